This is an optimization exercise on Yosys and OpenROAD, whose aim is small area, a short achievable clock period and few clock cycles, not a production implementation.
Function was checked by simulation only, so behaviour that the tests miss may differ from the original.
Order is by start time. A run may have started before the one above it ended, and the first run may already hold edits.
The series may have gaps, and a smaller design here may also do less where the tests do not look.
Power figures rest on the tool's default switching activity, not on a simulated workload.

==> design.v <==
module mux2to1_32(
    input [31:0] a,
    input [31:0] b,
    input sel,
    output [31:0] o
    );
assign o = sel ? a : b;
endmodule
module mux4to1_32(
    input [31:0] a,
	 input [31:0] b,
	 input [31:0] c,
	 input [31:0] d,
    input [1:0] sel,
    output [31:0] o
    );
assign o = sel[1] ? (sel[0]? d: c) : (sel[0]? b: a) ;
endmodule
module mux4to1_5(
    input [5:0] a,
	 input [5:0] b,
	 input [5:0] c,
	 input [5:0] d,
    input [1:0] sel,
    output [5:0] o
    );
assign o = sel[1] ? (sel[0]? d: c) : (sel[0]? b: a) ;
endmodule
module Regs(
	clk, 
	rst,
	reg_R_addr_A,
	reg_R_addr_B,
	reg_W_addr,
	wdata,
	reg_we,
	rdata_A,
	rdata_B
);
	input clk, rst, reg_we;
	input [4:0] reg_R_addr_A, reg_R_addr_B, reg_W_addr;
	input [31:0] wdata;
	output [31:0] rdata_A, rdata_B;
	wire [31:0] register [0:31]; 
	genvar i;
	assign register[0] = 32'h00000000;
	assign rdata_A = (reg_R_addr_A == 0) ? 0 : register[reg_R_addr_A]; 
	assign rdata_B = (reg_R_addr_B == 0) ? 0 : register[reg_R_addr_B]; 
	generate
		for (i=1; i<32; i=i+1) begin : r
			reg [31:0] q;
			assign register[i] = q;
			always @(posedge clk or posedge rst) begin
				if (rst==1) 
					q <= 0;
				else if ((reg_W_addr == i) && (reg_we == 1))
					q <= wdata;
			end
		end
	endgenerate
endmodule
module alu(A, B, ALU_operation, res, zero, overflow );
	input signed [31:0] A, B;
	input [2:0] ALU_operation;
	output [31:0] res;
	output zero, overflow ;
	wire [31:0] res_and, res_or, res_add, res_sub, res_nor, res_slt, res_xor, res_srl;
	reg [31:0] res;
	parameter one = 32'h00000001, zero_0 = 32'h00000000;
	assign res_and = A&B;
	assign res_or = A|B;
	assign res_add = A+B;
	assign res_sub = A-B;
	assign res_nor=~(A | B);
	assign res_slt =(A < B) ? one : zero_0;
	assign res_xor = A^B;
	assign res_srl = B>>1;
	always @*
		case (ALU_operation)
			3'b000: res=res_and;
			3'b001: res=res_or;
			3'b010: res=res_add;
			3'b110: res=res_sub;
			3'b100: res=res_nor;
			3'b111: res=res_slt;
			3'b011: res=res_xor;
			3'b101: res=res_srl;
			default: res=res_add;
		endcase
	assign zero = (res==0)? 1: 0;
endmodule
module data_path(
    clk,
    reset, 
    MIO_ready,
    IorD, 
    IRWrite, 
    RegDst,
    RegWrite,
    MemtoReg,
    ALUSrcA, 
    ALUSrcB, 
    PCSource, 
    PCWrite, 
    PCWriteCond, 
    Beq,
    ALU_operation, 
    PC_Current, 
    data2CPU, 
    Inst_R, 
    data_out, 
    M_addr, 
    zero, 
    overflow 
); 
    input clk, reset; 
    input MIO_ready, IorD, IRWrite, RegWrite, ALUSrcA, PCWrite, PCWriteCond, Beq;
    input [1:0] RegDst, MemtoReg, ALUSrcB, PCSource; 
    input [2:0] ALU_operation;
    input [31:0] data2CPU; 
    output [31:0] Inst_R, M_addr, data_out, PC_Current;
    output zero, overflow; 
    reg [31:0] Inst_R, ALU_Out, MDR, PC_Current; 
    wire reset, rst, zero, overflow, IRWrite, MIO_ready, RegWrite, Beq, modificative;
    wire IorD, ALUSrcA, PCWrite, PCWriteCond; 
    wire [1:0] RegDst, MemtoReg, ALUSrcB, PCSource; 
    wire [31:0] Alu_A, Alu_B, res; 
    wire [31:0] w_reg_data,  rdata_A,  rdata_B,  data_out,  data2CPU, M_addr; 
    wire [2:0] ALU_operation; 
    wire [15:0] imm; 
    wire [4:0] reg_Rs_addr_A, reg_Rt_addr_B, reg_rd_addr, reg_Wt_addr; 
    assign rst = reset; 
    always @(posedge clk or posedge rst)begin
        if (rst) begin
            Inst_R<=0; 
            MDR<=0;
            ALU_Out<=0;
        end else begin
            if (IRWrite && MIO_ready) 
                Inst_R<=data2CPU; 
            else 
                Inst_R<=Inst_R; 
            if (MIO_ready) MDR<=data2CPU;
            ALU_Out<=res; 
        end 
    end 
    alu x_ALU(
        .A(Alu_A),
        .B(Alu_B),
        .ALU_operation(ALU_operation),
        .res(res),
        .zero(zero),
        .overflow(overflow)
    ); 
    Regs reg_files( 
        .clk(clk),
        .rst(rst),
        .reg_R_addr_A(reg_Rs_addr_A),
        .reg_R_addr_B(reg_Rt_addr_B),
        .reg_W_addr(reg_Wt_addr),
        .wdata(w_reg_data),
        .reg_we(RegWrite),
        .rdata_A(rdata_A),
        .rdata_B(rdata_B)
    ); 
    assign reg_Rs_addr_A=Inst_R[25:21];  
    assign reg_Rt_addr_B=Inst_R[20:16];  
    assign reg_rd_addr=Inst_R[15:11];  
    assign imm=Inst_R[15:0];  
    mux4to1_32 mux_w_reg_data(
        .a(ALU_Out),  
        .b(MDR),  
        .c({imm,16'h0000}),  
        .d(PC_Current),  
        .sel(MemtoReg),
        .o(w_reg_data)
    );
    mux4to1_5 mux_w_reg_addr(
        .a(reg_Rt_addr_B),  
        .b(reg_rd_addr),  
        .c(5'b11111),  
        .d(5'b00000),  
        .sel(RegDst),
        .o(reg_Wt_addr)
    );  
    mux2to1_32 mux_Alu_A(
        .a(rdata_A),
        .b(PC_Current),
        .sel(ALUSrcA),
        .o(Alu_A)
    );
    mux4to1_32 mux_Alu_B(
        .a(rdata_B),
        .b(32'h00000004),  
        .c({{16{imm[15]}},imm}),  
        .d({{14{imm[15]}},imm,2'b00}),  
        .sel(ALUSrcB),
        .o(Alu_B)
    );
    assign modificative=PCWrite||(PCWriteCond&&(~(zero||Beq)|(zero&&Beq)));
    always @(posedge clk or posedge reset)begin 
        if (reset==1)  
            PC_Current<=32'h00000000; 
        else if (modificative==1)begin 
            case(PCSource)
                2'b00: if (MIO_ready || !IRWrite) PC_Current <= res;  
                2'b01: PC_Current <= ALU_Out;  
                2'b10: PC_Current <= {PC_Current[31:28],Inst_R[25:0],2'b00};  
                2'b11: PC_Current <= ALU_Out;  
            endcase 
        end
    end 
    assign data_out=rdata_B; 
    mux2to1_32 mux_M_addr (
        .a(ALU_Out),
        .b(PC_Current),
        .sel(IorD),
        .o(M_addr)
    ); 
endmodule  
module ctrl(
    clk,
    reset,
    Inst_in,
    zero,
    overflow,
    MIO_ready,
    MemRead, 
    MemWrite, 
    ALU_operation,
    state_out, 
    CPU_MIO, 
    IorD, 
    IRWrite, 
    RegDst,
    RegWrite,
    MemtoReg,
    ALUSrcA, 
    ALUSrcB, 
    PCSource, 
    PCWrite, 
    PCWriteCond, 
    Beq
); 
    input clk,reset; 
    input zero,overflow,MIO_ready;
    input [31:0] Inst_in; 
    output [2:0] ALU_operation; 
    output CPU_MIO,MemRead,MemWrite,IorD,IRWrite,RegWrite,ALUSrcA,PCWrite,PCWriteCond,Beq;
    output [4:0] state_out; 
    output [1:0] RegDst,MemtoReg,ALUSrcB,PCSource; 
    wire [4:0] 	state_out; 
    wire reset,MIO_ready; 
    reg	CPU_MIO,MemRead,MemWrite,IorD,IRWrite,RegWrite,ALUSrcA,PCWrite,PCWriteCond,Beq; 
    reg [1:0] RegDst,MemtoReg,ALUSrcB,PCSource; 
    reg [2:0] ALU_operation; 
    reg [4:0] state; 
    parameter 
        IF = 5'b00000,
        ID = 5'b00001,
        EX_R = 5'b00010,
        EX_Mem =5'b00011,
        EX_I = 5'b00100,
        Lui_WB = 5'b00101,
        EX_beq = 5'b00110,
        EX_bne = 5'b00111,
        EX_jr = 5'b01000,
        EX_JAL = 5'b01001,
        EX_jalr = 5'b10000,
        Exe_J = 5'b01010,
        MEM_RD = 5'b01011,
        MEM_WD = 5'b01100,
        WB_R = 5'b01101,
        WB_I = 5'b01110,
        WB_LW = 5'b01111,
        Error = 5'b11111; 
    parameter 
        AND = 3'b000,
        OR = 3'b001,
        ADD = 3'b010,
        SUB = 3'b110,
        NOR = 3'b100,
        SLT = 3'b111,
        XOR =  3'b011,
        SRL = 3'b101; 
    assign state_out=state; 
    always @(posedge clk or posedge reset)
        if (reset==1) begin
            {PCWrite,PCWriteCond,IorD,MemRead,MemWrite,IRWrite,MemtoReg,PCSource,ALUSrcB,ALUSrcA,RegWrite,RegDst, CPU_MIO}<=17'h12821;  
            Beq<=0;
            ALU_operation<=ADD;
            state <= IF; 
        end else 
            case (state)
                IF: begin
                    if(MIO_ready)begin
                        {PCWrite,PCWriteCond,IorD,MemRead,MemWrite,IRWrite,MemtoReg,PCSource,ALUSrcB,ALUSrcA,RegWrite,RegDst, CPU_MIO}<=17'h00060;
                        ALU_operation<=ADD;
                        state <= ID; 
                    end 
                    else begin
                        state <=IF; {PCWrite,PCWriteCond,IorD,MemRead,MemWrite,IRWrite,MemtoReg,PCSource,ALUSrcB,ALUSrcA,RegWrite,RegDst, CPU_MIO}<=17'h12821;
                    end 
                end 
                ID: begin 
                    case (Inst_in[31:26])
                        6'b000000: begin 
                            {PCWrite,PCWriteCond,IorD,MemRead,MemWrite,IRWrite,MemtoReg,PCSource,ALUSrcB,ALUSrcA,RegWrite,RegDst, CPU_MIO}<=17'h00010;
                            state <= EX_R; 
                            case (Inst_in[5:0])
                                6'b100000: ALU_operation<=ADD;
                                6'b100010: ALU_operation<=SUB;
                                6'b100100: ALU_operation<=AND;
                                6'b100101: ALU_operation<=OR;
                                6'b100111: ALU_operation<=NOR;
                                6'b101010: ALU_operation<=SLT;
                                6'b000010: ALU_operation<=SRL;  
                                6'b100110: ALU_operation<=XOR; 
                                6'b001000: begin 
                                    {PCWrite,PCWriteCond,IorD,MemRead,MemWrite,IRWrite,MemtoReg,PCSource,ALUSrcB,ALUSrcA,RegWrite,RegDst, CPU_MIO}<=17'h10010;
                                    ALU_operation<=ADD; 
                                    state <= EX_jr; 
                                end 
                                6'b001001:begin
                                    {PCWrite,PCWriteCond,IorD,MemRead,MemWrite,IRWrite,MemtoReg,PCSource,ALUSrcB,ALUSrcA,RegWrite,RegDst, CPU_MIO}<=17'h00208;   
                                    ALU_operation<=ADD;
                                    state <=EX_jalr;
                                end
                                default: ALU_operation <= ADD; 
                            endcase
                        end 
                        6'b100011: begin  
                            {PCWrite,PCWriteCond,IorD,MemRead,MemWrite,IRWrite,MemtoReg,PCSource,ALUSrcB,ALUSrcA,RegWrite,RegDst, CPU_MIO}<=17'h00050;
                            ALU_operation<=ADD;
                            state <= EX_Mem; 
                        end 
                        6'b101011:begin  
                            {PCWrite,PCWriteCond,IorD,MemRead,MemWrite,IRWrite,MemtoReg,PCSource,ALUSrcB,ALUSrcA,RegWrite,RegDst, CPU_MIO}<=17'h00050;
                            ALU_operation<=ADD;
                            state <= EX_Mem; 
                        end 
                        6'b000010:begin  
                            {PCWrite,PCWriteCond,IorD,MemRead,MemWrite,IRWrite,MemtoReg,PCSource,ALUSrcB,ALUSrcA,RegWrite,RegDst, CPU_MIO}<=17'h10160;
                            state <= Exe_J; 
                        end 
                        6'b000011:begin  
                            {PCWrite,PCWriteCond,IorD,MemRead,MemWrite,IRWrite,MemtoReg,PCSource,ALUSrcB,ALUSrcA,RegWrite,RegDst, CPU_MIO}<=17'h1076c;
                            state <= EX_JAL; 
                        end 
                        6'b000100:begin  
                            {PCWrite,PCWriteCond,IorD,MemRead,MemWrite,IRWrite,MemtoReg,PCSource,ALUSrcB,ALUSrcA,RegWrite,RegDst, CPU_MIO}<=17'h08090;
                            Beq<=1;
                            ALU_operation<= SUB;
                            state <= EX_beq;
                        end 
                        6'b000101:begin  
                            {PCWrite,PCWriteCond,IorD,MemRead,MemWrite,IRWrite,MemtoReg,PCSource,ALUSrcB,ALUSrcA,RegWrite,RegDst, CPU_MIO}<=17'h08090;
                            Beq<=0;
                            ALU_operation<= SUB; 
                            state <= EX_bne; 
                        end 
                        6'b001000:begin  
                            {PCWrite,PCWriteCond,IorD,MemRead,MemWrite,IRWrite,MemtoReg,PCSource,ALUSrcB,ALUSrcA,RegWrite,RegDst, CPU_MIO}<=17'h00050;
                            ALU_operation <= ADD;
                            state <= EX_I; 
                        end 
                        6'b001100:begin  
                            {PCWrite,PCWriteCond,IorD,MemRead,MemWrite,IRWrite,MemtoReg,PCSource,ALUSrcB,ALUSrcA,RegWrite,RegDst, CPU_MIO}<=17'h00050;
                            ALU_operation <= AND;
                            state <= EX_I;
                        end
                        6'b001101:begin  
                            {PCWrite,PCWriteCond,IorD,MemRead,MemWrite,IRWrite,MemtoReg,PCSource,ALUSrcB,ALUSrcA,RegWrite,RegDst, CPU_MIO}<=17'h00050;
                            ALU_operation <= OR;
                            state <= EX_I;
                        end
                        6'b001110:begin  
                            {PCWrite,PCWriteCond,IorD,MemRead,MemWrite,IRWrite,MemtoReg,PCSource,ALUSrcB,ALUSrcA,RegWrite,RegDst, CPU_MIO}<=17'h00050;
                            ALU_operation <= XOR;
                            state <= EX_I;
                        end
                        6'b001010:begin  
                            {PCWrite,PCWriteCond,IorD,MemRead,MemWrite,IRWrite,MemtoReg,PCSource,ALUSrcB,ALUSrcA,RegWrite,RegDst, CPU_MIO}<=17'h00050;
                            ALU_operation <= SLT;
                            state <= EX_I; 
                        end 
                        6'b001111:begin  
                            {PCWrite,PCWriteCond,IorD,MemRead,MemWrite,IRWrite,MemtoReg,PCSource,ALUSrcB,ALUSrcA,RegWrite,RegDst, CPU_MIO}<=17'h00468;
                            state <= Lui_WB; 
                        end 
                        default: begin
                            {PCWrite,PCWriteCond,IorD,MemRead,MemWrite,IRWrite,MemtoReg,PCSource,ALUSrcB,ALUSrcA,RegWrite,RegDst, CPU_MIO}<=17'h12821;
                            state <= Error; 
                        end
                    endcase
                end  
                EX_jalr:begin
                    {PCWrite,PCWriteCond,IorD,MemRead,MemWrite,IRWrite,MemtoReg,PCSource,ALUSrcB,ALUSrcA,RegWrite,RegDst, CPU_MIO}<=17'h10018;
                    ALU_operation<=ADD; state <= EX_jr;
                end
                EX_Mem: begin
                    if (Inst_in[31:26]==6'b100011) begin
                        {PCWrite,PCWriteCond,IorD,MemRead,MemWrite,IRWrite,MemtoReg,PCSource,ALUSrcB,ALUSrcA,RegWrite,RegDst, CPU_MIO}<=17'h06051; 
                        state <= MEM_RD;
                    end else if (Inst_in[31:26]==6'b101011) begin 
                        {PCWrite,PCWriteCond,IorD,MemRead,MemWrite,IRWrite,MemtoReg,PCSource,ALUSrcB,ALUSrcA,RegWrite,RegDst, CPU_MIO}<=17'h05051; 
                        state <= MEM_WD; 
                    end 
                end 
                MEM_RD: begin
                    if (MIO_ready) begin
                        {PCWrite,PCWriteCond,IorD,MemRead,MemWrite,IRWrite,MemtoReg,PCSource,ALUSrcB,ALUSrcA,RegWrite,RegDst, CPU_MIO}<=17'h00208; state <= WB_LW; 
                    end else begin
                        state <=MEM_RD; 
                        {PCWrite,PCWriteCond,IorD,MemRead,MemWrite,IRWrite,MemtoReg,PCSource,ALUSrcB,ALUSrcA,RegWrite,RegDst, CPU_MIO}<=17'h06050; 
                    end 
                end 
                MEM_WD:begin
                    if(MIO_ready)begin
                        {PCWrite,PCWriteCond,IorD,MemRead,MemWrite,IRWrite,MemtoReg,PCSource,ALUSrcB,ALUSrcA,RegWrite,RegDst, CPU_MIO}<=17'h12821;
                        ALU_operation<=ADD;
                        state <= IF; 
                    end else begin 
                        state <=MEM_WD; 
                        {PCWrite,PCWriteCond,IorD,MemRead,MemWrite,IRWrite,MemtoReg,PCSource,ALUSrcB,ALUSrcA,RegWrite,RegDst, CPU_MIO}<=17'h05050; 
                    end 
                end 
                WB_LW:begin
                    {PCWrite,PCWriteCond,IorD,MemRead,MemWrite,IRWrite,MemtoReg,PCSource,ALUSrcB,ALUSrcA,RegWrite,RegDst, CPU_MIO}<=17'h12821;
                    ALU_operation<=ADD; state <=IF; end
                EX_R:begin
                    {PCWrite,PCWriteCond,IorD,MemRead,MemWrite,IRWrite,MemtoReg,PCSource,ALUSrcB,ALUSrcA,RegWrite,RegDst, CPU_MIO}<=17'h0001a; state <= WB_R; end
                EX_I:begin
                    {PCWrite,PCWriteCond,IorD,MemRead,MemWrite,IRWrite,MemtoReg,PCSource,ALUSrcB,ALUSrcA,RegWrite,RegDst, CPU_MIO}<=17'h00058; state <= WB_I; end
                WB_R:begin
                    {PCWrite,PCWriteCond,IorD,MemRead,MemWrite,IRWrite,MemtoReg,PCSource,ALUSrcB,ALUSrcA,RegWrite,RegDst, CPU_MIO}<=17'h12821;
                    ALU_operation<=ADD; state <= IF; end
                WB_I:begin
                    {PCWrite,PCWriteCond,IorD,MemRead,MemWrite,IRWrite,MemtoReg,PCSource,ALUSrcB,ALUSrcA,RegWrite,RegDst, CPU_MIO}<=17'h12821;
                    ALU_operation<=ADD; state <= IF; end
                Exe_J:begin
                    {PCWrite,PCWriteCond,IorD,MemRead,MemWrite,IRWrite,MemtoReg,PCSource,ALUSrcB,ALUSrcA,RegWrite,RegDst, CPU_MIO}<=17'h12821;
                    ALU_operation<=ADD; state <= IF; end
                EX_bne:begin
                    {PCWrite,PCWriteCond,IorD,MemRead,MemWrite,IRWrite,MemtoReg,PCSource,ALUSrcB,ALUSrcA,RegWrite,RegDst, CPU_MIO}<=17'h12821;
                    ALU_operation<=ADD; state <= IF; end
                EX_beq:begin
                    {PCWrite,PCWriteCond,IorD,MemRead,MemWrite,IRWrite,MemtoReg,PCSource,ALUSrcB,ALUSrcA,RegWrite,RegDst, CPU_MIO}<=17'h12821;
                    ALU_operation<=ADD; state <= IF; end
                EX_jr:begin
                    {PCWrite,PCWriteCond,IorD,MemRead,MemWrite,IRWrite,MemtoReg,PCSource,ALUSrcB,ALUSrcA,RegWrite,RegDst, CPU_MIO}<=17'h12821;
                    ALU_operation<=ADD; state <= IF; end
                EX_JAL:begin
                    {PCWrite,PCWriteCond,IorD,MemRead,MemWrite,IRWrite,MemtoReg,PCSource,ALUSrcB,ALUSrcA,RegWrite,RegDst, CPU_MIO}<=17'h12821;
                    ALU_operation<=ADD; state <= IF; end
                Lui_WB:begin
                    {PCWrite,PCWriteCond,IorD,MemRead,MemWrite,IRWrite,MemtoReg,PCSource,ALUSrcB,ALUSrcA,RegWrite,RegDst, CPU_MIO}<=17'h12821;
                    ALU_operation<=ADD; state <= IF; end
                Error: state <= Error; 
                default: begin 
                    {PCWrite,PCWriteCond,IorD,MemRead,MemWrite,IRWrite,MemtoReg,PCSource,ALUSrcB,ALUSrcA,RegWrite,RegDst, CPU_MIO}<=17'h12821;
                    Beq<=0;ALU_operation<=ADD;
                    state <= Error; 
                end 
            endcase 
endmodule 
module Muliti_cycle_Cpu(
    clk, 
    reset, 
    MIO_ready, 
    mem_w, 
    Addr_out, 
    data_out, 
    data_in 
); 
    input clk,reset,MIO_ready;
    output 	 mem_w; 
    output [31:0] Addr_out; 
    output [31:0] data_out; 
    input [31:0]  data_in; 
    wire [31:0] 	 Inst,Addr_out,PC_Current,data_in,data_out; 
    wire [4:0] 	 state; 
    wire [2:0] 	 ALU_operation; 
    wire [1:0] 	 RegDst,MemtoReg,ALUSrcB,PCSource; 
    wire 	 CPU_MIO,MemRead,MemWrite,IorD,IRWrite,RegWrite,ALUSrcA,PCWrite,PCWriteCond,Beq;
    wire 	 reset,MIO_ready, mem_w,zero,overflow; 
    ctrl x_ctrl(
        .clk(clk),
        .reset(reset),
        .Inst_in(Inst),
        .zero(zero),
        .overflow(overflow),
        .MIO_ready(MIO_ready),
        .MemRead(MemRead),
        .MemWrite(MemWrite),
        .ALU_operation(ALU_operation),
        .state_out(state),
        .CPU_MIO(CPU_MIO),
        .IorD(IorD),
        .IRWrite(IRWrite),
        .RegDst(RegDst),
        .RegWrite(RegWrite),
        .MemtoReg(MemtoReg),
        .ALUSrcA(ALUSrcA),
        .ALUSrcB(ALUSrcB),
        .PCSource(PCSource),
        .PCWrite(PCWrite),
        .PCWriteCond(PCWriteCond),
        .Beq(Beq)
    ); 
    data_path x_datapath(
        .clk(clk),
        .reset(reset),
        .MIO_ready(MIO_ready),
        .IorD(IorD),
        .IRWrite(IRWrite),
        .RegDst(RegDst),
        .RegWrite(RegWrite),
        .MemtoReg(MemtoReg),
        .ALUSrcA(ALUSrcA),
        .ALUSrcB(ALUSrcB),
        .PCSource(PCSource),
        .PCWrite(PCWrite),
        .PCWriteCond(PCWriteCond),
        .Beq(Beq), 
        .ALU_operation(ALU_operation),
        .PC_Current(PC_Current),
        .data2CPU(data_in),
        .Inst_R(Inst),
        .data_out(data_out),
        .M_addr(Addr_out),
        .zero(zero),
        .overflow(overflow)
    ); 
    assign mem_w=MemWrite&&(~MemRead);
endmodule 
==> run.sh <==
#!/bin/bash
# synth_recipe.tcl (not shown) runs the flow's synth.tcl, then flattens the netlist and writes it again
# the make line also repeats each setting of config.mk as NAME=value (left out here)
make -C /OpenROAD-flow-scripts/flow DESIGN_CONFIG=/design/flow/config.mk WORK_HOME=/design/flow/orfs CLKGATE_MAP_FILE= SYNTH_SCRIPT=/design/flow/synth_recipe.tcl finish
==> config.mk <==
export PLATFORM = sky130hd
export DESIGN_NAME = Muliti_cycle_Cpu
export DESIGN_NICKNAME = Muliti_cycle_Cpu
export VERILOG_FILES = /design/flow/design.v
export SDC_FILE = /design/flow/constraint.sdc
export NUM_CORES = 4
export LEC_CHECK = 0
export CAP_MARGIN = 30
export CORE_MARGIN = 2
export CORE_UTILIZATION = 40
export SLEW_MARGIN = 30
==> constraint.sdc <==
create_clock -name core_clock -period 12.0 [get_ports {clk}]
set_input_delay 2.4000 -clock core_clock [delete_from_list [all_inputs] [get_ports {clk}]]
set_output_delay 2.4000 -clock core_clock [all_outputs]
set_load 0.01 [all_outputs]
==> results by group, run 1 <==
CTS
  • Clk sink count: about 1100
  • Max H-tree Level: 4
  • Clock latency (worst-skew pair): 830 ps
  • Post-CTS Setup Bufs: 0
  • CTS Buf Count: between 100 and 150
  • Root buffer cell: clkbuf_16
  • CTS resizes: 0
  • Worst-path clk slew: roughly 60 ps
  • Clock tree buffer depth: 3
  • CTS tree: built
  • Hold Buf Count CTS: 0

Critical path
  • Setup slack, reg-to-reg: around 1800 ps
  • CP Buf/Inv Count: 3
  • Top delay family on crit path: simple AND/OR/NAND/NOR gates
  • Cell breakdown of the critical path: buf_4 > nand3b_1 > nor2_2 > buf_4 > a22oi_1 > nand4_1 > or4_1 > nand2_1 > o21ai_0 > ha_1 > nor3_1 > a221oi_1 > o211a_1 > o21ai_0 > a31oi_1 > a21oi_1 > nor4b_1 > nand4_1 > o21a_1 > a221oi_4 > buf_4 > mux2_4
  • Slowest stage delay, CP: 850 ps
  • Worst reg2reg path depth: 22
  • Critical path launch point type: register
  • Cell at the slowest stage of the critical path: nor2_2
  • Worst reg2reg path startpoint: x_datapath.Inst_R[18]
  • Setup CP Type: register to register
  • Crit path depth: 22
  • Worst endpoint data arrival time: 10850 ps
  • Most frequent CP cell: buf_4
  • Critical Path Fanout Max: 32
  • Required @ worst endpoint: ~13000 ps
  • Crit. End Element: register
  • RR Endpoint: x_datapath.PC_Current[1]

Global route
  • Vias in the first global route: 60600
  • Largest net degree at the start of global routing: 160
  • Grt total ovfl: 0
  • Total global routing track utilization: 41.9%
  • First-pass GRT wire length: 482000 µm
  • Initial antenna violation count: 23

Timing
  • Worst slew margin: 22.2%
  • RSZ-0062 raised after global routing: no
  • Tcrit/Tclk final: between 80% and 90%
  • Hold Vio Cnt, Final: 0
  • Period minus WS final: between 10000 and 15000 ps
  • F_max: ~100 MHz
  • Setup Skew: just over 50 ps
  • Final Max Tran Viols: 0
  • Finish-stage setup viols: 0
  • Final hold slack: between 500 and 600 ps
  • Tightest Pin Transition: ~1200 ps

Synth
  • Post-synth EDFFs: 0
  • Mean Syn Cell Area: about 8.7 µm²
  • Largest cells by area after synthesis: dfrtp_1, o21ai_0, nand2_1, a22oi_1, clkbuf_1
  • Synthesized area: between 60000 and 70000 µm²
  • Top_reg_cell synth: dfrtp_1
  • Area leader, netlist: dfrtp_1
  • Share of the synthesized area in the top cell type: 44.8%
  • Synth Register Bits: between 1000 and 1500
  • Count of cell types in the netlist: 89
  • Syn. warnings: 7
  • Commonest cells in the synthesized netlist: nand2_1, dfrtp_1, o21ai_0, clkbuf_1, a22oi_1
  • Seq/Total Area, Yosys: 45.1%
  • Top-count cell post-synth: nand2_1
  • Post-Syn Instances: about 7300
  • Synth async-reset ratio: 100%

Layout
  • Final Instance Area: between 70000 and 80000 µm²
  • Finished Layout Cells: roughly 9300
  • Finished Core Util: 45.5%
  • Final net count: 7258
  • Share of layout cells above drive strength 1: a little under an eighth
  • Syn-to-layout area delta: 13.2%

Min path
  • Hold path depth: 2
  • Hold crit path type: register to register
  • Worst Hold End: x_ctrl.IRWrite
  • Hold path startpoint: x_ctrl.IRWrite

Detailed routing
  • DR WL/cell: 37.6 µm
  • Iter 0 DRT Violations: approximately 13000
  • Drt drc: 0
  • Post-DR vias/cell: around 7.1
  • Pre-antenna DRT Iters: 12
  • Detail Route Antenna Nets: 0
  • Via count: 65900
  • Total wire length: ~350000 µm

Placement
  • Area post-placement: between 60000 and 70000 µm²
  • Hpwl dp: approximately 220000 µm
  • IO Port Bufs: a little under 100
  • Final GP Congestion: between 1 and 1.5
  • Placed instance count: 9043

Floorplanning
  • Die Area: roughly 160000 µm²
  • Initial Utilization: between 40% and 50%
  • Die Y: about 400 µm
  • FP Rows: ~150
  • Core area: 158000 µm²
  • Die Span X: about 400 µm
  • IO Pins: 100

Run
  • Max-Cap Viols: 0

Pwr
  • PD cells: between 200 and 300 nW/µm²
  • Pleak: slightly above 30 nW
  • VDD IR max: approximately 160 µV

Status
  • Status: no timing/DRC/antenna violations
## how the worst max path moves through the flow
stage	to	slack, ps	from
finish	x_datapath.PC_Current[1]	1820	x_datapath.Inst_R[18]
global placement	x_datapath.PC_Current[26]	2310	x_datapath.Inst_R[16]
floorplan	x_ctrl.ALUSrcA	-6200	reset
detailed placement	x_datapath.PC_Current[26]	2490	x_datapath.Inst_R[16]
global route	x_datapath.PC_Current[27]	2010	x_datapath.Inst_R[17]
CTS	x_datapath.PC_Current[27]	2410	x_datapath.Inst_R[16]
## tightest hold or removal path, delay by kind of cell, from the launching register on
| family | cells | cell delay (ps) |
|---|---|---|
| flip-flops | 1 | 370 |
| AO/OA/AOI/OAI | 1 | 60 |
| buffers and inverters | 1 | 60 |
## state kept, by name, indices dropped and copies added, names as in the netlist, 2 cells and up
register and count:
x_ctrl.PCSource 2, x_ctrl.ALUSrcB 2, x_datapath.PC_Current 32, x_datapath.reg_files.r.q 992
x_datapath.ALU_Out 32, x_datapath.Inst_R 32, x_datapath.MDR 32, x_ctrl.MemtoReg 2
x_ctrl.state 5, x_ctrl.RegDst 2, x_ctrl.ALU_operation 3
## through the flow
stage	TNS (ps)	power [mW]	setup slack [ps]
after floorplan	-7078950	10.8	-6200
after global placement	0	14.4	2310
after detailed placement	0	14.5	2490
after CTS	0	18.8	2410
after global routing	0	19.9	2010
final	0	19.3	1820
## cell usage in the layout (no fill, tap or decap), types with 27 or more instances in the layout
master	instances
nand3_1	233
nor2_4	41
a31oi_1	48
clkbuf_8	30
nor2_1	244
or4_1	36
o21ai_0	1075
mux2i_1	87
nor4_1	40
ha_1	111
nor3_1	47
o22ai_1	34
inv_1	111
dfrtp_1	1129
a2111oi_0	65
nand4_1	153
a21oi_1	295
clkdlybuf4s50_1	98
buf_4	197
a221oi_1	88
a22o_1	83
nor2b_1	52
a222oi_1	35
nand2_1	1248
xnor2_1	27
clkbuf_16	136
and3_1	208
mux2_2	145
a22oi_1	488
## cell type report
class | instances | area (µm²)
fillers | 15300 | 86200
multi-input cells | 5396 | 32900
flip-flops and latches | 1145 | 28700
clock buffers | 191 | 3910
repair buffers | 319 | 2830
well taps | 2072 | 2590
clock inverters | 51 | 648
inverters | 113 | 428
diodes | 17 | 42.5
## cell families after synthesis
group | share of synthesized area [%]
AND/OR/NAND/NOR | 18.1
AO/OA/AOI/OAI | 24.8
flip-flops | 45.1
buffers and inverters | 4.81
adder cells (fa/ha/maj) | 2.26
multiplexers | 4.57
XOR/XNOR | 0.454
## power breakdown
| part | switching [mW] | internal (mW) |
|---|---|---|
| Clock | 1.83 | 2.45 |
| Sequential | 1.86 | 5.33 |
| Combinational | 5.43 | 2.40 |
## metal layers
| metal | GRT usage, % | vias to the layer above | routed length [µm] |
|---|---|---|---|
| li1 | - | 26300 | - |
| met5 | 1.81 | - | 552 |
| met3 | 18.5 | 1877 | 52600 |
| met2 | 58.6 | 5900 | 139000 |
| met4 | 28.5 | 18 | 31600 |
| met1 | 51.6 | 31800 | 126000 |
Testbench counts, summed over its fixed seeds: cycles 262,166.
==> run 2: changes to the inputs <==
==> design.v (replaced) <==
module Regs(
    input         clk,
    input         clr,
    input  [4:0]  ra,
    input  [4:0]  rb,
    input  [4:0]  wa,
    input  [31:0] wdata,
    input         we,
    output [31:0] rdata_A,
    output [31:0] rdata_B
);
    wire [31:0] register [0:31];
    assign register[0] = 32'h00000000;
    assign rdata_A = register[ra];
    assign rdata_B = register[rb];
    wire [31:0] wd = clr ? 32'h00000000 : wdata;
    genvar i;
    generate
        for (i = 1; i < 32; i = i + 1) begin : r
            reg [31:0] q;
            assign register[i] = q;
            always @(posedge clk)
                if (clr || (we && wa == i))
                    q <= wd;
        end
    endgenerate
endmodule
module Muliti_cycle_Cpu(
    input         clk,
    input         reset,
    input         MIO_ready,
    output        mem_w,
    output [31:0] Addr_out,
    output [31:0] data_out,
    input  [31:0] data_in
);
    reg [31:2] pc;           
    reg [31:2] addr;         
    reg        rst_q;        
    reg        d_valid;
    reg [31:0] ir;           
    reg        e_valid;
    reg [31:0] e_a, e_b, e_x;    
    reg [4:0]  e_rd;
    reg        e_we, e_lw, e_sw, e_beq, e_bne;
    reg        e_add, e_sub, e_and, e_or, e_xor, e_nor, e_slt, e_srl;
    reg [31:0] res;          
    reg [4:0]  w_rd;
    reg        w_we, w_lw, w_sw;
    assign Addr_out = {addr, 2'b00};
    assign data_out = res;
    assign mem_w    = w_sw;
    wire w_mem = w_lw | w_sw;
    wire hold  = w_mem & ~MIO_ready;     
    wire [31:0] wdata = w_lw ? data_in : res;
    wire        wr_en = w_we & ~hold;
    wire [5:0] op = ir[31:26];
    wire [5:0] fn = ir[5:0];
    wire [4:0] rs = ir[25:21];
    wire [4:0] rt = ir[20:16];
    wire [4:0] rd = ir[15:11];
    wire is_r    = (op == 6'b000000);
    wire is_jr   = is_r & ~fn[5] & fn[3];
    wire is_srl  = is_r & ~fn[5] & ~fn[3];
    wire is_rslt = is_r & fn[5] & fn[3];
    wire is_rlog = is_r & fn[5] & ~fn[3] & fn[2];
    wire is_rar  = is_r & fn[5] & ~fn[3] & ~fn[2];
    wire is_j    = (op[5:1] == 5'b00001) & ~op[0];
    wire is_jal  = (op[5:1] == 5'b00001) & op[0];
    wire is_br   = (op[5:1] == 5'b00010);
    wire is_imm  = ~op[5] & op[3];       
    wire is_lui  = is_imm & (op[2:0] == 3'b111);
    wire is_ilog = is_imm & op[2] & ~is_lui;
    wire is_mem  = op[5];
    wire is_lw   = is_mem & ~op[3];
    wire is_sw   = is_mem & op[3];
    wire uses_rt = is_r | is_br | is_sw;
    wire [4:0] dst = is_r ? rd : is_jal ? 5'd31 : rt;
    wire writes = (is_r & ~is_jr) | is_imm | is_lw | is_jal;
    wire d_we = writes & (dst != 5'd0);
    wire [1:0] lsel = is_r ? fn[1:0] : op[1:0];
    wire [31:0] rf_a, rf_b;
    wire [31:0] alu_out;
    wire fwdE_a = e_valid & e_we & (e_rd == rs);
    wire fwdE_b = e_valid & e_we & (e_rd == rt);
    wire fwdW_a = w_we & (w_rd == rs);
    wire fwdW_b = w_we & (w_rd == rt);
    wire [31:0] rs_val = fwdE_a ? alu_out : fwdW_a ? wdata : rf_a;
    wire [31:0] rt_val = fwdE_b ? alu_out : fwdW_b ? wdata : rf_b;
    wire haz_lu = e_valid & e_lw & ((e_rd == rs) | (uses_rt & (e_rd == rt))) & e_we;
    wire haz_jr = is_jr & ((e_valid & e_we & (e_rd == rs)) | (w_lw & w_we & (w_rd == rs)));
    wire d_go   = d_valid & ~haz_lu & ~haz_jr;
    wire [29:0] se30 = {{14{ir[15]}}, ir[15:0]};
    wire [31:2] br_tgt = pc + se30;
    wire [31:2] j_tgt  = {pc[31:28], ir[25:0]};
    wire [31:0] bx  = e_sub | e_slt ? ~e_b : e_b;
    wire [32:0] sum = {1'b0, e_a} + {1'b0, bx} + {32'b0, e_sub | e_slt};
    wire lt  = (e_a[31] ^ e_b[31]) ? e_a[31] : sum[31];
    wire eq  = (e_a == e_b);
    wire e_taken = e_valid & ((e_beq & eq) | (e_bne & ~eq));
    assign alu_out = ({32{e_add | e_sub}} & sum[31:0])
                   | ({32{e_and}} & (e_a & e_b))
                   | ({32{e_or }} & (e_a | e_b))
                   | ({32{e_xor}} & (e_a ^ e_b))
                   | ({32{e_nor}} & ~(e_a | e_b))
                   | ({32{e_slt}} & {31'b0, lt})
                   | ({32{e_srl}} & {1'b0, e_b[31:1]});
    wire d_redir  = d_go & (is_j | is_jal | is_jr);
    wire d_accept = ~d_valid | d_go;
    wire fetch_ok = ~w_mem & MIO_ready & d_accept;
    reg [31:2] pc_next;
    always @* begin
        if (e_taken)       pc_next = e_x[31:2];
        else if (d_redir)  pc_next = is_jr ? rs_val[31:2] : j_tgt;
        else if (fetch_ok) pc_next = pc + 30'd1;
        else               pc_next = pc;
    end
    always @(posedge clk) rst_q <= reset;
    Regs rf(
        .clk(clk), .clr(rst_q),
        .ra(rs), .rb(rt),
        .wa(w_rd), .wdata(wdata), .we(wr_en),
        .rdata_A(rf_a), .rdata_B(rf_b)
    );
    always @(posedge clk or posedge reset) begin
        if (reset) begin
            pc <= 30'd0;
            addr <= 30'd0;
            d_valid <= 1'b0;
            e_valid <= 1'b0;
            w_we <= 1'b0;
            w_lw <= 1'b0;
            w_sw <= 1'b0;
        end else if (!hold) begin
            pc   <= pc_next;
            addr <= (e_valid & (e_lw | e_sw)) ? sum[31:2] : pc_next;
            if (e_taken)
                d_valid <= 1'b0;
            else if (d_valid & ~d_go)
                d_valid <= 1'b1;
            else
                d_valid <= fetch_ok & ~d_redir;
            e_valid <= d_go & ~e_taken & ~is_j & ~is_jr;
            w_we <= e_valid & e_we;
            w_lw <= e_valid & e_lw;
            w_sw <= e_valid & e_sw;
        end
    end
    always @(posedge clk) begin
        if (!hold) begin
            if (d_accept & fetch_ok)
                ir <= data_in;
            e_a <= is_jal ? {pc, 2'b00} : is_lui ? 32'd0 : rs_val;
            e_b <= is_lui ? {ir[15:0], 16'd0}
                 : (is_imm | is_mem) ? {{16{ir[15]}}, ir[15:0]}
                 : is_jal ? 32'd0 : rt_val;
            e_x <= is_br ? {br_tgt, 2'b00} : rt_val;
            e_rd <= dst;
            e_we <= d_we;
            e_lw <= is_lw;
            e_sw <= is_sw;
            e_beq <= is_br & ~op[0];
            e_bne <= is_br & op[0];
            e_add <= is_rar & ~fn[1] | is_imm & (op[2:0] == 3'b000) | is_jal | is_mem;
            e_sub <= is_rar & fn[1];
            e_slt <= is_rslt | is_imm & (op[2:0] == 3'b010);
            e_and <= (is_rlog | is_ilog) & (lsel == 2'b00);
            e_or  <= (is_rlog | is_ilog) & (lsel == 2'b01) | is_lui;
            e_xor <= (is_rlog | is_ilog) & (lsel == 2'b10);
            e_nor <= is_rlog & (lsel == 2'b11);
            e_srl <= is_srl;
            res  <= e_sw ? e_x : alu_out;
            w_rd <= e_rd;
        end
    end
endmodule
==> run 2 against run 1 <==
  * First-iteration DRC count is 0.66% higher
  * Critical path depth is 15 lower
  * Sequential power up 6.1%
  * Utilization rose by 0.67 points
  * Combinational power decreased by 1%
  * Hold slack lost 4.7 ps
  * Largest power group unchanged
==> results by group, run 2 <==
Timing
  • F_max: about 180 MHz
  • Period minus WS final: approximately 5600 ps
  • Finish-stage setup viols: 0
  • Hold Vio Cnt, Final: 0
  • Tightest Pin Transition: between 1000 and 1500 ps
  • Final Max Tran Viols: 0
  • Worst slew margin: a little under a fifth
  • Setup TNS: 0 ps
  • RSZ-0062 raised after global routing: no
  • Setup Skew: around 41 ps
  • Tcrit/Tclk final: 46.5%

Synth
  • Top_reg_cell synth: edfxtp_1
  • Post-synth EDFFs: roughly 1200
  • Post-Syn Instances: about 5100
  • Syn. warnings: 2
  • Count of cell types in the netlist: 100
  • Largest cells by area after synthesis: edfxtp_1, a22oi_1, dfrtp_1, ha_1, nand2_1
  • Seq/Total Area, Yosys: between 60% and 70%
  • Simple-gate portion of the synthesized area: 11.2%
  • Mux contribution to synthesized area: 1.65%
  • Post-synthesis xor/xnor area fraction: 1.75%
  • Synth Area in Adders: around 2.7%
  • Mean Syn Cell Area: approximately 12 µm²
  • Synth Register Bits: 1241
  • Commonest cells in the synthesized netlist: edfxtp_1, a22oi_1, nand2_1, clkbuf_1, nor2_1
  • Synthesized area: roughly 61000 µm²
  • Top-count cell post-synth: edfxtp_1
  • Largest family of logic cells by synthesized area: compound AO/OA/AOI/OAI gates
  • Compound-Gate Fraction of Synth Area: about a fifth
  • Area leader, netlist: edfxtp_1
  • Synth async-reset ratio: 5.24%
  • Share of the synthesized area in the top cell type: between 50% and 60%

CTS
  • Post-CTS Setup Bufs: 0
  • Root buffer cell: clkbuf_16
  • Clk sink count: around 1200
  • Clock latency (worst-skew pair): 810 ps
  • Clock tree buffer depth: 3
  • CTS resizes: 0
  • CTS Buf Count: 132
  • CTS tree: built
  • Max H-tree Level: 4
  • Hold Buf Count CTS: 0
  • Worst-path clk slew: about 60 ps

Global route
  • Vias in the first global route: approximately 50000
  • Grt total ovfl: 0
  • Largest net degree at the start of global routing: 91
  • Initial antenna violation count: 31
  • Total global routing track utilization: 38.9%
  • First-pass GRT wire length: 422000 µm

Detailed routing
  • Detail Route Antenna Nets: 0
  • Iter 0 DRT Violations: between 10000 and 15000
  • Via count: ~55000
  • Total wire length: 315000 µm
  • Met3 wire len: 52800 µm
  • Pre-antenna DRT Iters: 10
  • Uppermost layer routed: met5
  • Wl on met1: 104000 µm
  • Met2 wire length: about 130000 µm
  • Post-DR vias/cell: ~7.5
  • Drt drc: 0
  • DR WL/cell: approximately 43 µm

Floorplanning
  • FP Rows: ~140
  • Die Y: 396 µm
  • Core area: about 150000 µm²
  • Initial Utilization: roughly 40%
  • IO Pins: 100
  • Die Area: 157000 µm²
  • Die Span X: slightly below 400 µm

Run
  • Max-Cap Viols: 0

Min path
  • Hold crit path type: register to register

Layout
  • Most frequent cells in the layout: edfxtp_1, a22oi_1, nand2_1
  • Commonest non-fill, non-tap cell in the layout: edfxtp_1
  • Final net count: about 5300
  • Max reg flops: between 900 and 1000
  • Filler cells: approximately 14000
  • Finished Core Util: 46.2%
  • Share of layout cells above drive strength 1: 11.4%
  • Syn-to-layout area delta: 14.5%
  • Final Instance Area: about 70000 µm²
  • Largest Register: rf.r.q

Critical path
  • Critical Path Fanout Max: 90
  • Critical path launch point type: input port
  • Worst endpoint data arrival time: roughly 6000 ps
  • Cell at the slowest stage of the critical path: o21bai_4
  • Most frequent CP cell: buf_4
  • Required @ worst endpoint: 12440 ps
  • Cell breakdown of the critical path: clkdlybuf4s50_1 > nor2_4 > buf_4 > inv_8 > nand3_1 > o21bai_4 > buf_4
  • Slowest stage delay, CP: 740 ps
  • Crit. End Element: register
  • Setup CP Type: input port to register

Pwr
  • VDD IR max: between 150 and 200 µV
  • Clock share of power: between 20% and 30%
  • Combinational share of power: between 30% and 40%
  • Switch share: 42.8%
  • Flop pwr share: 38.8%
  • Switching Power: around 8.4 mW
  • Power Internal: between 10 and 15 mW
  • PD cells: roughly 280 nW/µm²
  • Pleak: 25.6 nW

Placement
  • IO Port Bufs: 97
  • Hpwl dp: a little under 200000 µm
  • Area post-placement: between 60000 and 70000 µm²
  • Final GP Congestion: 0.993

Status
  • Status: no timing/DRC/antenna violations
## run 2: final cells by class
cell class,instances,area [µm²],share of cell area (%)
multi-input cells,3385,23400,33.3
well taps,2030,2540,3.61
diodes,17,42.5,0.0605
inverters,106,407,0.578
repair buffers,296,2540,3.62
flip-flops and latches,1241,36900,52.5
clock buffers,160,3580,5.09
clock inverters,77,832,1.18
## run 2: final timing paths
| path | from | endpoint | slack (ps) | cells past startpoint |
|---|---|---|---|---|
| max | MIO_ready | rf.r[3].q[8] | 6420 | 7 |
| min | addr[22] | addr[22] | 500 | 2 |
| max reg2reg | ir[21] | addr[30] | 6450 | 11 |
| min reg2reg | addr[22] | addr[22] | 500 | 2 |
| max in group asynchronous | reset | w_lw | 8950 | 3 |
| min in group asynchronous | reset | pc[20] | 1860 | 2 |
## run 2: power groups by stage
| stage | Combinational [mW] | Sequential, mW | Clock [mW] |
|---|---|---|---|
| finish | 7.75 | 7.63 | 4.28 |
| global route | 8.02 | 7.66 | 4.44 |
| CTS | 7.37 | 7.54 | 4.26 |
| detailed placement | 7.32 | 7.61 | 0 |
| global placement | 7.30 | 7.63 | 0 |
| floorplan | 4.20 | 7.09 | 0 |
## run 2: per-layer routing
layer  GRT usage [%]  vias to the layer above
li1                -                    20600
met1            47.2                    26500
met4            27.0                       30
met2            55.3                     6138
met5           0.216                        -
met3            17.0                     1713
## run 2: worst max-delay path: cells and delay by family
family / cells / cell delay, ps
AO/OA/AOI/OAI: 1 / 740
AND/OR/NAND/NOR: 2 / 710
buffers and inverters: 4 / 2070
## run 2: metrics by stage
step / std cells / power (mW) / hold slack, ps / worst slack [ps]
after floorplan: 5082 / 11.3 / 491 / 4260
after global placement: 7053 / 14.9 / 486 / 5730
after detailed placement: 7055 / 14.9 / 488 / 5680
after CTS: 7292 / 19.2 / 501 / 6490
after global routing: 7297 / 20.1 / 528 / 6330
final: 7312 / 19.7 / 496 / 6420
## run 2: cell families after synthesis
group                      count (synthesis)
xor gates and xnor gates                 123
other                                      1
DFF                                     1241
muxes                                     97
AOI/OAI and AO/OA                       1647
buffers and inverters                    456
and+or+nand+nor                         1387
adders and majority gates                129
Testbench counts for the RTL of run 2, summed over its fixed seeds: cycles 103,445.
==> run 3: changes to the inputs <==
--- a/design.v
+++ b/design.v
@@ -20,6 +20,6 @@
             reg [31:0] q;
+            wire sel = clr | (we & (wa == i));
             assign register[i] = q;
             always @(posedge clk)
-                if (clr || (we && wa == i))
-                    q <= wd;
+                q <= q ^ ({32{sel}} & (q ^ wd));
         end
@@ -43,3 +43,4 @@
     reg [31:0] e_a, e_b, e_x;    
-    reg [4:0]  e_rd;
+    reg [4:0]  e_rd, e_rs, e_rt;
+    reg        e_ra, e_rb, e_rx;      
     reg        e_we, e_lw, e_sw, e_beq, e_bne;
@@ -52,6 +53,4 @@
     assign mem_w    = w_sw;
-    wire w_mem = w_lw | w_sw;
-    wire hold  = w_mem & ~MIO_ready;     
-    wire [31:0] wdata = w_lw ? data_in : res;
-    wire        wr_en = w_we & ~hold;
+    wire stall = w_lw | w_sw;            
+    wire ready = MIO_ready;
     wire [5:0] op = ir[31:26];
@@ -67,4 +66,3 @@
     wire is_rar  = is_r & fn[5] & ~fn[3] & ~fn[2];
-    wire is_j    = (op[5:1] == 5'b00001) & ~op[0];
-    wire is_jal  = (op[5:1] == 5'b00001) & op[0];
+    wire is_jal  = (op[5:1] == 5'b00001) & op[0];    
     wire is_br   = (op[5:1] == 5'b00010);
@@ -76,3 +74,2 @@
     wire is_sw   = is_mem & op[3];
-    wire uses_rt = is_r | is_br | is_sw;
     wire [4:0] dst = is_r ? rd : is_jal ? 5'd31 : rt;
@@ -80,2 +77,5 @@
     wire d_we = writes & (dst != 5'd0);
+    wire a_reg = ~is_jal & ~is_lui & (rs != 5'd0);      
+    wire b_reg = (is_r | is_br) & (rt != 5'd0);         
+    wire x_reg = is_sw & (rt != 5'd0);                  
     wire [1:0] lsel = is_r ? fn[1:0] : op[1:0];
@@ -83,20 +83,29 @@
     wire [31:0] alu_out;
-    wire fwdE_a = e_valid & e_we & (e_rd == rs);
-    wire fwdE_b = e_valid & e_we & (e_rd == rt);
+    wire e_fw   = e_valid & e_we & ~e_lw;      
+    wire fwdE_a = e_fw & (e_rd == rs);
+    wire fwdE_b = e_fw & (e_rd == rt);
     wire fwdW_a = w_we & (w_rd == rs);
     wire fwdW_b = w_we & (w_rd == rt);
-    wire [31:0] rs_val = fwdE_a ? alu_out : fwdW_a ? wdata : rf_a;
-    wire [31:0] rt_val = fwdE_b ? alu_out : fwdW_b ? wdata : rf_b;
-    wire haz_lu = e_valid & e_lw & ((e_rd == rs) | (uses_rt & (e_rd == rt))) & e_we;
-    wire haz_jr = is_jr & ((e_valid & e_we & (e_rd == rs)) | (w_lw & w_we & (w_rd == rs)));
-    wire d_go   = d_valid & ~haz_lu & ~haz_jr;
+    wire [31:0] rs_old = fwdW_a ? res : rf_a;
+    wire [31:0] rt_old = fwdW_b ? res : rf_b;
+    wire haz_jr = is_jr & e_valid & e_we & e_lw & (e_rd == rs);
+    wire d_go   = d_valid & ~haz_jr & ~stall;
     wire [29:0] se30 = {{14{ir[15]}}, ir[15:0]};
-    wire [31:2] br_tgt = pc + se30;
-    wire [31:2] j_tgt  = {pc[31:28], ir[25:0]};
-    wire [31:0] bx  = e_sub | e_slt ? ~e_b : e_b;
-    wire [32:0] sum = {1'b0, e_a} + {1'b0, bx} + {32'b0, e_sub | e_slt};
-    wire lt  = (e_a[31] ^ e_b[31]) ? e_a[31] : sum[31];
+    wire [31:2] br_tgt = pc + se30;           
+    wire [31:0] a_oth = is_jal ? {pc[31:28], ir[25:0], 2'b00} : is_lui ? 32'd0 : rs_old;
+    wire [31:0] b_oth = b_reg ? rt_old
+                      : is_lui ? {ir[15:0], 16'd0}
+                      : (is_imm | is_mem) ? {{16{ir[15]}}, ir[15:0]}
+                      : 32'd0;
+    wire [31:0] x_oth = is_br ? {br_tgt, 2'b00} : rt_old;
+    wire [31:0] a_nxt = (fwdE_a & a_reg) ? alu_out : a_oth;
+    wire [31:0] b_nxt = (fwdE_b & b_reg) ? alu_out : b_oth;
+    wire [31:0] x_nxt = (fwdE_b & ~is_br) ? alu_out : x_oth;
+    wire [31:0] s_add = e_a + e_b;
+    wire [31:0] s_sub = e_a - e_b;
+    wire lt  = (e_a[31] ^ e_b[31]) ? e_a[31] : s_sub[31];
     wire eq  = (e_a == e_b);
-    wire e_taken = e_valid & ((e_beq & eq) | (e_bne & ~eq));
-    assign alu_out = ({32{e_add | e_sub}} & sum[31:0])
+    wire e_taken = e_valid & ~stall & ((e_beq & eq) | (e_bne & ~eq));
+    assign alu_out = ({32{e_add}} & s_add)
+                   | ({32{e_sub}} & s_sub)
                    | ({32{e_and}} & (e_a & e_b))
@@ -107,12 +116,16 @@
                    | ({32{e_srl}} & {1'b0, e_b[31:1]});
-    wire d_redir  = d_go & (is_j | is_jal | is_jr);
+    wire d_redir  = d_go & is_jr;
     wire d_accept = ~d_valid | d_go;
-    wire fetch_ok = ~w_mem & MIO_ready & d_accept;
-    reg [31:2] pc_next;
-    always @* begin
-        if (e_taken)       pc_next = e_x[31:2];
-        else if (d_redir)  pc_next = is_jr ? rs_val[31:2] : j_tgt;
-        else if (fetch_ok) pc_next = pc + 30'd1;
-        else               pc_next = pc;
-    end
+    wire fetch_ok = ready & d_accept & ~stall;
+    wire [31:2] pc_inc = pc + 30'd1;
+    wire [31:2] jr_tgt = (fwdE_a & ~e_lw) ? alu_out[31:2] : rs_old[31:2];
+    wire [31:2] pc_redir = e_taken ? e_x[31:2] : jr_tgt;
+    wire f_jmp = (data_in[31:27] == 5'b00001);
+    wire f_jal = f_jmp & data_in[26];
+    wire [31:2] f_tgt = {pc_inc[31:28], data_in[25:0]};
+    wire        redir = e_taken | d_redir;
+    wire        adv   = d_accept & ~stall;       
+    wire [31:2] pc_nrdy = redir ? pc_redir : pc;
+    wire [31:2] pc_rdy  = redir ? pc_redir : adv ? (f_jmp ? f_tgt : pc_inc) : pc;
+    wire [31:2] pc_next = ready ? pc_rdy : pc_nrdy;
     always @(posedge clk) rst_q <= reset;
@@ -121,3 +134,3 @@
         .ra(rs), .rb(rt),
-        .wa(w_rd), .wdata(wdata), .we(wr_en),
+        .wa(w_rd), .wdata(res), .we(w_we),
         .rdata_A(rf_a), .rdata_B(rf_b)
@@ -133,5 +146,10 @@
             w_sw <= 1'b0;
-        end else if (!hold) begin
+        end else if (stall) begin
+            if (ready) addr <= pc;
+            w_lw <= w_lw & ~ready;
+            w_sw <= w_sw & ~ready;
+            w_we <= w_lw & ready & (w_rd != 5'd0);
+        end else begin
             pc   <= pc_next;
-            addr <= (e_valid & (e_lw | e_sw)) ? sum[31:2] : pc_next;
+            addr <= (e_valid & (e_lw | e_sw)) ? s_add[31:2] : pc_next;
             if (e_taken)
@@ -141,5 +159,5 @@
             else
-                d_valid <= fetch_ok & ~d_redir;
-            e_valid <= d_go & ~e_taken & ~is_j & ~is_jr;
-            w_we <= e_valid & e_we;
+                d_valid <= fetch_ok & ~d_redir & ~(f_jmp & ~f_jal);
+            e_valid <= d_go & ~e_taken & ~is_jr;
+            w_we <= e_valid & e_we & ~e_lw;
             w_lw <= e_valid & e_lw;
@@ -149,11 +167,21 @@
     always @(posedge clk) begin
-        if (!hold) begin
-            if (d_accept & fetch_ok)
-                ir <= data_in;
-            e_a <= is_jal ? {pc, 2'b00} : is_lui ? 32'd0 : rs_val;
-            e_b <= is_lui ? {ir[15:0], 16'd0}
-                 : (is_imm | is_mem) ? {{16{ir[15]}}, ir[15:0]}
-                 : is_jal ? 32'd0 : rt_val;
-            e_x <= is_br ? {br_tgt, 2'b00} : rt_val;
+        if (stall) begin
+            if (w_lw) begin
+                res <= data_in;
+                if (e_ra && e_rs == w_rd) e_a <= data_in;
+                if (e_rb && e_rt == w_rd) e_b <= data_in;
+                if (e_rx && e_rt == w_rd) e_x <= data_in;
+            end
+        end else begin
+            if (d_accept)
+                ir <= f_jal ? {data_in[31:26], pc_inc[27:2]} : data_in;
+            e_a <= a_nxt;
+            e_b <= b_nxt;
+            e_x <= x_nxt;
             e_rd <= dst;
+            e_rs <= rs;
+            e_rt <= rt;
+            e_ra <= a_reg;
+            e_rb <= b_reg;
+            e_rx <= x_reg;
             e_we <= d_we;
==> flow/run.sh (new file) <==
#!/bin/bash
# Layout with the standard flow (standard.sh), changing only how it is made:
# timing repair aims for 8 ns of setup slack (the SDC and clock period are
# unchanged), the clock tree uses larger sink clusters without dummy loads, and
# the port buffers are buf_2 cells.
set -uo pipefail
CTS="-sink_clustering_enable -repair_clock_nets -dont_use_dummy_load -sink_clustering_size 24 -sink_clustering_max_diameter 80"
bash standard.sh SETUP_SLACK_MARGIN=8 "CTS_ARGS=$CTS" "BUFFER_PORTS_ARGS=-buffer_cell sky130_fd_sc_hd__buf_2" finish > standard_make.log 2>&1
exit $?
==> standard.sh (new file) <==
#!/bin/bash
# synth_recipe.tcl (not shown) runs the flow's synth.tcl, then flattens the netlist and writes it again
# the make line also repeats each setting of config.mk as NAME=value (left out here)
make -C /OpenROAD-flow-scripts/flow DESIGN_CONFIG=/design/flow/config.mk WORK_HOME=/design/flow/orfs CLKGATE_MAP_FILE= SYNTH_SCRIPT=/design/flow/synth_recipe.tcl "${@:-finish}"
--- a/config.mk
+++ b/config.mk
@@ -9,3 +9,3 @@
 export CORE_MARGIN = 2
-export CORE_UTILIZATION = 40
+export CORE_UTILIZATION = 55
 export SLEW_MARGIN = 30
removed: run.sh
==> run 3 against run 2 <==
  * Maximum frequency rose by 29%
  * Non-clock buffer count rose by 111
  * Still clean on timing, DRC and antenna
  * Final cell count fell by 1.3%
  * Synthesized cell count rose by 11%
  * Largest power group unchanged
  * Highest routed layer unchanged
  * Flip-flop and latch count rose by 13
  * Sequential power barely moved
  * Clock-buffer cell count fell by 93
  * Combinational power rose by 56%
  * Utilization rose by 15 points
  * First-iteration DRC count rose by 7.1%
  * Setup slack improved by 1200 ps
==> results by group, run 3 <==
Layout
  • Footprint of the multi-input gates: around 27000 µm²
  • Commonest non-fill, non-tap cell in the layout: edfxtp_1
  • Filler cells: 9362
  • Share of layout cells above drive strength 1: approximately 15%
  • Most frequent cells in the layout: edfxtp_1, a22oi_1, nand2_1
  • Final net count: just under 6000
  • Sequential cell area: around 37000 µm²
  • Syn-to-layout area delta: 10.7%

CTS
  • CTS Buf Count: 67
  • Hold Buf Count CTS: 0
  • Worst-path clk slew: ~100 ps
  • Clock tree buffer depth: 3
  • Clock latency (worst-skew pair): roughly 710 ps
  • Max H-tree Level: 3
  • Clk sink count: ~1300
  • Root buffer cell: clkbuf_16
  • CTS tree: built

Critical path
  • Critical Path Fanout Max: 23
  • Top delay family on crit path: compound AO/OA/AOI/OAI gates
  • Required @ worst endpoint: 12520 ps
  • Worst endpoint data arrival time: 4850 ps
  • Most frequent CP cell: a21oi_1
  • Setup CP Type: register to register
  • Cell at the slowest stage of the critical path: and2_2
  • Critical path launch point type: register
  • Cell breakdown of the critical path: buf_4 > nor3b_1 > and2_2 > buf_6 > a22oi_1 > nand4_1 > nor2_1 > a21oi_1 > a21oi_1 > o21ai_0 > o21a_1
  • CP Buf/Inv Count: 2
  • Slowest stage delay, CP: 560 ps
  • Crit. End Element: register

Pwr
  • Pleak: about 26 nW
  • VDD IR max: 176 µV
  • Combinational share of power: about 55%
  • PD cells: around 310 nW/µm²
  • Power Internal: between 10 and 15 mW
  • Flop pwr share: between 30 and 40%
  • Switch share: 49.3%
  • Switching Power: 10.9 mW
  • Clock share of power: 10.9%

Global route
  • Grt total ovfl: 0
  • Largest net degree at the start of global routing: 67
  • Initial antenna violation count: 13
  • Total global routing track utilization: 52.6%
  • Vias in the first global route: about 54000
  • First-pass GRT wire length: approximately 440000 µm

Detailed routing
  • Total wire length: 326000 µm
  • Via count: a little under 60000
  • Post-DR vias/cell: ~8.2
  • DR WL/cell: roughly 45 µm
  • Pre-antenna DRT Iters: 13
  • Detail Route Antenna Nets: 0
  • Drt drc: 0
  • Iter 0 DRT Violations: ~14000

Timing
  • Final hold slack: approximately 560 ps
  • Finish-stage setup viols: 0
  • F_max: 231 MHz
  • Tcrit/Tclk final: between 30% and 40%
  • Final Max Tran Viols: 0
  • Worst slew margin: 21.7%
  • Final worst slack: ~7700 ps
  • Setup Skew: slightly below 90 ps
  • Hold Vio Cnt, Final: 0
  • Tightest Pin Transition: roughly 1200 ps
  • Period minus WS final: around 4300 ps
  • Setup TNS: 0 ps
  • RSZ-0062 raised after global routing: yes

Placement
  • Final GP Congestion: around 1.0
  • Pre-CTS setup slack: approximately 7000 ps
  • IO Port Bufs: just under 100
  • Hpwl dp: just under 200000 µm

Status
  • Status: no timing/DRC/antenna violations

Synth
  • Commonest cells in the synthesized netlist: edfxtp_1, a22oi_1, nand2_1, clkbuf_1, nor2_1
  • Share of the synthesized area in the top cell type: between 50 and 60%
  • Top-count cell post-synth: edfxtp_1
  • Post-synth EDFFs: between 1000 and 1500
  • Count of cell types in the netlist: 90
  • Area leader, netlist: edfxtp_1
  • Syn. warnings: 2
  • Synthesized area: 64500 µm²
  • Top_reg_cell synth: edfxtp_1
  • Post-Syn Instances: ~5600
  • Seq/Total Area, Yosys: 57.9%
  • Largest cells by area after synthesis: edfxtp_1, a22oi_1, nand2_1, ha_1, dfrtp_1
  • Mean Syn Cell Area: approximately 11 µm²
  • Synth Register Bits: between 1000 and 1500
  • Synth async-reset ratio: ~5.2%

Floorplanning
  • FP Rows: approximately 130
  • IO Pins: 100
  • Die Y: between 300 and 400 µm
  • Die Area: ~120000 µm²
  • Die Span X: between 300 and 400 µm
  • Core area: around 120000 µm²
  • Initial Utilization: a little under three fifths

Min path
  • Hold crit path type: register to register

Run
  • Max-Cap Viols: 0
run 3: final timing paths:
check	from	end	slack, ps	depth (start not counted)
max	ir[16]	e_b[1]	7670	11
min	e_x[27]	pc[27]	560	2
max reg2reg	ir[16]	e_b[1]	7670	11
min reg2reg	e_x[27]	pc[27]	560	2
max in group asynchronous	reset	pc[28]	9210	3
min in group asynchronous	reset	w_we	1630	2
run 3: layout make-up:
| type | count | share of cell area (%) |
|---|---|---|
| Clock buffer | 67 | 2.35 |
| Sequential cell | 1254 | 52.3 |
| Tap cell | 1524 | 2.67 |
| Timing Repair Buffer | 407 | 4.38 |
| Antenna cell | 15 | 0.0526 |
| Inverter | 136 | 0.743 |
| Multi-Input combinational cell | 3817 | 37.6 |
run 3: tightest hold or removal path, stage by stage, from the launching register on:
cell and delay, ps:
edfxtp_1 370, a32oi_1 90, nand2_1 70
run 3: per-layer routing:
layer	routed length, µm	vias up	part of all wire [%]	track usage, %
li1	-	22400	-	-
met1	103000	28200	32	62.5
met2	131000	6691	40	73.8
met3	57100	2117	18	23.5
met4	34600	20	11	41.2
met5	687	-	0.21	3.08
run 3: power by group through the flow:
| stage | registers, mW | logic, mW | clock network (mW) |
|---|---|---|---|
| floorplan | 7.14 | 6.05 | 0 |
| global placement | 7.70 | 10.2 | 0 |
| detailed placement | 7.71 | 10.2 | 0 |
| CTS | 7.55 | 10.9 | 2.37 |
| global route | 7.67 | 12.3 | 2.51 |
| finish | 7.64 | 12.1 | 2.43 |
run 3: what timing repair did:
item | CTS | global route
pin swaps | 32 | 31
setup endpoints to repair | 160 | 130
setup buffers | 54 | 34
cloned | 2 | 1
hold endpoints to repair | 0 | 0
gates resized for setup | 170 | 121
run 3: logic make-up (layout without fill, tap and decap cells):
logic type,count (synthesis),count (layout),share of synthesized area [%]
XOR/XNOR,109,109,1.48
multiplexers,97,97,1.53
AND/OR/NAND/NOR,1541,1543,11.6
adder cells (fa/ha/maj),137,137,2.70
flip-flops,1254,1254,57.9
AO/OA/AOI/OAI,1929,1929,21.5
buffers and inverters,552,610,3.34
other,1,17,0.00581
run 3: through the flow:
step	util, %	total power, mW	std cells	cell area [µm²]
floorplan	-	13.2	5621	64600
global placement	58.2	17.9	7045	67600
detailed placement	58.2	17.9	7047	67600
CTS	60.7	20.9	7170	70500
global route	61.4	22.5	7207	71400
finish	61.5	22.2	7220	71400
Testbench counts for the RTL of run 3, summed over its fixed seeds: cycles 102,062.
==> run 4: changes to the inputs <==
--- a/design.v
+++ b/design.v
@@ -23,3 +23,3 @@
             always @(posedge clk)
-                q <= q ^ ({32{sel}} & (q ^ wd));
+                if (sel) q <= wd;
         end
@@ -41,15 +41,18 @@
     reg [31:0] ir;           
+    reg        d_pred;       
     reg        e_valid;
     reg [31:0] e_a, e_b, e_x;    
-    reg [4:0]  e_rd, e_rs, e_rt;
-    reg        e_ra, e_rb, e_rx;      
-    reg        e_we, e_lw, e_sw, e_beq, e_bne;
+    reg [4:0]  e_rd;
+    reg        e_la, e_lb, e_lx;      
+    reg        e_we, e_lw, e_sw, e_beq, e_bne, e_pred;
     reg        e_add, e_sub, e_and, e_or, e_xor, e_nor, e_slt, e_srl;
     reg [31:0] res;          
+    reg [31:0] dout;         
     reg [4:0]  w_rd;
     reg        w_we, w_lw, w_sw;
+    reg        w_mem;        
     assign Addr_out = {addr, 2'b00};
-    assign data_out = res;
+    assign data_out = dout;
     assign mem_w    = w_sw;
-    wire stall = w_lw | w_sw;            
+    wire stall = w_mem;                  
     wire ready = MIO_ready;
@@ -83,5 +86,4 @@
     wire [31:0] alu_out;
-    wire e_fw   = e_valid & e_we & ~e_lw;      
-    wire fwdE_a = e_fw & (e_rd == rs);
-    wire fwdE_b = e_fw & (e_rd == rt);
+    wire fwdE_a = e_valid & e_we & (e_rd == rs);
+    wire fwdE_b = e_valid & e_we & (e_rd == rt);
     wire fwdW_a = w_we & (w_rd == rs);
@@ -93,3 +95,3 @@
     wire [29:0] se30 = {{14{ir[15]}}, ir[15:0]};
-    wire [31:2] br_tgt = pc + se30;           
+    wire [31:2] br_tgt = pc + (se30 ^ {30{d_pred}}) + {29'd0, d_pred};
     wire [31:0] a_oth = is_jal ? {pc[31:28], ir[25:0], 2'b00} : is_lui ? 32'd0 : rs_old;
@@ -100,5 +102,5 @@
     wire [31:0] x_oth = is_br ? {br_tgt, 2'b00} : rt_old;
-    wire [31:0] a_nxt = (fwdE_a & a_reg) ? alu_out : a_oth;
-    wire [31:0] b_nxt = (fwdE_b & b_reg) ? alu_out : b_oth;
-    wire [31:0] x_nxt = (fwdE_b & ~is_br) ? alu_out : x_oth;
+    wire [31:0] a_nxt = (fwdE_a & ~e_lw & a_reg) ? alu_out : a_oth;
+    wire [31:0] b_nxt = (fwdE_b & ~e_lw & b_reg) ? alu_out : b_oth;
+    wire [31:0] x_nxt = (fwdE_b & ~e_lw & ~is_br) ? alu_out : x_oth;
     wire [31:0] s_add = e_a + e_b;
@@ -107,3 +109,3 @@
     wire eq  = (e_a == e_b);
-    wire e_taken = e_valid & ~stall & ((e_beq & eq) | (e_bne & ~eq));
+    wire e_taken = e_valid & ~stall & (((e_beq & eq) | (e_bne & ~eq)) ^ e_pred);
     assign alu_out = ({32{e_add}} & s_add)
@@ -124,3 +126,6 @@
     wire f_jal = f_jmp & data_in[26];
-    wire [31:2] f_tgt = {pc_inc[31:28], data_in[25:0]};
+    wire [6:0]  f_lo7 = {1'b0, pc_inc[7:2]} + {1'b0, data_in[5:0]};
+    wire f_bpred = (data_in[31:27] == 5'b00010) & (&data_in[15:5]) & f_lo7[6];
+    wire [31:2] f_tgt = f_jmp ? {pc_inc[31:28], data_in[25:0]} : {pc_inc[31:8], f_lo7[5:0]};
+    wire f_redir = f_jmp | f_bpred;
     wire        redir = e_taken | d_redir;
@@ -128,3 +133,8 @@
     wire [31:2] pc_nrdy = redir ? pc_redir : pc;
-    wire [31:2] pc_rdy  = redir ? pc_redir : adv ? (f_jmp ? f_tgt : pc_inc) : pc;
+    wire s_red = redir;
+    wire s_ft  = ~redir & adv & f_redir;
+    wire s_inc = ~redir & adv & ~f_redir;
+    wire s_hld = ~redir & ~adv;
+    wire [31:2] pc_rdy = ({30{s_red}} & pc_redir) | ({30{s_ft}} & f_tgt)
+                       | ({30{s_inc}} & pc_inc) | ({30{s_hld}} & pc);
     wire [31:2] pc_next = ready ? pc_rdy : pc_nrdy;
@@ -146,2 +156,3 @@
             w_sw <= 1'b0;
+            w_mem <= 1'b0;
         end else if (stall) begin
@@ -150,2 +161,3 @@
             w_sw <= w_sw & ~ready;
+            w_mem <= ~ready;
             w_we <= w_lw & ready & (w_rd != 5'd0);
@@ -164,2 +176,3 @@
             w_sw <= e_valid & e_sw;
+            w_mem <= e_valid & (e_lw | e_sw);
         end
@@ -170,9 +183,11 @@
                 res <= data_in;
-                if (e_ra && e_rs == w_rd) e_a <= data_in;
-                if (e_rb && e_rt == w_rd) e_b <= data_in;
-                if (e_rx && e_rt == w_rd) e_x <= data_in;
+                if (e_la) e_a <= data_in;
+                if (e_lb) e_b <= data_in;
+                if (e_lx) e_x <= data_in;
             end
         end else begin
-            if (d_accept)
+            if (d_accept) begin
                 ir <= f_jal ? {data_in[31:26], pc_inc[27:2]} : data_in;
+                d_pred <= f_bpred;
+            end
             e_a <= a_nxt;
@@ -181,7 +196,5 @@
             e_rd <= dst;
-            e_rs <= rs;
-            e_rt <= rt;
-            e_ra <= a_reg;
-            e_rb <= b_reg;
-            e_rx <= x_reg;
+            e_la <= e_lw & fwdE_a & a_reg;
+            e_lb <= e_lw & fwdE_b & b_reg;
+            e_lx <= e_lw & fwdE_b & x_reg;
             e_we <= d_we;
@@ -191,2 +204,3 @@
             e_bne <= is_br & op[0];
+            e_pred <= is_br & d_pred;
             e_add <= is_rar & ~fn[1] | is_imm & (op[2:0] == 3'b000) | is_jal | is_mem;
@@ -200,2 +214,3 @@
             res  <= e_sw ? e_x : alu_out;
+            if (e_sw) dout <= e_x;
             w_rd <= e_rd;
==> flow/run.sh (replaced) <==
#!/bin/bash
# Layout with the standard flow (standard.sh), changing only how it is made:
# timing repair aims for 8 ns of setup slack on the worst 10% of endpoints (the
# SDC and clock period are unchanged), the clock tree uses larger sink clusters
# without dummy loads, and the port buffers are buf_2 cells.
set -uo pipefail
CTS="-sink_clustering_enable -repair_clock_nets -dont_use_dummy_load -sink_clustering_size 24 -sink_clustering_max_diameter 80"
bash standard.sh SETUP_SLACK_MARGIN=8 TNS_END_PERCENT=10 "CTS_ARGS=$CTS" "BUFFER_PORTS_ARGS=-buffer_cell sky130_fd_sc_hd__buf_2" finish > standard_make.log 2>&1
exit $?
==> run 4 against run 3 <==
  * Register-to-register slack worse by 220 ps
  * Combinational power hardly changed
  * Sequential share of layout area fell by 0.36 points
  * Global-route usage grew 2.5 points
  * Clock skew grew 14 ps
  * Critical path depth increased by 1
  * Clock power up 7%
  * Design area up 2.7%
  * Die area rose by 1.5%
  * Setup slack worse by 220 ps
  * Final cell count rose by 1.1%
  * Largest cell class unchanged
  * Largest power group unchanged
  * Highest routed layer unchanged
==> results by group, run 4 <==
Pwr
  • VDD IR max: between 200 and 250 µV
  • Combinational share of power: 53.9%
  • Switching Power: around 11 mW
  • Flop pwr share: about a third
  • Power Internal: approximately 11 mW
  • Pleak: around 27 nW
  • Switch share: between 40% and 50%
  • Clock share of power: 11.5%
  • PD cells: roughly 300 nW/µm²
  • Total power: between 20 and 25 mW

Timing
  • Period minus WS final: roughly 4600 ps
  • RSZ-0062 raised after global routing: yes
  • Hold Vio Cnt, Final: 0
  • Finish-stage setup viols: 0
  • Tcrit/Tclk final: a little under two fifths
  • Worst slew margin: around a fifth
  • F_max: approximately 220 MHz
  • Setup TNS: 0 ps
  • Setup Skew: roughly 100 ps
  • Tightest Pin Transition: between 1000 and 1500 ps
  • Final Max Tran Viols: 0

Placement
  • Hpwl dp: approximately 200000 µm
  • IO Port Bufs: between 90 and 100
  • Final GP Congestion: 1.11
  • Area post-placement: a little under 70000 µm²

Layout
  • Max reg flops: around 990
  • Largest Register: rf.r.q
  • Filler cells: around 9400
  • Commonest non-fill, non-tap cell in the layout: edfxtp_1
  • Sequential cell area: around 38000 µm²
  • Syn-to-layout area delta: 12.0%
  • Most frequent cells in the layout: edfxtp_1, a22oi_1, nand2_1
  • Final net count: about 6000
  • Final Instance Area: approximately 73000 µm²
  • Share of layout cells above drive strength 1: between 10% and 20%
  • Footprint of the multi-input gates: between 20000 and 30000 µm²

Global route
  • Initial antenna violation count: 22
  • Grt total ovfl: 0
  • Total global routing track utilization: between 50% and 60%
  • First-pass GRT wire length: ~460000 µm
  • Largest net degree at the start of global routing: 64
  • Vias in the first global route: roughly 55000

Min path
  • Hold path depth: 0
  • Hold path startpoint: e_x[0]
  • Hold crit path type: register to register
  • Worst Hold End: dout[0]

Synth
  • Synthesized area: between 60000 and 70000 µm²
  • Synth async-reset ratio: 5.16%
  • Top-count cell post-synth: edfxtp_1
  • Seq/Total Area, Yosys: 58.1%
  • Mean Syn Cell Area: 11.6 µm²
  • Post-Syn Instances: 5635
  • Post-synth EDFFs: 1212
  • Synth Register Bits: between 1000 and 1500
  • Top_reg_cell synth: edfxtp_1
  • Count of cell types in the netlist: 100
  • Commonest cells in the synthesized netlist: edfxtp_1, a22oi_1, nand2_1, nor2_1, clkbuf_1
  • Largest cells by area after synthesis: edfxtp_1, a22oi_1, ha_1, nand2_1, dfrtp_1
  • Syn. warnings: 2
  • Area leader, netlist: edfxtp_1
  • Share of the synthesized area in the top cell type: between 50% and 60%

CTS
  • Worst-path clk slew: around 100 ps
  • Clock tree buffer depth: 3
  • Max H-tree Level: 3
  • Hold Buf Count CTS: 0
  • Clock latency (worst-skew pair): roughly 750 ps
  • Root buffer cell: clkbuf_16
  • Clk sink count: 1279
  • CTS tree: built
  • CTS Buf Count: 75

Floorplanning
  • FP Rows: approximately 130
  • Die Y: about 350 µm
  • Die Area: approximately 120000 µm²
  • Die Span X: roughly 350 µm
  • Core area: approximately 120000 µm²
  • IO Pins: 100
  • Initial Utilization: about 55%

Critical path
  • Worst reg2reg path startpoint: ir[20]
  • Crit. End Element: register
  • Required @ worst endpoint: 12380 ps
  • Critical Path Fanout Max: 17
  • RR Endpoint: e_b[9]
  • Worst endpoint data arrival time: between 4000 and 5000 ps
  • Worst reg2reg path depth: 12
  • Setup CP Type: register to register
  • Critical path launch point type: register
  • Setup slack, reg-to-reg: ~7400 ps

Status
  • Status: no timing/DRC/antenna violations

Detailed routing
  • Total wire length: approximately 340000 µm
  • Detail Route Antenna Nets: 0
  • Drt drc: 0
  • Post-DR vias/cell: 8.35
  • Pre-antenna DRT Iters: 14
  • Via count: between 60000 and 70000
  • Iter 0 DRT Violations: around 15000
  • DR WL/cell: 47.2 µm

Run
  • Max-Cap Viols: 0
[run 4: power groups by stage]
stage | Combinational, mW | Clock (mW) | Sequential [mW]
floorplan | 5.82 | 0 | 7.17
global placement | 10.1 | 0 | 7.77
detailed placement | 10.2 | 0 | 7.78
CTS | 10.8 | 2.55 | 7.67
global route | 12.2 | 2.67 | 7.80
finish | 12.1 | 2.59 | 7.79
[run 4: how the worst max path moves through the flow]
stage / to / cells after the start / slack [ps] / start
after global routing: addr[7] / 13 / 7730 / data_in[0]
after CTS: addr[31] / 17 / 7800 / e_a[7]
final: e_b[9] / 12 / 7440 / ir[20]
after floorplan: addr[7] / 13 / 7300 / data_in[0]
after global placement: addr[7] / 13 / 6690 / data_in[0]
after detailed placement: addr[7] / 13 / 6710 / data_in[0]
[run 4: area by class of cell]
class                   count  share of cell area [%]
diodes                     16                  0.0546
multi-input cells        3827                    37.5
well taps                1536                    2.62
inverters                 129                   0.669
repair buffers            436                    4.67
flip-flops and latches   1279                    51.9
clock buffers              75                    2.56
[run 4: worst max-delay path, stage by stage, from the launching register on]
cell	delay, ps
edfxtp_1	630
or2_2	560
nor2_4	140
buf_4	510
buf_4	530
a22oi_1	130
nand4_1	150
nor2_1	70
nand3_1	300
o211ai_1	320
o21ai_0	200
a221oi_1	130
nor2_2	510
[run 4: cells by family (layout without fill, tap and decap cells)]
group	after synthesis	count (layout)	synth area share (%)
multiplexers	111	111	1.74
flip-flops	1279	1279	58.1
other	1	18	0.00573
adder cells (fa/ha/maj)	144	144	2.81
AND/OR/NAND/NOR	1525	1527	11.2
AO/OA/AOI/OAI	1914	1914	21.2
buffers and inverters	532	640	3.20
XOR/XNOR	129	129	1.73
[run 4: layer usage]
layer | track usage (%) | vias to the layer above | wire (µm)
met5 | 2.52 | - | 782
met4 | 49.0 | 30 | 41400
met3 | 26.5 | 2334 | 60900
met2 | 75.7 | 7239 | 135000
met1 | 63.2 | 28800 | 106000
li1 | - | 22600 | -
[run 4: through the flow]
stage / utilization, % / setup WS, ps / hold WS, ps / std cells
6_report: 62.1 / 7440 / 452 / 7298
5_1_grt: 62.1 / 7730 / 468 / 7282
4_1_cts: 61.0 / 7800 / 438 / 7216
3_5_place_dp: 58.2 / 6710 / 456 / 7060
3_3_place_gp: 58.1 / 6690 / 460 / 7056
2_1_floorplan: - / 7300 / 426 / 5636
[run 4: repair_timing]
| action | 4_1_cts | 5_1_grt |
|---|---|---|
| resized for setup | 161 | 121 |
| setup buffers | 80 | 61 |
| endpoints found under the setup margin | 180 | 154 |
| gates cloned | 1 | 3 |
| pin swaps | 63 | 60 |
Testbench counts for the RTL of run 4, summed over its fixed seeds: cycles 96,068.
==> run 5: changes to the inputs <==
--- a/design.v
+++ b/design.v
@@ -3,4 +3,6 @@
     input         clr,
-    input  [4:0]  ra,
-    input  [4:0]  rb,
+    input  [3:0]  ra_hi,
+    input  [7:0]  ra_lo,
+    input  [3:0]  rb_hi,
+    input  [7:0]  rb_lo,
     input  [4:0]  wa,
@@ -11,7 +13,5 @@
 );
-    wire [31:0] register [0:31];
-    assign register[0] = 32'h00000000;
-    assign rdata_A = register[ra];
-    assign rdata_B = register[rb];
     wire [31:0] wd = clr ? 32'h00000000 : wdata;
+    wire [31:0] ta [1:31];
+    wire [31:0] tb [1:31];
     genvar i;
@@ -21,7 +21,17 @@
             wire sel = clr | (we & (wa == i));
-            assign register[i] = q;
             always @(posedge clk)
                 if (sel) q <= wd;
+            wire sa = ra_hi[i / 8] & ra_lo[i % 8];
+            wire sb = rb_hi[i / 8] & rb_lo[i % 8];
+            if (i == 1) begin : f
+                assign ta[i] = {32{sa}} & q;
+                assign tb[i] = {32{sb}} & q;
+            end else begin : n
+                assign ta[i] = ta[i-1] | ({32{sa}} & q);
+                assign tb[i] = tb[i-1] | ({32{sb}} & q);
+            end
         end
     endgenerate
+    assign rdata_A = ta[31];
+    assign rdata_B = tb[31];
 endmodule
@@ -41,2 +51,4 @@
     reg [31:0] ir;           
+    reg [3:0]  rs_hi, rt_hi;     
+    reg [7:0]  rs_lo, rt_lo;     
     reg        d_pred;       
@@ -143,3 +155,3 @@
         .clk(clk), .clr(rst_q),
-        .ra(rs), .rb(rt),
+        .ra_hi(rs_hi), .ra_lo(rs_lo), .rb_hi(rt_hi), .rb_lo(rt_lo),
         .wa(w_rd), .wdata(res), .we(w_we),
@@ -190,2 +202,6 @@
                 ir <= f_jal ? {data_in[31:26], pc_inc[27:2]} : data_in;
+                rs_hi <= 4'b0001 << data_in[25:24];
+                rs_lo <= 8'b00000001 << data_in[23:21];
+                rt_hi <= 4'b0001 << data_in[20:19];
+                rt_lo <= 8'b00000001 << data_in[18:16];
                 d_pred <= f_bpred;
==> flow/run.sh (replaced) <==
#!/bin/bash
# Layout with the standard flow (standard.sh), changing only how it is made:
# timing repair aims for 8 ns of setup slack (the SDC and clock period are
# unchanged), the clock tree uses larger sink clusters without dummy loads, and
# the port buffers are buf_2 cells.
set -uo pipefail
CTS="-sink_clustering_enable -repair_clock_nets -dont_use_dummy_load -sink_clustering_size 24 -sink_clustering_max_diameter 80"
bash standard.sh SETUP_SLACK_MARGIN=8 "CTS_ARGS=$CTS" "BUFFER_PORTS_ARGS=-buffer_cell sky130_fd_sc_hd__buf_2" finish > standard_make.log 2>&1
exit $?
==> run 5 against run 4 <==
  * Still clean
  * Setup slack better by 140 ps
  * Combinational power barely moved
  * Clock-buffer cell count decreased by 5
  * Clock power hardly changed
  * Flip-flop and latch count increased by 24
  * Critical endpoint is now e_x[31]
  * Largest cell class unchanged
==> results by group, run 5 <==
Min path
  • Hold crit path type: register to register

Timing
  • Setup TNS: 0 ps
  • Setup Skew: 77.4 ps
  • Tightest Pin Transition: approximately 1200 ps
  • Hold Vio Cnt, Final: 0
  • Period minus WS final: between 4000 and 5000 ps
  • Finish-stage setup viols: 0
  • Tcrit/Tclk final: between 30% and 40%
  • F_max: approximately 230 MHz
  • Final worst slack: around 7600 ps
  • Worst slew margin: 16.4%
  • Final Max Tran Viols: 0
  • RSZ-0062 raised after global routing: yes

Placement
  • Hpwl dp: approximately 210000 µm
  • IO Port Bufs: a little under 100
  • Final GP Congestion: around 1.0
  • Pre-CTS setup slack: about 6300 ps

CTS
  • Hold Buf Count CTS: 0
  • Worst-path clk slew: around 110 ps
  • CTS tree: built
  • Max H-tree Level: 3
  • Root buffer cell: clkbuf_16
  • Clock tree buffer depth: 3
  • CTS Buf Count: 70
  • Clock latency (worst-skew pair): around 740 ps
  • Clk sink count: approximately 1300

Synth
  • Seq/Total Area, Yosys: between 50% and 60%
  • Synthesized area: approximately 65000 µm²
  • Area leader, netlist: edfxtp_1
  • Post-Syn Instances: ~5400
  • Count of cell types in the netlist: 100
  • Top-count cell post-synth: edfxtp_1
  • Top_reg_cell synth: edfxtp_1
  • Post-synth EDFFs: roughly 1200
  • Syn. warnings: 2
  • Mean Syn Cell Area: roughly 12 µm²
  • Commonest cells in the synthesized netlist: edfxtp_1, a22oi_1, clkbuf_1, nand2_1, nor2_1
  • Share of the synthesized area in the top cell type: 56.7%
  • Synth Register Bits: ~1300
  • Synth async-reset ratio: 5.07%
  • Largest cells by area after synthesis: edfxtp_1, a22oi_1, a221oi_1, a22o_1, dfrtp_1

Critical path
  • Crit. End Element: register
  • Critical path launch point type: register
  • Required @ worst endpoint: between 10000 and 15000 ps
  • Cell at the slowest stage of the critical path: ha_1
  • Slowest stage delay, CP: about 480 ps
  • Cell breakdown of the critical path: inv_1 > ha_1 > inv_1 > a21oi_4 > a21boi_4 > and3_1 > a21bo_4 > o41ai_4 > a21oi_2 > o21bai_1 > fa_1 > a222oi_1 > o211a_1 > o221ai_4 > a21bo_2 > o21ai_1 > a21oi_1
  • Worst endpoint data arrival time: about 4900 ps
  • CP Buf/Inv Count: 2
  • Most frequent CP cell: inv_1
  • Top delay family on crit path: compound AO/OA/AOI/OAI gates
  • Critical Path Fanout Max: 8
  • Setup CP Type: register to register

Status
  • Status: no timing/DRC/antenna violations

Layout
  • Final net count: 5572
  • Share of layout cells above drive strength 1: about 15%
  • Commonest non-fill, non-tap cell in the layout: edfxtp_1
  • Most frequent cells in the layout: edfxtp_1, a22oi_1, nand2_1
  • Syn-to-layout area delta: 10.2%
  • Largest Register: rf.r.q
  • Max reg flops: 992

Global route
  • Largest net degree at the start of global routing: 67
  • First-pass GRT wire length: 458000 µm
  • Initial antenna violation count: 34
  • Grt total ovfl: 0
  • Vias in the first global route: about 54000
  • Total global routing track utilization: between 50% and 60%

Floorplanning
  • FP Rows: ~130
  • Initial Utilization: between 50% and 60%
  • Die Span X: between 300 and 400 µm
  • Die Area: 122000 µm²
  • Core area: approximately 120000 µm²
  • IO Pins: 100
  • Die Y: roughly 350 µm

Detailed routing
  • Iter 0 DRT Violations: about 14000
  • Via count: 59500
  • Pre-antenna DRT Iters: 10
  • Total wire length: 344000 µm
  • Drt drc: 0
  • DR WL/cell: ~49 µm
  • Post-DR vias/cell: about 8.5
  • Detail Route Antenna Nets: 0

Pwr
  • Total power: ~23 mW
  • PD cells: 312 nW/µm²
  • Pleak: roughly 26 nW
  • VDD IR max: 216 µV

Run
  • Max-Cap Viols: 0
run 5: layout make-up:
| cell class | instances | area [µm²] |
|---|---|---|
| Inverter | 144 | 546 |
| Antenna cell | 33 | 82.6 |
| Clock buffer | 70 | 1750 |
| Fill cell | 9433 | 46000 |
| Timing Repair Buffer | 383 | 2990 |
| Multi-Input combinational cell | 3500 | 26000 |
| Sequential cell | 1303 | 38800 |
| Tap cell | 1536 | 1920 |
run 5: through the flow:
stage | cell area (µm²) | std cells | hold WS, ps | util (%)
6_report | 72100 | 6969 | 535 | 61.1
5_1_grt | 72100 | 6939 | 533 | 61.0
4_1_cts | 71200 | 6909 | 526 | 60.3
3_5_place_dp | 68400 | 6790 | 508 | 58.0
3_3_place_gp | 68200 | 6780 | 511 | 57.8
2_1_floorplan | 65600 | 5369 | 426 | -
run 5: kinds of logic (layout without fill, tap and decap cells):
logic type | count (synthesis) | in the layout | share of synthesized area, %
flip-flops | 1303 | 1303 | 59.3
multiplexers | 122 | 122 | 1.91
adder cells (fa/ha/maj) | 135 | 135 | 2.64
AO/OA/AOI/OAI | 1913 | 1913 | 22.0
other | 1 | 35 | 0.00573
buffers and inverters | 569 | 597 | 3.50
XOR/XNOR | 122 | 122 | 1.63
AND/OR/NAND/NOR | 1203 | 1206 | 9.04
run 5: final timing paths:
| kind | from | endpoint | slack [ps] | depth (start not counted) |
|---|---|---|---|---|
| setup / recovery | e_a[18] | e_x[31] | 7580 | 17 |
| setup reg to reg | e_a[18] | e_x[31] | 7580 | 17 |
| hold reg to reg | e_x[20] | dout[20] | 530 | 0 |
| max in group asynchronous | reset | w_mem | 9340 | 3 |
| min in group asynchronous | reset | addr[24] | 1650 | 2 |
| hold / removal | e_x[20] | dout[20] | 530 | 0 |
run 5: timing repair:
action,CTS,global route
setup endpoints to repair,153,143
buffers inserted,44,26
gates resized for setup,120,108
pin swaps,34,39
endpoints found under the hold margin,0,0
gates cloned,5,0
run 5: where the power goes:
| part | total (mW) | internal (mW) | leakage, nW | switching (mW) |
|---|---|---|---|---|
| Sequential | 7.97 | 6.66 | 13.4 | 1.31 |
| Combinational | 12.0 | 3.75 | 11.5 | 8.24 |
| Clock | 2.56 | 1.05 | 0.863 | 1.51 |
| Total | 22.5 | 11.5 | 25.7 | 11.1 |
run 5: layer usage:
metal / track usage, % / up-vias / routed length, µm
met2: 76.1 / 7112 / 135000
met1: 63.3 / 28300 / 105000
met3: 27.1 / 2372 / 61000
met5: 0.960 / - / 456
met4: 49.6 / 28 / 42100
li1: - / 21700 / -
Testbench counts for the RTL of run 5, summed over its fixed seeds: cycles 96,068.
==> run 6: changes to the inputs <==
--- a/design.v
+++ b/design.v
@@ -3,6 +3,4 @@
     input         clr,
-    input  [3:0]  ra_hi,
-    input  [7:0]  ra_lo,
-    input  [3:0]  rb_hi,
-    input  [7:0]  rb_lo,
+    input  [31:1] ra,
+    input  [31:1] rb,
     input  [4:0]  wa,
@@ -23,4 +21,4 @@
                 if (sel) q <= wd;
-            wire sa = ra_hi[i / 8] & ra_lo[i % 8];
-            wire sb = rb_hi[i / 8] & rb_lo[i % 8];
+            wire sa = ra[i];
+            wire sb = rb[i];
             if (i == 1) begin : f
@@ -51,4 +49,3 @@
     reg [31:0] ir;           
-    reg [3:0]  rs_hi, rt_hi;     
-    reg [7:0]  rs_lo, rt_lo;     
+    reg [31:1] rs_oh, rt_oh;     
     reg        d_pred;       
@@ -152,2 +149,6 @@
     wire [31:2] pc_next = ready ? pc_rdy : pc_nrdy;
+    function [31:1] oh31(input [4:0] n);
+        integer k;
+        for (k = 1; k < 32; k = k + 1) oh31[k] = (n == k);
+    endfunction
     always @(posedge clk) rst_q <= reset;
@@ -155,3 +156,3 @@
         .clk(clk), .clr(rst_q),
-        .ra_hi(rs_hi), .ra_lo(rs_lo), .rb_hi(rt_hi), .rb_lo(rt_lo),
+        .ra(rs_oh), .rb(rt_oh),
         .wa(w_rd), .wdata(res), .we(w_we),
@@ -202,6 +203,4 @@
                 ir <= f_jal ? {data_in[31:26], pc_inc[27:2]} : data_in;
-                rs_hi <= 4'b0001 << data_in[25:24];
-                rs_lo <= 8'b00000001 << data_in[23:21];
-                rt_hi <= 4'b0001 << data_in[20:19];
-                rt_lo <= 8'b00000001 << data_in[18:16];
+                rs_oh <= oh31(data_in[25:21]);
+                rt_oh <= oh31(data_in[20:16]);
                 d_pred <= f_bpred;
==> run 6 against run 5 <==
  * Total power rose by 5.1%
  * Utilization rose by 0.13 points
  * Sequential power rose by 2.9%
  * Global-route usage fell by 2.2 points
  * Sequential share of layout area rose by 0.59 points
  * Critical path depth rose by 1
  * Clock power rose by 4%
  * Largest cell class unchanged
==> results by group, run 6 <==
Status
  • Status: no timing/DRC/antenna violations

CTS
  • Max H-tree Level: 3
  • Worst-path clk slew: 100 ps
  • Hold Buf Count CTS: 0
  • Clock latency (worst-skew pair): 750 ps
  • Root buffer cell: clkbuf_16
  • CTS tree: built
  • Clk sink count: about 1300
  • CTS Buf Count: 75
  • Clock tree buffer depth: 3

Detailed routing
  • Via count: 59800
  • Pre-antenna DRT Iters: 13
  • Total wire length: roughly 340000 µm
  • Drt drc: 0
  • Iter 0 DRT Violations: around 15000
  • DR WL/cell: roughly 47 µm
  • Post-DR vias/cell: between 8 and 9
  • Detail Route Antenna Nets: 0

Min path
  • Hold path depth: 0
  • Hold crit path type: register to register
  • Worst Hold End: w_rd[0]
  • Hold path startpoint: e_rd[0]

Floorplanning
  • Core area: around 120000 µm²
  • Initial Utilization: between 50% and 60%
  • Die Area: ~120000 µm²
  • Die Y: between 300 and 400 µm
  • IO Pins: 100
  • FP Rows: about 130
  • Die Span X: approximately 350 µm

Synth
  • Commonest cells in the synthesized netlist: edfxtp_1, a22oi_1, clkbuf_1, nand2_1, nor2_1
  • Area leader, netlist: edfxtp_1
  • Post-Syn Instances: 5429
  • Mean Syn Cell Area: between 10 and 15 µm²
  • Top-count cell post-synth: edfxtp_1
  • Syn. warnings: 2
  • Synthesized area: between 60000 and 70000 µm²
  • Post-synth EDFFs: ~1300
  • Synth Register Bits: between 1000 and 1500
  • Count of cell types in the netlist: between 100 and 150
  • Synth async-reset ratio: around 4.9%
  • Largest cells by area after synthesis: edfxtp_1, a22oi_1, a221oi_1, a22o_1, dfrtp_1
  • Seq/Total Area, Yosys: about 60%
  • Top_reg_cell synth: edfxtp_1
  • Share of the synthesized area in the top cell type: 57.6%

Pwr
  • Clock share of power: about 11%
  • Flop pwr share: about a third
  • PD cells: ~320 nW/µm²
  • Power Internal: around 12 mW
  • Switch share: around half
  • Combinational share of power: approximately 54%
  • Switching Power: around 12 mW
  • Total power: roughly 24 mW
  • VDD IR max: roughly 280 µV
  • Pleak: 26.0 nW

Timing
  • Setup TNS: 0 ps
  • Setup Skew: around 94 ps
  • Tcrit/Tclk final: 36.7%
  • Finish-stage setup viols: 0
  • Worst slew margin: between 10% and 20%
  • F_max: roughly 230 MHz
  • Period minus WS final: 4410 ps
  • RSZ-0062 raised after global routing: yes
  • Final Max Tran Viols: 0
  • Final hold slack: 537 ps
  • Hold Vio Cnt, Final: 0
  • Tightest Pin Transition: ~1300 ps

Layout
  • Finished Layout Cells: roughly 7100
  • Sequential cell area: roughly 40000 µm²
  • Largest Register: rf.r.q
  • Most frequent cells in the layout: edfxtp_1, a22oi_1, nand2_1
  • Share of layout cells above drive strength 1: 14.4%
  • Commonest non-fill, non-tap cell in the layout: edfxtp_1
  • Syn-to-layout area delta: 10.5%
  • Finished Core Util: between 60 and 70%
  • Final net count: between 5000 and 6000
  • Filler cells: roughly 9500
  • Max reg flops: slightly below 1000
  • Footprint of the multi-input gates: around 26000 µm²

Global route
  • Grt total ovfl: 0
  • First-pass GRT wire length: between 400000 and 500000 µm
  • Vias in the first global route: 53800
  • Total global routing track utilization: 53.2%
  • Initial antenna violation count: 16
  • Largest net degree at the start of global routing: 72

Placement
  • Placed instance count: between 6000 and 7000
  • Hpwl dp: around 200000 µm
  • Final GP Congestion: 1.10
  • IO Port Bufs: 97

Critical path
  • RR Endpoint: addr[31]
  • Setup slack, reg-to-reg: 7590 ps
  • Setup CP Type: register to register
  • Critical Path Fanout Max: 6
  • Worst reg2reg path startpoint: e_a[6]
  • Critical path launch point type: register
  • Required @ worst endpoint: around 13000 ps
  • Crit. End Element: register
  • Worst endpoint data arrival time: 4970 ps
  • Worst reg2reg path depth: 18

Run
  • Max-Cap Viols: 0
[run 6: changes by cell type after synthesis, moves of 29 or more]
| cell | delta |
|---|---|
| and2_1 | -56 |
| a221oi_1 | +52 |
| a22o_1 | +42 |
| a22oi_1 | -98 |
| a21oi_1 | +76 |
| a31oi_1 | -42 |
| nand2_1 | +29 |
| edfxtp_1 | +38 |
| nor2_1 | +48 |
[run 6: through the flow]
| step | setup slack, ps | area, µm² |
|---|---|---|
| finish | 7590 | 73400 |
| global route | 7510 | 73400 |
| CTS | 7650 | 72200 |
| detailed placement | 6500 | 69500 |
| global placement | 6620 | 69300 |
| floorplan | 7630 | 66600 |
[run 6: area by class of cell]
cell class | instances | share of cell area (%)
multi-input combinational | 3553 | 35.6
clock buffer | 75 | 2.56
antenna | 33 | 0.112
inverter | 136 | 0.712
timing repair buffer | 376 | 3.88
sequential | 1341 | 54.4
tap | 1612 | 2.75
[run 6: kinds of logic (layout without fill, tap and decap cells)]
logic type,after synthesis,in the layout,synth area share [%]
flops,1341,1341,60.1
compound gates,1972,1972,22.3
xor+xnor,119,119,1.57
fa+ha+maj,135,135,2.60
simple gates,1216,1217,8.71
mux,108,108,1.65
buf+inv,537,587,3.10
other cells,1,35,0.00564
[run 6: per-layer routing]
metal	global-route usage [%]	up-vias	wire length [µm]
met5	0.942	-	828
met4	33.2	18	28800
met3	29.1	1832	67800
met2	67.4	7181	125000
met1	69.7	28700	114000
li1	-	22100	-
[run 6: power by group through the flow]
stage                     sequential [mW]  combinational (mW)  clock (mW)
after floorplan                      7.54                6.15           0
after global placement               8.17                10.9           0
after global routing                 8.20                12.9        2.76
after detailed placement             8.17                10.9           0
final                                8.20                12.8        2.65
after CTS                            8.06                11.4        2.61
[run 6: worst max-delay path by stage]
stage | slack [ps] | from | to | depth (start not counted)
final | 7590 | e_a[6] | addr[31] | 18
after floorplan | 7630 | data_in[0] | addr[3] | 14
after global routing | 7510 | e_a[6] | addr[31] | 18
after CTS | 7650 | e_a[4] | addr[31] | 19
after global placement | 6620 | data_in[0] | addr[5] | 14
after detailed placement | 6500 | data_in[0] | addr[5] | 14
[run 6: what timing repair did]
item                                    in CTS  in global routing
hold endpoints to repair                     0                  0
gates resized for setup                    123                139
pin swaps                                   33                 46
buffers inserted                            35                 39
cloned                                       1                  1
endpoints found under the setup margin     113                101
[run 6: critical path: stages, from the launching register on]
cell and delay [ps]:
edfxtp_1 460, ha_4 200, or3_4 410, a2111oi_4 410, or3_4 220, o2111a_2 230
o21a_4 160, a31oi_4 130, a31oi_4 230, nor2_1 70, nor2_1 150, o21bai_2 90
fa_2 430, a22oi_2 150, nand2_1 80, a21oi_2 160, o31ai_4 160, a221o_1 340
a41o_1 210
Testbench counts for the RTL of run 6, summed over its fixed seeds: cycles 96,068.
==> run 7: changes to the inputs <==
--- a/design.v
+++ b/design.v
@@ -3,4 +3,6 @@
     input         clr,
-    input  [31:1] ra,
-    input  [31:1] rb,
+    input  [3:0]  ra_hi,
+    input  [7:0]  ra_lo,
+    input  [3:0]  rb_hi,
+    input  [7:0]  rb_lo,
     input  [4:0]  wa,
@@ -21,4 +23,4 @@
                 if (sel) q <= wd;
-            wire sa = ra[i];
-            wire sb = rb[i];
+            wire sa = ra_hi[i / 8] & ra_lo[i % 8];
+            wire sb = rb_hi[i / 8] & rb_lo[i % 8];
             if (i == 1) begin : f
@@ -49,3 +51,4 @@
     reg [31:0] ir;           
-    reg [31:1] rs_oh, rt_oh;     
+    reg [3:0]  rs_hi, rt_hi;     
+    reg [7:0]  rs_lo, rt_lo;     
     reg        d_pred;       
@@ -149,6 +152,2 @@
     wire [31:2] pc_next = ready ? pc_rdy : pc_nrdy;
-    function [31:1] oh31(input [4:0] n);
-        integer k;
-        for (k = 1; k < 32; k = k + 1) oh31[k] = (n == k);
-    endfunction
     always @(posedge clk) rst_q <= reset;
@@ -156,3 +155,3 @@
         .clk(clk), .clr(rst_q),
-        .ra(rs_oh), .rb(rt_oh),
+        .ra_hi(rs_hi), .ra_lo(rs_lo), .rb_hi(rt_hi), .rb_lo(rt_lo),
         .wa(w_rd), .wdata(res), .we(w_we),
@@ -203,4 +202,6 @@
                 ir <= f_jal ? {data_in[31:26], pc_inc[27:2]} : data_in;
-                rs_oh <= oh31(data_in[25:21]);
-                rt_oh <= oh31(data_in[20:16]);
+                rs_hi <= 4'b0001 << data_in[25:24];
+                rs_lo <= 8'b00000001 << data_in[23:21];
+                rt_hi <= 4'b0001 << data_in[20:19];
+                rt_lo <= 8'b00000001 << data_in[18:16];
                 d_pred <= f_bpred;
==> flow/run.sh (replaced) <==
#!/bin/bash
# Layout with the standard flow (standard.sh), changing only how it is made:
# timing repair aims for 8.5 ns of setup slack (the SDC and clock period are
# unchanged), the clock tree uses larger sink clusters without dummy loads, and
# the port buffers are buf_2 cells.
set -uo pipefail
CTS="-sink_clustering_enable -repair_clock_nets -dont_use_dummy_load -sink_clustering_size 24 -sink_clustering_max_diameter 80"
bash standard.sh SETUP_SLACK_MARGIN=8.5 "CTS_ARGS=$CTS" "BUFFER_PORTS_ARGS=-buffer_cell sky130_fd_sc_hd__buf_2" finish > standard_make.log 2>&1
exit $?
==> run 7 against run 6 <==
  * Still clean
  * Clock power is 3% lower
  * Clock skew is 5.6 ps lower
  * Design area is 4.0% higher
  * Global-route usage is 2.1 points higher
  * Sequential power is 3.0% lower
  * Maximum frequency is 0.19% higher
  * Flip-flop and latch count is 38 lower
  * Die area is 1.5% lower
  * First-iteration DRC count is 4.3% lower
  * Register-to-register slack hardly changed
  * Hold slack better by 8.6 ps
  * Critical path type unchanged
==> results by group, run 7 <==
Status
  • Status: no timing/DRC/antenna violations

Placement
  • Hpwl dp: a little over 200000 µm
  • IO Port Bufs: 97
  • Final GP Congestion: ~1.1

Critical path
  • Setup CP Type: register to register
  • Crit. End Element: register
  • Worst endpoint data arrival time: 4780 ps
  • Critical Path Fanout Max: 12
  • Critical path launch point type: register
  • Required @ worst endpoint: around 12000 ps

CTS
  • CTS tree: built
  • Clock tree buffer depth: 3
  • CTS Buf Count: 71
  • Worst-path clk slew: roughly 100 ps
  • Clk sink count: 1303
  • Clock latency (worst-skew pair): between 700 and 800 ps
  • Root buffer cell: clkbuf_16
  • Hold Buf Count CTS: 0
  • Max H-tree Level: 3

Detailed routing
  • Via count: a little over 60000
  • Detail Route Antenna Nets: 0
  • DR WL/cell: 48.4 µm
  • Pre-antenna DRT Iters: 14
  • Total wire length: around 350000 µm
  • Drt drc: 0
  • Iter 0 DRT Violations: 14600
  • Post-DR vias/cell: between 8 and 9

Floorplanning
  • Core area: around 120000 µm²
  • IO Pins: 100
  • Die Y: 349 µm
  • FP Rows: between 100 and 150
  • Initial Utilization: a little under three fifths
  • Die Area: 122000 µm²
  • Die Span X: 349 µm

Pwr
  • Flop pwr share: ~33%
  • VDD IR max: approximately 180 µV
  • Power Internal: around 13 mW
  • Clock share of power: roughly a tenth
  • Pleak: about 27 nW
  • PD cells: about 320 nW/µm²
  • Total power: roughly 24 mW
  • Switching Power: about 12 mW
  • Combinational share of power: 56.4%
  • Switch share: approximately half

Run
  • Max-Cap Viols: 0

Synth
  • Area leader, netlist: edfxtp_1
  • Share of the synthesized area in the top cell type: between 50 and 60%
  • Post-synth EDFFs: between 1000 and 1500
  • Commonest cells in the synthesized netlist: edfxtp_1, a22oi_1, clkbuf_1, nand2_1, nor2_1
  • Synthesized area: approximately 65000 µm²
  • Top-count cell post-synth: edfxtp_1
  • Seq/Total Area, Yosys: 59.3%
  • Mean Syn Cell Area: 12.2 µm²
  • Synth Register Bits: 1303
  • Top_reg_cell synth: edfxtp_1
  • Post-Syn Instances: approximately 5400
  • Largest cells by area after synthesis: edfxtp_1, a22oi_1, a221oi_1, a22o_1, dfrtp_1
  • Synth async-reset ratio: a little over 5%
  • Syn. warnings: 2
  • Count of cell types in the netlist: 100

Layout
  • Commonest non-fill, non-tap cell in the layout: edfxtp_1
  • Largest Register: rf.r.q
  • Footprint of the multi-input gates: ~27000 µm²
  • Final net count: 5787
  • Syn-to-layout area delta: 16.7%
  • Most frequent cells in the layout: edfxtp_1, a22oi_1, buf_4
  • Filler cells: 8996
  • Max reg flops: between 900 and 1000
  • Sequential cell area: roughly 39000 µm²
  • Share of layout cells above drive strength 1: between 20 and 25%

Timing
  • Tightest Pin Transition: about 1200 ps
  • F_max: between 200 and 250 MHz
  • Worst slew margin: 17.8%
  • Finish-stage setup viols: 0
  • Setup Skew: roughly 88 ps
  • Hold Vio Cnt, Final: 0
  • Period minus WS final: about 4400 ps
  • Setup TNS: 0 ps
  • Final Max Tran Viols: 0
  • RSZ-0062 raised after global routing: yes
  • Tcrit/Tclk final: a little over a third

Global route
  • Vias in the first global route: around 55000
  • Total global routing track utilization: 55.2%
  • Largest net degree at the start of global routing: around 140
  • First-pass GRT wire length: approximately 460000 µm
  • Grt total ovfl: 0
  • Initial antenna violation count: 34

Min path
  • Hold crit path type: register to register
==> run 7: critical path: stages (launching register included) <==
cell,delay [ps]
edfxtp_1,400
inv_1,60
ha_1,460
or3_4,570
o21ai_0,240
a21bo_4,270
o41ai_4,300
a21oi_2,130
o21bai_2,160
fa_2,460
a222oi_1,340
o211a_1,250
o221ai_4,130
buf_4,170
nand2_1,50
a41oi_1,100
==> run 7: cell families (layout without fill, tap and decap cells) <==
kind of cell	after synthesis	in the layout	synth area share, %
XOR/XNOR	122	122	1.63
buffers and inverters	569	813	3.50
flip-flops	1303	1303	59.3
AND/OR/NAND/NOR	1203	1205	9.04
multiplexers	122	122	1.91
other	1	31	0.00573
adder cells (fa/ha/maj)	135	135	2.64
AO/OA/AOI/OAI	1913	1913	22.0
==> run 7: cell type report <==
cell class | count | share of cell area, %
sequential | 1303 | 50.8
timing repair buffer | 598 | 7.60
inverter | 144 | 0.734
antenna | 29 | 0.0950
multi-input combinational | 3499 | 35.9
clock buffer | 71 | 2.33
tap | 1536 | 2.52
==> run 7: routing by layer <==
metal	share of wire [%]	GRT usage, %	routed length [µm]	vias to the layer above
li1	-	-	-	22100
met1	30	62.9	105000	28900
met2	40	76.7	138000	7227
met3	18	27.8	63200	2466
met4	12	47.3	41100	38
met5	0.21	0.520	719	-
==> run 7: power by group through the flow <==
stage | Clock [mW] | Sequential (mW) | Combinational [mW]
2_1_floorplan | 0 | 7.31 | 6.11
3_3_place_gp | 0 | 7.89 | 10.2
3_5_place_dp | 0 | 7.90 | 10.2
4_1_cts | 2.52 | 7.80 | 11.8
5_1_grt | 2.67 | 7.96 | 13.7
6_report | 2.57 | 7.95 | 13.6
==> run 7: what timing repair did <==
item,4_1_cts,5_1_grt
hold endpoints to repair,0,0
gates resized for setup,472,324
endpoints found under the setup margin,270,237
buffers inserted,172,112
cloned,6,5
pin swaps,88,111
==> run 7: final timing paths <==
path / startpoint / end / slack, ps / cells after the start
worst min register to register: e_x[23] / dout[23] / 550 / 0
max in group asynchronous: reset / addr[8] / 9430 / 3
worst max register to register: e_a[24] / e_b[31] / 7600 / 15
min in group asynchronous: reset / addr[21] / 1590 / 2
worst min-delay path: e_x[23] / dout[23] / 550 / 0
worst max-delay path: e_a[24] / e_b[31] / 7600 / 15
==> run 7: stage by stage <==
step / worst slack [ps] / utilization (%) / cells / hold slack (ps) / instance area [µm²]
4_1_cts: 7510 / 62.5 / 7034 / 543 / 73800
2_1_floorplan: 7630 / - / 5369 / 426 / 65800
3_3_place_gp: 6700 / 57.8 / 6779 / 512 / 68300
3_5_place_dp: 6730 / 58.0 / 6785 / 507 / 68500
5_1_grt: 7400 / 64.6 / 7154 / 554 / 76300
6_report: 7600 / 64.7 / 7180 / 546 / 76400
Testbench counts for the RTL of run 7, summed over its fixed seeds: cycles 96,068.
==> run 8: changes to the inputs <==
--- a/design.v
+++ b/design.v
@@ -57,3 +57,4 @@
     reg [4:0]  e_rd;
-    reg        e_la, e_lb, e_lx;      
+    reg        e_la, e_lb;            
+    reg        e_fx;                  
     reg        e_we, e_lw, e_sw, e_beq, e_bne, e_pred;
@@ -116,3 +117,2 @@
     wire [31:0] b_nxt = (fwdE_b & ~e_lw & b_reg) ? alu_out : b_oth;
-    wire [31:0] x_nxt = (fwdE_b & ~e_lw & ~is_br) ? alu_out : x_oth;
     wire [31:0] s_add = e_a + e_b;
@@ -197,3 +197,2 @@
                 if (e_lb) e_b <= data_in;
-                if (e_lx) e_x <= data_in;
             end
@@ -210,3 +209,3 @@
             e_b <= b_nxt;
-            e_x <= x_nxt;
+            e_x <= x_oth;
             e_rd <= dst;
@@ -214,3 +213,3 @@
             e_lb <= e_lw & fwdE_b & b_reg;
-            e_lx <= e_lw & fwdE_b & x_reg;
+            e_fx <= fwdE_b & x_reg;
             e_we <= d_we;
@@ -229,4 +228,4 @@
             e_srl <= is_srl;
-            res  <= e_sw ? e_x : alu_out;
-            if (e_sw) dout <= e_x;
+            res  <= alu_out;
+            if (e_sw) dout <= e_fx ? res : e_x;
             w_rd <= e_rd;
==> flow/run.sh (replaced) <==
#!/bin/bash
# Layout with the standard flow (standard.sh), changing only how it is made:
# timing repair aims for 8 ns of setup slack (the SDC and clock period are
# unchanged), the clock tree uses larger sink clusters without dummy loads, and
# the port buffers are buf_2 cells.
set -uo pipefail
CTS="-sink_clustering_enable -repair_clock_nets -dont_use_dummy_load -sink_clustering_size 24 -sink_clustering_max_diameter 80"
bash standard.sh SETUP_SLACK_MARGIN=8 "CTS_ARGS=$CTS" "BUFFER_PORTS_ARGS=-buffer_cell sky130_fd_sc_hd__buf_2" finish > standard_make.log 2>&1
exit $?
==> run 8 against run 7 <==
  * Clock skew increased by 17 ps
  * Global-route usage down 0.38 points
  * First-iteration DRC count increased by 4.5%
  * Utilization decreased by 3.6 points
  * Sequential power shrank 0.9%
  * Setup slack better by 40 ps
  * Flip-flop and latch count unchanged
  * Synthesized area up 0.10%
  * Sequential share of layout area is 3.0 points higher
  * Routed wire length is 1.4% lower
  * Total power decreased by 4.5%
  * Combinational power decreased by 7%
  * Critical path type unchanged
  * Critical endpoint is now e_b[10]
  * Largest cell class unchanged
  * Highest routed layer unchanged
==> results by group, run 8 <==
Status
  • Status: no timing/DRC/antenna violations

Pwr
  • Clock share of power: a little under an eighth
  • Combinational share of power: between 50% and 60%
  • Flop pwr share: roughly a third
  • Total power: between 20 and 25 mW
  • Pleak: roughly 26 nW
  • PD cells: ~320 nW/µm²
  • Power Internal: about 12 mW
  • Switch share: about half
  • VDD IR max: 266 µV
  • Switching Power: about 12 mW

CTS
  • Worst-path clk slew: around 80 ps
  • Max H-tree Level: 3
  • Root buffer cell: clkbuf_16
  • Clock tree buffer depth: 3
  • CTS tree: built
  • Clk sink count: approximately 1300
  • CTS Buf Count: 73
  • Hold Buf Count CTS: 0
  • Clock latency (worst-skew pair): 730 ps

Critical path
  • Crit. End Element: register
  • RR Endpoint: e_b[10]
  • Setup slack, reg-to-reg: between 7000 and 8000 ps
  • Worst reg2reg path depth: 10
  • Critical path launch point type: register
  • Setup CP Type: register to register
  • Worst endpoint data arrival time: a little under 5000 ps
  • Critical Path Fanout Max: 22
  • Required @ worst endpoint: approximately 12000 ps
  • Worst reg2reg path startpoint: rt_hi[3]

Layout
  • Finished Layout Cells: 6945
  • Footprint of the multi-input gates: 26100 µm²
  • Filler cells: 9354
  • Commonest non-fill, non-tap cell in the layout: edfxtp_1
  • Largest Register: rf.r.q
  • Syn-to-layout area delta: 10.1%
  • Final net count: 5556
  • Share of layout cells above drive strength 1: between 15 and 20%
  • Most frequent cells in the layout: edfxtp_1, a22oi_1, nor2_1
  • Final Instance Area: 72100 µm²
  • Sequential cell area: approximately 39000 µm²
  • Finished Core Util: between 60% and 70%
  • Max reg flops: around 1000

Synth
  • Top-count cell post-synth: edfxtp_1
  • Area leader, netlist: edfxtp_1
  • Synth async-reset ratio: ~5%
  • Post-synth EDFFs: around 1200
  • Syn. warnings: 2
  • Synth Register Bits: 1303
  • Seq/Total Area, Yosys: 59.2%
  • Commonest cells in the synthesized netlist: edfxtp_1, a22oi_1, clkbuf_1, nor2_1, nand2_1
  • Post-Syn Instances: 5372
  • Mean Syn Cell Area: ~12 µm²
  • Largest cells by area after synthesis: edfxtp_1, a22oi_1, a22o_1, a221oi_1, dfrtp_1
  • Share of the synthesized area in the top cell type: a little under three fifths
  • Top_reg_cell synth: edfxtp_1
  • Count of cell types in the netlist: slightly below 100
  • Synthesized area: 65500 µm²

Run
  • Max-Cap Viols: 0

Timing
  • Setup TNS: 0 ps
  • Tcrit/Tclk final: 36.3%
  • Final Max Tran Viols: 0
  • F_max: 229 MHz
  • Period minus WS final: about 4400 ps
  • Hold Vio Cnt, Final: 0
  • Finish-stage setup viols: 0
  • Tightest Pin Transition: 1170 ps
  • RSZ-0062 raised after global routing: yes
  • Setup Skew: 105 ps
  • Worst slew margin: between 20% and 30%

Detailed routing
  • DR WL/cell: roughly 50 µm
  • Post-DR vias/cell: approximately 8.6
  • Via count: just under 60000
  • Drt drc: 0
  • Total wire length: 343000 µm
  • Iter 0 DRT Violations: between 15000 and 20000
  • Pre-antenna DRT Iters: 13
  • Detail Route Antenna Nets: 0

Min path
  • Hold path depth: 1
  • Worst Hold End: w_sw
  • Hold crit path type: register to register
  • Hold path startpoint: w_sw

Placement
  • IO Port Bufs: 97
  • Area post-placement: approximately 68000 µm²
  • Hpwl dp: just over 200000 µm
  • Final GP Congestion: 1.06
  • Placed instance count: around 6800

Floorplanning
  • IO Pins: 100
  • Die Area: between 100000 and 150000 µm²
  • FP Rows: between 100 and 150
  • Die Span X: 349 µm
  • Core area: about 120000 µm²
  • Die Y: between 300 and 400 µm
  • Initial Utilization: ~55%

Global route
  • Grt total ovfl: 0
  • Largest net degree at the start of global routing: 67
  • First-pass GRT wire length: between 400000 and 500000 µm
  • Vias in the first global route: approximately 54000
  • Total global routing track utilization: a little over half
  • Initial antenna violation count: 28
==> run 8: changes by cell type after synthesis, moves of 20 or more <==
cell,delta
mux2i_1,-28
a22oi_1,-61
a21oi_1,-37
o21ai_1,+22
o31ai_1,-23
nand2_1,-24
o21ai_0,+21
a22o_1,+44
mux2_2,+33
nand3_1,+20
==> run 8: per-layer routing <==
metal | wire, µm | track usage (%)
met4 | 40400 | 48.0
met5 | 802 | 3.28
met3 | 61500 | 28.4
met1 | 105000 | 62.5
met2 | 135000 | 74.7
==> run 8: logic make-up after synthesis <==
| group | count (synthesis) | share of synthesized area [%] |
|---|---|---|
| AO/OA/AOI/OAI | 1900 | 22.0 |
| flip-flops | 1303 | 59.2 |
| AND/OR/NAND/NOR | 1188 | 8.97 |
| buffers and inverters | 594 | 3.50 |
| adder cells (fa/ha/maj) | 135 | 2.64 |
| multiplexers | 127 | 2.04 |
| XOR/XNOR | 124 | 1.66 |
| other | 1 | 0.00572 |
==> run 8: stage by stage <==
stage | setup WS (ps) | hold slack [ps]
final | 7640 | 507
after global routing | 7540 | 529
after CTS | 7720 | 506
after detailed placement | 6610 | 488
after global placement | 6610 | 484
after floorplan | 7130 | 489
==> run 8: timing repair <==
item | in CTS | in global routing
gates cloned | 1 | 1
buffers inserted | 54 | 31
pin swaps | 31 | 36
hold endpoints to repair | 0 | 0
setup endpoints to repair | 151 | 116
gates resized for setup | 135 | 135
==> run 8: power groups by stage <==
stage | logic, mW | clock network (mW) | registers (mW)
2_1_floorplan | 5.99 | 0 | 7.28
3_3_place_gp | 10.6 | 0 | 7.84
6_report | 12.6 | 2.60 | 7.88
5_1_grt | 12.6 | 2.69 | 7.88
3_5_place_dp | 10.7 | 0 | 7.85
4_1_cts | 11.2 | 2.55 | 7.73
==> run 8: worst max path at each step <==
stage,cells after the start,slack [ps],from,to
after floorplan,13,7130,data_in[0],addr[2]
after global placement,14,6610,data_in[0],addr[5]
after detailed placement,9,6610,MIO_ready,addr[24]
after CTS,15,7720,data_in[0],addr[2]
after global routing,15,7540,data_in[0],addr[5]
final,10,7640,rt_hi[3],e_b[10]
==> run 8: cell type report <==
type | instances | share of cell area, %
antenna | 25 | 0.0867
clock buffer | 73 | 2.53
inverter | 151 | 0.795
multi-input combinational | 3478 | 36.2
sequential | 1303 | 53.8
tap | 1536 | 2.66
timing repair buffer | 379 | 3.96
==> run 8: worst max-delay path, cell delays in order (launching register included) <==
cell,delay [ps]
edfxtp_1,540
and2_2,590
buf_4,710
a22oi_1,190
nand3_1,140
nor3_1,70
a31oi_2,570
o21ai_0,160
a21oi_1,590
o21ai_0,270
nand2_1,290
Testbench counts for the RTL of run 8, summed over its fixed seeds: cycles 96,068.

## afterwards: timing with drivers on the ports
The results above use ideal ports. As a check the final layouts listed here were re-extracted and re-timed, cells and wires unchanged.
Step 1: set_driving_cell puts a clkbuf_16 on clk and a buf_2 on each other input, an assumption about the parent block.
Step 2 moves the port delays by t, midway between the first and last clock arrival at a register: inputs arrive t later, outputs are due t later. That takes back most of the time a late clock gives input paths.
Slacks: no drivers / after step 1 / after step 2; pairs: no drivers / after step 1.
| run | shift t [ns] | setup slack, ns | slew at the worst register clock pin (ns) |
|---|---|---|---|
| run 1 | 0.889 | 1.820 / 1.820 / 1.820 | 0.07 / 0.07 |
| run 2 | 0.865 | 6.419 / 6.448 / 5.605 | 0.07 / 0.07 |
| run 3 | 0.746 | 7.665 / 7.665 / 7.420 | 0.10 / 0.10 |
| run 4 | 0.765 | 7.442 / 7.442 / 7.070 | 0.10 / 0.10 |
| run 5 | 0.783 | 7.581 / 7.581 / 7.085 | 0.11 / 0.11 |
| run 6 | 0.773 | 7.594 / 7.594 / 7.149 | 0.10 / 0.10 |
| run 7 | 0.772 | 7.602 / 7.597 / 6.825 | 0.11 / 0.11 |
| run 8 | 0.751 | 7.642 / 7.642 / 6.963 | 0.11 / 0.11 |
After both steps every run listed still meets setup and hold. The setup slack of run 2, which loses most, moves by +0.029 ns with the drivers and by -0.814 ns with both steps.
